Source: an optimization exercise on an open RTL-to-GDS flow (aim: small area). Production flows keep margins and buffers that such runs may drop. In this exercise RTL edits were held to simulation tests only and were not proved equivalent to the original. The runs stand in the order in which they began. Some may have run side by side, so a run need not build on the results above it, and the first need not be the original design. Some runs may be left out. An edit can pass the tests and still lose a function that they never use. Power and IR drop assume default switching activity.

==> flow/design.v <==
module WSG_8CH
(
	input			 CLK24M,
	input			 RESET,
	input	 [5:0] ADDR,
	input  [7:0] DATA,
	input			 WE,
	input			 SND_ENABLE,
	output [7:0] WAVE_AD,
	input  [3:0] WAVE_DT,
	output reg [7:0] SOUT
);
reg	[9:0] clk24k_cnt;
wire  STEP_WSGx8 = (clk24k_cnt[6:0] == 7'h7F);		 
wire	STEP_WSG   = (clk24k_cnt[9:0] == 10'h1FF);	 
reg	 [7:0] fl [0:7];
reg	 [7:0] fm [0:7];
reg	 [3:0] fh [0:7];
reg	 [2:0] fv [0:7];
reg	 [3:0]  v [0:7];
wire	 [2:0] ra = ADDR[5:3];
integer i;
always @( posedge CLK24M ) begin
	if ( RESET ) begin
		for ( i = 0; i < 8; i = i + 1 ) begin
			v[i]  <= 4'h0;
			fl[i] <= 8'h0;
			fm[i] <= 8'h0;
			fh[i] <= 4'h0;
			fv[i] <= 3'h0;
		end
	end
	else if ( WE ) begin
		case ( ADDR[2:0] )
		3'h3:  v[ra] <= DATA[3:0];
		3'h4: fl[ra] <= DATA;
		3'h5: fm[ra] <= DATA;
		3'h6: begin
				fh[ra] <= DATA[3:0];
				fv[ra] <= DATA[6:4];
				end
		default: ;
		endcase
	end
	clk24k_cnt <= RESET ? 10'h0 : clk24k_cnt+1;
end
reg	[2:0]	phase;
reg	[7:0] o, ot;
reg  [19:0] c [0:7];
reg   [7:0] wa;
reg   [3:0] wm;
reg			en;
wire  [7:0] va = WAVE_DT * wm;
wire [19:0] cx = c[phase];
wire [19:0] fq = { fh[phase], fm[phase], fl[phase] };
assign WAVE_AD  = wa;
always @ ( posedge CLK24M ) begin
	if ( RESET ) begin
		for ( i = 0; i < 8; i = i + 1 )
			c[i] <= 20'h0;
		o     <= 8'h0;
		ot    <= 8'h0;
		en    <= 1'b0;
		wm    <= 4'h0;
		wa    <= 8'h0;
		phase <= 3'h0;
	end
	else if ( STEP_WSGx8 ) begin
		if ( phase ) begin
			ot <= ot + (en ? { 4'h0, va[7:4] } : 0);
		end
		else begin
			o  <= ot;
			ot <= (en ? { 4'h0, va[7:4] } : 0);
		end
		c[phase] <= cx + fq;
		en       <= (fq!=0);
		wm       <= v[phase];
		wa       <= { fv[phase], cx[19:15] };
		phase    <= phase + 1;
	end
end
wire [6:0] wsgmix = ( o[6:0] | {7{o[7]}} );
always @ ( posedge CLK24M ) begin
	if ( RESET )
		SOUT <= 8'h0;
	else if ( STEP_WSG )
		SOUT <= SND_ENABLE ? { wsgmix, 1'b0 } : 0;
end
endmodule
==> flow/run.sh <==
#!/bin/bash
# synth_recipe.tcl (not shown) runs the flow's synth.tcl, then flattens the netlist and writes it again
# the make line also repeats each setting of config.mk as NAME=value (left out here)
make -C /OpenROAD-flow-scripts/flow DESIGN_CONFIG=/design/flow/config.mk WORK_HOME=/design/flow/orfs CLKGATE_MAP_FILE= SYNTH_SCRIPT=/design/flow/synth_recipe.tcl finish
==> flow/config.mk <==
export PLATFORM = sky130hd
export DESIGN_NAME = WSG_8CH
export DESIGN_NICKNAME = WSG_8CH
export VERILOG_FILES = /design/flow/design.v
export SDC_FILE = /design/flow/constraint.sdc
export NUM_CORES = 8
export LEC_CHECK = 0
export CAP_MARGIN = 20
export CORE_MARGIN = 2
export CORE_UTILIZATION = 40
export SLEW_MARGIN = 20
==> flow/constraint.sdc <==
create_clock -name core_clock -period 10.0 [get_ports {CLK24M}]
set_input_delay 2.0000 -clock core_clock [delete_from_list [all_inputs] [get_ports {CLK24M}]]
set_output_delay 2.0000 -clock core_clock [all_outputs]
set_load 0.01 [all_outputs]
==> results of run 1 <==
through the flow:
stage | util, % | cells | setup slack (ns) | area, um2
global placement | 42.5 | 2175 | 3.89 | 21400
CTS | 45.4 | 2256 | 4.41 | 22800
floorplan | - | 1538 | 4.63 | 20400
finish | 45.4 | 2256 | 4.38 | 22800
global route | 45.4 | 2256 | 4.04 | 22800
detailed placement | 42.5 | 2175 | 3.86 | 21400
final cells by class:
class	instances	area (um2)	area share, %
clock buffers	57	1260	5.51
clock inverters	24	193	0.845
inverters	17	63.8	0.280
multi-input cells	1002	7620	33.4
flip-flops and latches	428	12300	54.1
well taps	672	841	3.69
repair buffers	56	490	2.15
worst max path at each step:
stage                    start  endpoint  slack, ns  depth (start not counted)
floorplan           WAVE_DT[0]     ot[6]       4.63                         18
global placement    WAVE_DT[1]     ot[6]       3.89                         19
detailed placement  WAVE_DT[1]     ot[6]       3.86                         19
CTS                 WAVE_DT[1]     ot[6]       4.41                         19
global route        WAVE_DT[0]     ot[6]       4.04                         19
finish              WAVE_DT[1]     ot[6]       4.38                         19
kinds of logic (layout without fill, tap and decap cells):
kind of cell	count (synthesis)	count (layout)
DFF	428	428
buffers and inverters	108	154
and+or+nand+nor	657	657
other	1	1
xor gates and xnor gates	36	36
muxes	145	145
adders and majority gates	41	41
AOI/OAI and AO/OA	122	122
worst reg2reg max path, delay by kind of cell, from the launching register on:
family                   cells  cell delay (ns)
AO/OA/AOI/OAI                5             1.36
XOR/XNOR                     1             0.63
adder cells (fa/ha/maj)      1             0.32
buffers and inverters        1             0.74
flip-flops                   1             0.80
multiplexers                 2             1.05
AND/OR/NAND/NOR              1             0.10
layer usage:
layer,vias up,part of all wire [%]
met2,329,49
met1,6102,44
met5,-,0
met3,55,5.4
li1,5606,-
met4,0,1.3
placed cells by master (no fill, tap or decap), types with 33 or more instances in the layout:
cell type and n:
edfxtp_1 376, mux2_2 41, nand2_1 60, dfxtp_1 49, ha_1 36, clkbuf_16 48
or2_2 33, mux4_2 90, and2_1 227, a21oi_1 48, nor2_1 245
flip-flops by register name (all words and copies together), names as in the netlist, named ones only:
| name | count |
|---|---|
| SOUT | 7 |
| v | 32 |
| wa | 8 |
| fm | 64 |
| wm | 4 |
| fv | 24 |
| clk24k_cnt | 10 |
| phase | 3 |
| fh | 32 |
| c | 160 |
| en | 1 |
| fl | 64 |
| o | 8 |
| ot | 8 |
power by group:
| part | leakage (nW) | internal (mW) | switching (mW) |
|---|---|---|---|
| Sequential | 4.13 | 2.01 | 0.0212 |
| Clock | 0.717 | 0.963 | 0.695 |
| Combinational | 3.01 | 0.0733 | 0.151 |
| Total | 7.86 | 3.04 | 0.868 |
==> flow_summary.toml, run 1 <==
[outcome]
run_status = "finished clean"

[worst_setup_path]
r2r_cells = 11
path_max_fanout = 4
cp-start-kind = "input pin"
cp.arrival_ns = 6.09
end_kind = "register"
cp_cell_sequence = "clkdlybuf4s50_1, nand2_1, fa_1, inv_1, fa_1, ha_1, nand4_1, o21bai_1, xor2_1, and2_1, ha_1, inv_1, fa_1, nor2b_1, o21ai_0, a21oi_1, nand3_1, xor2_1, nor3_1"
path_class = "input pin to register"
required_ns = 10.47
critPathMaxStageDelay_ns = 0.53
path_delay_family = "adder cells"
r2r_slack_ns = 4.73
crit_top_cell = "fa_1"
cp.buffers_inverters = 3
r2r-end = "c[0][15]"
critPathSlowestCell = "clkdlybuf4s50_1"

[sta]
max_freq_mhz = 178
slew_headroom_pct = 28.9
rsz0062_at_grt = "false"
setup_violations = 0
hold_viol = 0
fin_crit_sh_pct = 56.2
hold_ws_ns = 0.451
finalSetupTns_ns = 0
drv_slew = 0
worst_clock_skew_ns = 0.0237
min_period_ns = 5.62
max_slew.worst_pin.slew_ns = 1.06

[synth]
synth_top_family_by_area = "simple AND/OR/NAND/NOR gates"
synth-simple-area-share_pct = 16.4
synth.most_common_cell = "edfxtp_1"
yosysSeqAreaShare_pct = 60.5
syn_area_per_cell_um2 = 13.3
yosysTopAreaCell = "edfxtp_1"
synth_compound_area_share_pct = 3.75
yosys-top-cells-area = "edfxtp_1 (55%), mux4_2 (9.9%), and2_1 (7.0%), dfxtp_1 (5.1%), nor2_1 (4.5%)"
syn-num-nets = 1601
synth_cell_types = 54
ys_ff_latch = 428
synth_edf_count = 376
ys_async_sr_fraction_pct = 0
synthAdderAreaFrac_pct = 2.70
syn_inst = 1538
synth_common_cells = "edfxtp_1 (376), nor2_1 (246), and2_1 (227), mux4_2 (90), clkbuf_1 (62)"
muxShareOfSynthArea_pct = 12.9
syn-cell-area_um2 = 20400
yosys.area.top_type_share_pct = 55.4
synthXorXnorAreaFrac_pct = 1.62
yosys_warnings = 1
synth_ff_type = "edfxtp_1"

[cts]
htreeDepth = 2
cts.repair_timing.setup_buffer_count = 0
cts.hold.buffers_added = 0
cts_tree = "yes"
clkTransAtPathRegs_ns = 0.06
postCtsResizedCells = 0
cts-root-buf = "clkbuf_16"
clk_path_buf_depth = 3
cts_sinks = 428
cts_buffers = 45
clk_latency_ns = 0.56

[floorplan]
core_um2 = 50300
initial_utilization_pct = 40.6
pin_count = 38
fp.dieW_um = 230
die_y_um = 230
num_rows = 82
die_area_um2 = 52800

[route]
wire_per_inst_um = 21.2
antenna_left = 0
drcViolationCount = 0
via_per_inst = 5.36
dr_total_vias = 12100
wl_mm = 47.9
drtIter0Drc = 950
dr.pass1.iters = 5

[job]
cap_violations = 0

[pwr]
power_mw = 3.91
ir_drop_mv = 0.110
power_density_nw_per_um2 = 171
p_leak_nw = 7.86

[global_routing]
grt_max_degree = 62
track_usage_pct = 18.3
grt_pass1_vias = 12300
gr-usage-met3_pct = 2.70
grt_overflow = 0
grt_util_met2_pct = 31.0
met1_usage_pct = 25.5
antenna_found_initial = 1
grt-busiest-layer = "met2"
grt_pass1_wl_mm = 74.3

[worst_hold_path]
hp-class = "register to register"
min_to = "SOUT[4]"
worstHoldStart = "SOUT[4]"
holdPathStages = 2

[placed_design]
port_buffers = 36
routabilityCongestion = 0.815
post-dp-hpwl_mm = 31.1

[cells_and_area]
nets = 1613
num_antenna_cells = 0
nFillCells = 4543
area_delta_synth_final_pct = 11.9
layout-drive-gt1-share_pct = 16.9
==> run 2, diff against run 1 <==
==> flow/design.v (replaced) <==
module WSG_8CH
(
	input			 CLK24M,
	input			 RESET,
	input	 [5:0] ADDR,
	input  [7:0] DATA,
	input			 WE,
	input			 SND_ENABLE,
	output [7:0] WAVE_AD,
	input  [3:0] WAVE_DT,
	output [7:0] SOUT
);
integer i;
reg	[6:0] cnt;
reg	[7:0] sel;		 
wire	step   = (cnt == 7'h7F);
wire	step_o = step & sel[3];
wire	[7:0] cc;
wire	[6:0] cnt_inc;
assign cc[0] = 1'b1;
genvar g;
generate for ( g = 0; g < 7; g = g + 1 ) begin : cinc
	assign cnt_inc[g] = cnt[g] ^ cc[g];
	assign cc[g+1]    = cnt[g] & cc[g];
end endgenerate
always @( posedge CLK24M ) begin
	cnt <= RESET ? 7'h0 : cnt_inc;
	sel <= RESET ? 8'h1 : step ? { sel[6:0], sel[7] } : sel;
end
wire	ld_s   = step & ~RESET;
wire	hold_s = ~step & ~RESET;
reg	 [7:0] fl [0:7];
reg	 [7:0] fm [0:7];
reg	 [3:0] fh [0:7];
reg	 [2:0] fv [0:7];
reg	 [3:0]  v [0:7];
wire	 [7:0] d = DATA & {8{~RESET}};
wire	 [7:0] vsel = 8'h1 << ADDR[5:3];
wire	 [7:0] w3, w4, w5, w6;
generate for ( g = 0; g < 8; g = g + 1 ) begin : chreg
	assign w3[g] = RESET | (WE & vsel[g] & (ADDR[2:0] == 3'h3));
	assign w4[g] = RESET | (WE & vsel[g] & (ADDR[2:0] == 3'h4));
	assign w5[g] = RESET | (WE & vsel[g] & (ADDR[2:0] == 3'h5));
	assign w6[g] = RESET | (WE & vsel[g] & (ADDR[2:0] == 3'h6));
	always @( posedge CLK24M ) begin
		v[g]  <= ({4{w3[g]}} & d[3:0]) | ({4{~w3[g]}} & v[g]);
		fl[g] <= ({8{w4[g]}} & d)      | ({8{~w4[g]}} & fl[g]);
		fm[g] <= ({8{w5[g]}} & d)      | ({8{~w5[g]}} & fm[g]);
		fh[g] <= ({4{w6[g]}} & d[3:0]) | ({4{~w6[g]}} & fh[g]);
		fv[g] <= ({3{w6[g]}} & d[6:4]) | ({3{~w6[g]}} & fv[g]);
	end
end endgenerate
reg [19:0] fq;
reg  [3:0] vq;
reg  [2:0] fvq;
always @* begin
	fq = 20'h0; vq = 4'h0; fvq = 3'h0;
	for ( i = 0; i < 8; i = i + 1 ) begin
		fq  = fq  | ({20{sel[i]}} & { fh[i], fm[i], fl[i] });
		vq  = vq  | ({4{sel[i]}} & v[i]);
		fvq = fvq | ({3{sel[i]}} & fv[i]);
	end
end
reg  [19:0] ring [0:6];
reg  [19:0] R;
reg         first;		 
wire [19:0] sum;
wire [20:0] sc;
assign sc[0] = 1'b0;
generate for ( g = 0; g < 20; g = g + 1 ) begin : radd
	assign sum[g]  = R[g] ^ fq[g] ^ sc[g];
	assign sc[g+1] = (R[g] & fq[g]) | (sc[g] & (R[g] ^ fq[g]));
end endgenerate
always @( posedge CLK24M ) begin
	ring[0] <= step ? sum : ring[6];
	for ( i = 1; i < 7; i = i + 1 )
		ring[i] <= ring[i-1];
end
wire ld_r = ld_s & ~first;
always @( posedge CLK24M ) begin
	R     <= ({20{ld_r}} & ring[6]) | ({20{hold_s}} & R);
	first <= RESET | (first & ~(step & sel[6]));
end
reg   [7:0] wa;
reg   [3:0] wm;		 
reg   [6:0] o, ot;
reg   [6:0] so;
wire  [7:0] va = WAVE_DT * wm;
wire  [6:0] add = { 3'h0, va[7:4] };
wire        p0 = sel[0];
wire  [6:0] ot_n = (p0 ? 7'h0 : ot) + add;
wire        ld_o = ld_s & p0;
wire        hold_o = ~RESET & ~(step & p0);
wire  [3:0] wm_n = (fq != 20'h0) ? vq : 4'h0;
wire        ld_so = step_o & ~RESET;
wire        hold_so = ~step_o & ~RESET;
assign WAVE_AD = wa;
assign SOUT    = { so, 1'b0 };
always @( posedge CLK24M ) begin
	ot <= ({7{ld_s}} & ot_n) | ({7{hold_s}} & ot);
	o  <= ({7{ld_o}} & ot) | ({7{hold_o}} & o);
	wm <= ({4{ld_s}} & wm_n) | ({4{hold_s}} & wm);
	wa <= ({8{ld_s}} & { fvq, R[19:15] }) | ({8{hold_s}} & wa);
	so <= ({7{ld_so & SND_ENABLE}} & o) | ({7{hold_so}} & so);
end
endmodule
==> run 2 against run 1 <==
Die area fell by 28%. Critical path type is now register to register. Clock skew grew 0.0039 ns. Clock power hardly changed. Still clean. Via count decreased by 34%.
==> flow_summary.toml, run 2 <==
[sta]
hold_viol = 0
drv_slew = 0
finalSetupTns_ns = 0
fin_crit_sh_pct = 90.0
max_slew.worst_pin.slew_ns = 1.04
rsz0062_at_grt = "false"
setup_violations = 0
slew_headroom_pct = 30.5
max_freq_mhz = 111
min_period_ns = 9.00
worst_clock_skew_ns = 0.0276

[placed_design]
routabilityCongestion = 0.773
post-dp-hpwl_mm = 17.9
place_area_um2 = 15400
port_buffers = 36

[worst_setup_path]
crit_top_cell = "fa_1"
critPathMaxStageDelay_ns = 0.47
cp-start-kind = "register"
cp.buffers_inverters = 4
path_class = "register to register"
end_kind = "register"
path_delay_family = "adder cells"
path_max_fanout = 3
critPathSlowestCell = "fa_1"
required_ns = 10.37
cp.arrival_ns = 9.37

[pwr]
p_leak_nw = 5.90
ir_drop_mv = 0.140
power_density_nw_per_um2 = 217

[cells_and_area]
area_delta_synth_final_pct = 15.7
layout-drive-gt1-share_pct = 10.2
stdcell_area_um2 = 16900
final_cell_mix = "edfxtp_1 (216), dfxtp_1 (209), nand2_1 (97)"
nets = 1107
final_common_cell = "edfxtp_1"
num_antenna_cells = 0
post-route-util_pct = 47.2

[cts]
cts.hold.buffers_added = 0
htreeDepth = 2
clk_path_buf_depth = 3
cts_buffers = 41
cts_tree = "yes"
cts-root-buf = "clkbuf_16"
clkTransAtPathRegs_ns = 0.06
postCtsResizedCells = 0
cts_sinks = 425
cts.repair_timing.setup_buffer_count = 0
clk_latency_ns = 0.54

[global_routing]
track_usage_pct = 15.6
antenna_found_initial = 0
grt_pass1_wl_mm = 45.9
grt_overflow = 0
grt_pass1_vias = 7821
grt_max_degree = 68

[floorplan]
die_y_um = 195
fp.dieW_um = 195
initial_utilization_pct = 40.8
core_um2 = 35700
num_rows = 69
pin_count = 38
die_area_um2 = 38000

[synth]
yosys.area.top_type_share_pct = 44.5
syn_inst = 995
yosys_warnings = 7
ys_ff_latch = 425
yosysTopAreaCell = "edfxtp_1"
synth.most_common_cell = "edfxtp_1"
yosysSeqAreaShare_pct = 73.2
syn-num-nets = 1059
syn_area_per_cell_um2 = 14.7
synth_common_cells = "edfxtp_1 (216), dfxtp_1 (209), nand2_1 (97), a22oi_1 (85), a21oi_1 (37)"
yosys-top-cells-area = "edfxtp_1 (44%), dfxtp_1 (29%), a22oi_1 (4.4%), fa_1 (3.0%), nand2_1 (2.5%)"
ys_async_sr_fraction_pct = 0
synth_edf_count = 216
syn-cell-area_um2 = 14600
synth_cell_types = 47
synth_ff_type = "edfxtp_1"

[route]
dr_total_vias = 7992
drtIter0Drc = 708
wire_per_inst_um = 19.3
drcViolationCount = 0
via_per_inst = 5.20
antenna_left = 0
dr.pass1.iters = 5
wl_mm = 29.7

[outcome]
run_status = "finished clean"

[job]
cap_violations = 0

[worst_hold_path]
hp-class = "register to register"
-- run 2: cell types whose count changed in the layout (fill, tap and decap cells not counted), moves of 20 or more --
cell and delta:
and4_1 +21, nor3_1 -20, nand2_1 +37, or2_2 -32, a22oi_1 +85, mux2_2 -41
dfxtp_1 +160, edfxtp_1 -160, and2_1 -219, a22o_1 +30, nor2_1 -234, mux4_2 -90
-- run 2: layer usage --
metal  GRT usage, %  wire length (um)
met1           22.9             14300
met2           24.1             13100
met3           2.48              1660
met4           4.41               617
met5              0                 0
-- run 2: worst paths after layout --
kind	from	cells past startpoint	slack, ns	to
worst max-delay path	sel[3]	28	1.0	ring[0][19]
worst min-delay path	ring[3][0]	0	0.32	ring[4][0]
worst max register to register	sel[3]	28	1.0	ring[0][19]
worst min register to register	ring[3][0]	0	0.32	ring[4][0]
-- run 2: kinds of logic after synthesis --
family	after synthesis	share of synthesized area, %
adder cells (fa/ha/maj)	42	4.74
other	1	0.0257
AO/OA/AOI/OAI	240	11.8
buffers and inverters	87	2.93
multiplexers	1	0.0686
flip-flops	425	73.2
AND/OR/NAND/NOR	190	6.76
XOR/XNOR	9	0.541
-- run 2: area by class of cell --
cell class | instances | area [um2]
flip-flops and latches | 425 | 10700
fillers | 3139 | 18900
repair buffers | 57 | 513
clock buffers | 53 | 1240
multi-input cells | 483 | 3520
inverters | 35 | 131
clock inverters | 22 | 228
well taps | 461 | 577
-- run 2: worst reg2reg max path: cells and delay by family, from the launching register on --
family,cells,cell delay [ns]
simple gates,1,0.21
xor+xnor,2,0.30
compound gates,2,0.19
fa+ha+maj,19,7.50
flops,1,0.36
buf+inv,4,0.24
-- run 2: through the flow --
step / hold slack (ns) / total power [mW] / setup WS (ns) / instances
5_1_grt: 0.324 / 3.78 / 0.559 / 1536
2_1_floorplan: 0.310 / 2.02 / 1.18 / 995
4_1_cts: 0.318 / 3.69 / 0.910 / 1536
3_3_place_gp: 0.310 / 2.07 / 0.980 / 1461
6_report: 0.317 / 3.67 / 0.999 / 1536
3_5_place_dp: 0.312 / 2.07 / 0.965 / 1461
-- run 2: power by group --
group	total (mW)	internal, mW	switching (mW)
clock network	1.64	0.987	0.648
registers	1.93	1.91	0.0208
logic	0.0986	0.0296	0.0691
total	3.67	2.93	0.738
==> run 3, diff against run 2 <==
--- a/flow/config.mk
+++ b/flow/config.mk
@@ -8,4 +8,6 @@
 export CAP_MARGIN = 20
 export CORE_MARGIN = 2
 export CORE_UTILIZATION = 40
+export CTS_BUF_LIST = sky130_fd_sc_hd__clkbuf_8
+export CTS_CLUSTER_SIZE = 30
 export SLEW_MARGIN = 20
==> run 3 against run 2 <==
Area after synthesis unchanged. Register-to-register slack gained 0.02 ns. Sequential cell count unchanged. Die area stayed put. Combinational power shrank 0.5%. Synthesized cell count unchanged. Sequential share of layout area up 0.39 points. Critical path type unchanged. Critical endpoint unchanged.
==> flow_summary.toml, run 3 <==
[synth]
synth.most_common_cell = "edfxtp_1"
yosysSeqAreaShare_pct = 73.2
yosys-top-cells-area = "edfxtp_1 (44%), dfxtp_1 (29%), a22oi_1 (4.4%), fa_1 (3.0%), nand2_1 (2.5%)"
synth_cell_types = 47
syn_inst = 995
synth_common_cells = "edfxtp_1 (216), dfxtp_1 (209), nand2_1 (97), a22oi_1 (85), a21oi_1 (37)"
syn-num-nets = 1059
syn-cell-area_um2 = 14600
yosysTopAreaCell = "edfxtp_1"
synth_ff_type = "edfxtp_1"
yosys_warnings = 7
ys_ff_latch = 425
yosys.area.top_type_share_pct = 44.5
synth_edf_count = 216
ys_async_sr_fraction_pct = 0
syn_area_per_cell_um2 = 14.7

[global_routing]
antenna_found_initial = 0
grt_pass1_wl_mm = 46.3
grt_max_degree = 68
grt_pass1_vias = 8028
grt_overflow = 0
track_usage_pct = 15.9

[floorplan]
initial_utilization_pct = 40.8
num_rows = 69
pin_count = 38
core_um2 = 35700
die_area_um2 = 38000
fp.dieW_um = 195
die_y_um = 195

[pwr]
p_leak_nw = 5.93
ir_drop_mv = 0.0906
power_mw = 3.52
power_density_nw_per_um2 = 210

[sta]
worst_clock_skew_ns = 0.0214
slew_headroom_pct = 31.3
drv_slew = 0
fin_crit_sh_pct = 89.8
finalSetupTns_ns = 0
hold_viol = 0
max_slew.worst_pin.slew_ns = 1.03
min_period_ns = 8.98
rsz0062_at_grt = "false"
setup_violations = 0
max_freq_mhz = 111

[cts]
cts_tree = "yes"
htreeDepth = 3
postCtsResizedCells = 0
clk_latency_ns = 0.57
cts_buffers = 66
cts-root-buf = "clkbuf_8"
clk_path_buf_depth = 3
cts.repair_timing.setup_buffer_count = 0
cts_sinks = 425
clkTransAtPathRegs_ns = 0.06
cts.hold.buffers_added = 0

[cells_and_area]
multi_input_area_um2 = 3510
layout.area.seq_um2 = 10700
layout-drive-gt1-share_pct = 11.4
final_cell_mix = "edfxtp_1 (216), dfxtp_1 (209), nand2_1 (97)"
num_antenna_cells = 0
nFillCells = 3171
nets = 1132
area_delta_synth_final_pct = 15.0
final_common_cell = "edfxtp_1"

[route]
top_layer = "met4"
drtIter0Drc = 574
via_per_inst = 5.17
dr_total_vias = 8145
drcViolationCount = 0
dr_wl_met3_mm = 1.74
dr.pass1.iters = 7
wl_mm = 29.8
antenna_left = 0
wire_per_inst_um = 18.9
dr_wl_met2_mm = 13.2
drt-met1-wl_mm = 14.3

[worst_setup_path]
cp-start-kind = "register"
path_class = "register to register"
path_max_fanout = 3
end_kind = "register"
rr_startpoint = "sel[3]"
r2r_slack_ns = 1.02
required_ns = 10.42
critPathMaxStageDelay_ns = 0.46
cp.arrival_ns = 9.40
r2r-end = "ring[0][19]"
crit_top_cell = "fa_1"
critPathSlowestCell = "fa_1"
r2r_cells = 28

[placed_design]
port_buffers = 36
routabilityCongestion = 0.773
post-dp-hpwl_mm = 17.9

[worst_hold_path]
worstHoldStart = "ring[2][6]"
holdPathStages = 0
hp-class = "register to register"
min_to = "ring[3][6]"

[job]
cap_violations = 0

[outcome]
run_status = "finished clean"
run 3: cell counts after synthesis:
Identical to the previous run, type by type.
run 3: critical path: cells and delay by family (launching register included):
kind / cells / cell delay (ns)
flops: 1 / 0.36
simple gates: 1 / 0.21
xor+xnor: 2 / 0.31
buf+inv: 4 / 0.24
compound gates: 2 / 0.19
fa+ha+maj: 19 / 7.49
run 3: worst max-delay path by stage:
stage                start     endpoint  depth (start not counted)
global placement    sel[2]  ring[0][19]                         28
floorplan           sel[3]  ring[0][19]                         29
finish              sel[3]  ring[0][19]                         28
detailed placement  sel[0]  ring[0][19]                         28
global route        sel[1]  ring[0][19]                         28
CTS                 sel[3]  ring[0][19]                         28
run 3: stage by stage:
stage	setup slack [ns]	utilization [%]	cells	area [um2]	hold WS [ns]
6_report	1.02	46.9	1575	16800	0.309
4_1_cts	0.930	46.9	1575	16800	0.310
3_5_place_dp	0.965	43.1	1461	15400	0.312
3_3_place_gp	0.980	43.1	1461	15400	0.310
2_1_floorplan	1.18	-	995	14600	0.310
5_1_grt	0.579	46.9	1575	16800	0.315
run 3: layout make-up:
class | instances | area share (%)
well taps | 461 | 3.44
repair buffers | 57 | 3.06
flip-flops and latches | 425 | 63.6
inverters | 35 | 0.783
multi-input cells | 483 | 20.9
clock buffers | 80 | 6.56
clock inverters | 34 | 1.60
run 3: logic make-up (layout without fill, tap and decap cells):
family                   after synthesis  count (layout)  share of synthesized area [%]
AO/OA/AOI/OAI                        240             240                           11.8
multiplexers                           1               1                         0.0686
other                                  1               1                         0.0257
AND/OR/NAND/NOR                      190             190                           6.76
XOR/XNOR                               9               9                          0.541
flip-flops                           425             425                           73.2
buffers and inverters                 87             206                           2.93
adder cells (fa/ha/maj)               42              42                           4.74
run 3: report_power, final:
group / internal (mW) / switching, mW / total [mW]
combinational: 0.0295 / 0.0686 / 0.0981
clock: 0.850 / 0.634 / 1.48
sequential: 1.91 / 0.0205 / 1.93
total: 2.79 / 0.723 / 3.52
run 3: per-layer routing:
metal | up-vias | track usage (%)
li1 | 3820 | -
met1 | 4018 | 23.0
met2 | 251 | 23.8
met3 | 56 | 3.28
met4 | 0 | 5.29
met5 | - | 0
==> run 4, diff against run 3 <==
--- a/flow/design.v
+++ b/flow/design.v
@@ -83,23 +83,26 @@
 end
 reg   [7:0] wa;
 reg   [3:0] wm;		 
-reg   [6:0] o, ot;
+reg   [3:0] f;
+reg   [6:0] ot, o;
 reg   [6:0] so;
-wire  [7:0] va = WAVE_DT * wm;
-wire  [6:0] add = { 3'h0, va[7:4] };
-wire        p0 = sel[0];
-wire  [6:0] ot_n = (p0 ? 7'h0 : ot) + add;
-wire        ld_o = ld_s & p0;
-wire        hold_o = ~RESET & ~(step & p0);
+wire        it = (wm != 4'h0);
+wire  [4:0] fs = { 1'b0, f } + { 1'b0, WAVE_DT };
+wire  [6:0] ot_inc = ot + { 6'h0, it & fs[4] };
+wire  [3:0] wm_dec = wm - { 3'h0, it };
 wire  [3:0] wm_n = (fq != 20'h0) ? vq : 4'h0;
+wire        p7 = step & sel[7];
+wire        ld_o = p7 & ~RESET;
+wire        hold_o = ~p7 & ~RESET;
 wire        ld_so = step_o & ~RESET;
 wire        hold_so = ~step_o & ~RESET;
 assign WAVE_AD = wa;
 assign SOUT    = { so, 1'b0 };
 always @( posedge CLK24M ) begin
-	ot <= ({7{ld_s}} & ot_n) | ({7{hold_s}} & ot);
+	f  <= {4{it}} & fs[3:0];
+	ot <= {7{hold_o}} & ot_inc;
 	o  <= ({7{ld_o}} & ot) | ({7{hold_o}} & o);
-	wm <= ({4{ld_s}} & wm_n) | ({4{hold_s}} & wm);
+	wm <= ({4{ld_s}} & wm_n) | ({4{hold_s}} & wm_dec);
 	wa <= ({8{ld_s}} & { fvq, R[19:15] }) | ({8{hold_s}} & wa);
 	so <= ({7{ld_so & SND_ENABLE}} & o) | ({7{hold_so}} & so);
 end
--- a/flow/config.mk
+++ b/flow/config.mk
@@ -9,5 +9,6 @@
 export CORE_MARGIN = 2
 export CORE_UTILIZATION = 40
 export CTS_BUF_LIST = sky130_fd_sc_hd__clkbuf_8
-export CTS_CLUSTER_SIZE = 30
+export CTS_CLUSTER_DIAMETER = 100
+export CTS_CLUSTER_SIZE = 15
 export SLEW_MARGIN = 20
==> run 4 against run 3 <==
Worst setup slack got worse by 0.17 ns. Sequential cell count increased by 4. Die area decreased by 1.7%. Fmax decreased by 1.9%. Sequential share of layout area increased by 4.7 points. Clock power decreased by 42%. Critical path depth decreased by 2. Utilization decreased by 2.4 points. Area after synthesis decreased by 1.8%. Critical path type unchanged.
==> flow_summary.toml, run 4 <==
[placed_design]
routabilityCongestion = 0.783
post-place-ws_ns = 0.769
port_buffers = 36
post-dp-hpwl_mm = 17.6

[worst_setup_path]
cp.arrival_ns = 9.55
r2r_cells = 26
path_max_fanout = 28
required_ns = 10.40
r2r_slack_ns = 0.84
path_class = "register to register"
r2r-end = "ring[0][19]"
end_kind = "register"
cp-start-kind = "register"
rr_startpoint = "sel[0]"

[cells_and_area]
nets = 1053
num_antenna_cells = 0
final_common_cell = "edfxtp_1"
layout-drive-gt1-share_pct = 7.21
area_delta_synth_final_pct = 9.93
final_cell_mix = "edfxtp_1 (216), dfxtp_1 (213), a22oi_1 (95)"

[synth]
synth_common_cells = "edfxtp_1 (216), dfxtp_1 (213), a22oi_1 (95), nand2_1 (72), inv_1 (32)"
yosys_warnings = 7
synth_edf_count = 216
synth_top_family_by_area = "compound AO/OA/AOI/OAI gates"
ys_async_sr_fraction_pct = 0
synth_compound_area_share_pct = 11.0
yosysSeqAreaShare_pct = 75.0
yosys.area.top_type_share_pct = 45.3
synth-simple-area-share_pct = 6.59
syn-cell-area_um2 = 14300
ys_ff_latch = 429
yosysTopAreaCell = "edfxtp_1"
syn-num-nets = 1011
muxShareOfSynthArea_pct = 0.210
synth_ff_type = "edfxtp_1"
syn_inst = 956
synth.most_common_cell = "edfxtp_1"
synth_cell_types = 44
synthXorXnorAreaFrac_pct = 0.673
syn_area_per_cell_um2 = 15.0
yosys-top-cells-area = "edfxtp_1 (45%), dfxtp_1 (30%), a22oi_1 (5.0%), fa_1 (2.7%), nand2_1 (1.9%)"
synthAdderAreaFrac_pct = 3.88

[sta]
layout_setup_ws_ns = 0.842
fin_crit_sh_pct = 91.6
finalSetupTns_ns = 0
worst_clock_skew_ns = 0.0234
rsz0062_at_grt = "false"
hold_viol = 0
min_period_ns = 9.16
drv_slew = 0
setup_violations = 0
slew_headroom_pct = 32.0
max_freq_mhz = 109
max_slew.worst_pin.slew_ns = 1.02

[worst_hold_path]
worstHoldStart = "ring[3][1]"
hp-class = "register to register"
min_to = "ring[4][1]"
holdPathStages = 0

[cts]
cts_buffers = 34
cts.repair_timing.setup_buffer_count = 0
cts.hold.buffers_added = 0
cts-root-buf = "clkbuf_8"
postCtsResizedCells = 0
htreeDepth = 2
cts_sinks = 429
clkTransAtPathRegs_ns = 0.09
cts_tree = "yes"
clk_latency_ns = 0.55
clk_path_buf_depth = 3

[route]
antenna_left = 0
dr_total_vias = 7645
drtIter0Drc = 731
dr.pass1.iters = 5
wl_mm = 28.8
via_per_inst = 5.19
wire_per_inst_um = 19.5
drcViolationCount = 0

[global_routing]
grt_overflow = 0
track_usage_pct = 15.4
antenna_found_initial = 0
grt_pass1_wl_mm = 44.9
grt_max_degree = 64
grt_pass1_vias = 7711

[floorplan]
die_y_um = 193
num_rows = 69
core_um2 = 35400
initial_utilization_pct = 40.5
fp.dieW_um = 193
pin_count = 38
die_area_um2 = 37300

[job]
cap_violations = 0

[pwr]
ir_drop_mv = 0.104
p_leak_nw = 5.38
power_density_nw_per_um2 = 191

[outcome]
run_status = "finished clean"
-- run 4: changes by cell type in the layout (fill, tap and decap cells not counted), sizes merged, moves of 6 or more --
cell    delta
a21oi     -12
a22oi      +7
and2       -7
and4       -6
clkbuf    -43
clkinv    -10
ha         -6
inv        -8
nand2     -25
nand4      +8
nor2      +11
o211ai     +8
o21ai      -7
-- run 4: layer usage --
metal / GRT usage (%) / wire length (um) / vias to the layer above
li1: - / - / 3600
met1: 22.6 / 13800 / 3806
met2: 24.1 / 13000 / 197
met3: 2.32 / 1540 / 42
met4: 3.99 / 464 / 0
met5: 0 / 0 / -
-- run 4: area by class of cell --
type,count,area [um2]
inverter,32,120
multi-input combinational,446,3240
tap,461,577
clock buffer,37,509
clock inverter,13,53.8
timing repair buffer,55,498
sequential,429,10800
fill,3165,19600
-- run 4: logic make-up (layout without fill, tap and decap cells) --
family | count (synthesis) | after routing
buffers and inverters | 81 | 137
XOR/XNOR | 11 | 11
other | 1 | 1
adder cells (fa/ha/maj) | 33 | 33
flip-flops | 429 | 429
AND/OR/NAND/NOR | 180 | 180
multiplexers | 3 | 3
AO/OA/AOI/OAI | 218 | 218
-- run 4: per-stage QoR --
step	total power [mW]	instance area, um2	hold WS, ns	cells	utilization, %
after CTS	3.04	15700	0.315	1473	44.5
after global placement	2.19	15200	0.310	1423	42.9
after global routing	3.14	15700	0.333	1473	44.5
after floorplan	2.12	14300	0.310	956	-
final	3.01	15700	0.322	1473	44.5
after detailed placement	2.19	15200	0.312	1423	42.9
-- run 4: worst max-delay path by stage --
| stage | start | to | slack, ns | cells past startpoint |
|---|---|---|---|---|
| 4_1_cts | sel[0] | ring[0][19] | 0.77 | 26 |
| 6_report | sel[0] | ring[0][19] | 0.84 | 26 |
| 3_5_place_dp | sel[0] | ring[0][19] | 0.77 | 26 |
| 2_1_floorplan | sel[7] | ring[0][19] | 1.06 | 29 |
| 3_3_place_gp | sel[0] | ring[0][19] | 0.85 | 26 |
| 5_1_grt | sel[0] | ring[0][19] | 0.44 | 26 |
-- run 4: power breakdown --
part	switching (mW)	internal, mW
Combinational	0.108	0.0688
Clock	0.520	0.339
Sequential	0.0302	1.94
-- run 4: critical path: stages, from the launching register on --
cell and delay (ns):
dfxtp_1 0.34, buf_4 0.37, a22oi_1 0.16, and4_1 0.23, fa_1 0.39, fa_1 0.43
fa_1 0.43, fa_1 0.43, fa_1 0.44, fa_1 0.43, fa_1 0.42, fa_1 0.42
fa_1 0.42, fa_1 0.43, fa_1 0.46, fa_1 0.44, fa_1 0.42, fa_1 0.44
fa_1 0.41, inv_1 0.08, fa_1 0.16, inv_1 0.05, fa_1 0.41, fa_1 0.41
xnor2_1 0.18, xnor2_1 0.13, o21ai_0 0.08
==> run 5, diff against run 4 <==
==> flow/flow/run.sh (new file) <==
#!/bin/bash
# Layout flow: the standard ORFS flow (standard.sh), unchanged synthesis,
# with a smaller clock tree (larger sink clusters, no dummy loads) and
# minimum-size buffers on the input and output ports.
set -euo pipefail
CTS="-sink_clustering_enable -repair_clock_nets -dont_use_dummy_load -buf_list sky130_fd_sc_hd__clkbuf_8 -sink_clustering_size 15 -sink_clustering_max_diameter 100"
BP="-inputs -outputs -buffer_cell sky130_fd_sc_hd__buf_1"
bash standard.sh synth > synth.log 2>&1
bash standard.sh "CTS_ARGS=$CTS" "BUFFER_PORTS_ARGS=$BP" finish > layout.log 2>&1
==> flow/standard.sh (new file) <==
#!/bin/bash
# synth_recipe.tcl (not shown) runs the flow's synth.tcl, then flattens the netlist and writes it again
# the make line also repeats each setting of config.mk as NAME=value (left out here)
make -C /OpenROAD-flow-scripts/flow DESIGN_CONFIG=/design/flow/config.mk WORK_HOME=/design/flow/orfs CLKGATE_MAP_FILE= SYNTH_SCRIPT=/design/flow/synth_recipe.tcl "${@:-finish}"
--- a/flow/config.mk
+++ b/flow/config.mk
@@ -8,7 +8,4 @@
 export CAP_MARGIN = 20
 export CORE_MARGIN = 2
 export CORE_UTILIZATION = 40
-export CTS_BUF_LIST = sky130_fd_sc_hd__clkbuf_8
-export CTS_CLUSTER_DIAMETER = 100
-export CTS_CLUSTER_SIZE = 15
 export SLEW_MARGIN = 20
removed: flow/run.sh
==> run 5 against run 4 <==
Clock power decreased by 5.7%. Final cell count down 1.0%. Clock-buffer cell count is 3 lower. Still clean on timing, DRC and antenna. Routed wire length increased by 0.11%. Critical path type unchanged. Critical path depth up 2.
==> flow_summary.toml, run 5 <==
[outcome]
run_status = "finished clean"

[sta]
min_period_ns = 9.10
slew_headroom_pct = 28.7
worst_clock_skew_ns = 0.0561
rsz0062_at_grt = "false"
layout_setup_ws_ns = 0.904
hold_viol = 0
setup_violations = 0
fin_crit_sh_pct = 91.0
finalSetupTns_ns = 0
max_slew.worst_pin.slew_ns = 1.07
max_freq_mhz = 110
drv_slew = 0

[worst_setup_path]
end_kind = "register"
cp.arrival_ns = 9.45
rr_startpoint = "sel[1]"
crit_end = "ring[0][19]"
path_delay_family = "adder cells"
cp.depth = 28
cp-start-kind = "register"
path_class = "register to register"
cp.buffers_inverters = 4
critPathLaunch = "sel[1]"
path_max_fanout = 3
required_ns = 10.35
r2r-end = "ring[0][19]"
critPathMaxStageDelay_ns = 0.45
crit_top_cell = "fa_1"
r2r_cells = 28
r2r_slack_ns = 0.90
critPathSlowestCell = "fa_1"

[pwr]
power_mw = 2.96
p_sw_share_pct = 21.7
intPower_mw = 2.32
power.switching_mw = 0.642
clkPwrFrac_pct = 27.4
p_leak_nw = 5.20
p_seq_share_pct = 66.7
comb_power_share_pct = 5.8
ir_drop_mv = 0.0862
power_density_nw_per_um2 = 192

[cts]
postCtsResizedCells = 0
cts_tree = "yes"
htreeDepth = 2
clk_path_buf_depth = 3
cts.hold.buffers_added = 0
clk_latency_ns = 0.55
cts_buffers = 34
cts.repair_timing.setup_buffer_count = 0
cts_sinks = 429
cts-root-buf = "clkbuf_8"
clkTransAtPathRegs_ns = 0.10

[route]
drtIter0Drc = 738
via_per_inst = 5.26
dr_total_vias = 7663
antenna_left = 0
wl_mm = 28.8
drcViolationCount = 0
wire_per_inst_um = 19.8
dr.pass1.iters = 5

[synth]
syn-num-nets = 1011
synth_common_cells = "edfxtp_1 (216), dfxtp_1 (213), a22oi_1 (95), nand2_1 (72), inv_1 (32)"
syn-cell-area_um2 = 14300
yosys.area.top_type_share_pct = 45.3
synth_ff_type = "edfxtp_1"
synth.most_common_cell = "edfxtp_1"
yosysSeqAreaShare_pct = 75.0
ys_ff_latch = 429
yosysTopAreaCell = "edfxtp_1"
syn_inst = 956
synth_cell_types = 44
syn_area_per_cell_um2 = 15.0
yosys_warnings = 7
synth_edf_count = 216
yosys-top-cells-area = "edfxtp_1 (45%), dfxtp_1 (30%), a22oi_1 (5.0%), fa_1 (2.7%), nand2_1 (1.9%)"
ys_async_sr_fraction_pct = 0

[floorplan]
fp.dieW_um = 193
num_rows = 69
pin_count = 38
initial_utilization_pct = 40.5
die_y_um = 193
die_area_um2 = 37300
core_um2 = 35400

[global_routing]
antenna_found_initial = 0
grt_pass1_vias = 7613
grt_max_degree = 56
track_usage_pct = 15.6
grt_overflow = 0
grt_pass1_wl_mm = 45.3

[placed_design]
port_buffers = 36
post-dp-hpwl_mm = 17.5
routabilityCongestion = 0.775
dp.cells = 1423
post-place-ws_ns = 0.883

[cells_and_area]
post-route-util_pct = 43.6
nets = 1054
nFillCells = 3138
final_cell_mix = "edfxtp_1 (216), dfxtp_1 (213), a22oi_1 (95)"
layout-drive-gt1-share_pct = 6.82
final_cells = 1458
num_antenna_cells = 0
final_common_cell = "edfxtp_1"
area_delta_synth_final_pct = 7.70

[job]
cap_violations = 0

[worst_hold_path]
hp-class = "register to register"
[run 5: cell counts after synthesis]
No cell type changed its count.
[run 5: worst reg2reg max path, delay by kind of cell, from the launching register on]
| family | cells | cell delay [ns] |
|---|---|---|
| AOI/OAI and AO/OA | 2 | 0.17 |
| xor gates and xnor gates | 2 | 0.33 |
| adders and majority gates | 19 | 7.57 |
| buffers and inverters | 4 | 0.25 |
| DFF | 1 | 0.37 |
| and+or+nand+nor | 1 | 0.21 |
[run 5: layer usage]
metal	vias up	global-route usage, %	wire (um)
li1	3582	-	-
met1	3826	23.3	13700
met2	218	24.0	13000
met3	37	2.32	1660
met4	0	3.53	457
met5	-	0	0
[run 5: layout make-up]
type | count | area (um2) | area share [%]
flip-flops and latches | 429 | 10800 | 69.7
multi-input cells | 446 | 3230 | 20.9
well taps | 461 | 577 | 3.74
clock buffers | 34 | 468 | 3.03
repair buffers | 56 | 284 | 1.84
inverters | 32 | 120 | 0.779
[run 5: per-stage QoR]
| step | area [um2] | hold slack [ns] |
|---|---|---|
| 2_1_floorplan | 14300 | 0.310 |
| 3_3_place_gp | 15000 | 0.310 |
| 3_5_place_dp | 15000 | 0.312 |
| 4_1_cts | 15400 | 0.309 |
| 5_1_grt | 15400 | 0.312 |
| 6_report | 15400 | 0.314 |
[run 5: worst min path at each step]
| stage | start | to | depth (start not counted) |
|---|---|---|---|
| 4_1_cts | ring[0][2] | ring[1][2] | 0 |
| 3_5_place_dp | ring[0][10] | ring[1][10] | 0 |
| 5_1_grt | ring[4][10] | ring[5][10] | 0 |
| 6_report | ring[4][10] | ring[5][10] | 0 |
| 3_3_place_gp | ring[3][4] | ring[4][4] | 0 |
| 2_1_floorplan | ring[0][0] | ring[1][0] | 0 |
[run 5: logic make-up after synthesis]
kind of cell	share of synthesized area, %
fa+ha+maj	3.88
buf+inv	2.58
other cells	0.0262
xor+xnor	0.673
simple gates	6.59
mux	0.210
flops	75.0
compound gates	11.0
[run 5: power groups by stage]
stage | combinational, mW | sequential [mW] | clock [mW]
2_1_floorplan | 0.117 | 2.00 | 0
3_3_place_gp | 0.169 | 2.01 | 0
3_5_place_dp | 0.172 | 2.01 | 0
4_1_cts | 0.174 | 1.97 | 0.838
5_1_grt | 0.196 | 1.98 | 0.902
6_report | 0.173 | 1.97 | 0.810
==> run 6, diff against run 5 <==
==> flow/design.v (replaced) <==
module WSG_8CH
(
	input			 CLK24M,
	input			 RESET,
	input	 [5:0] ADDR,
	input  [7:0] DATA,
	input			 WE,
	input			 SND_ENABLE,
	output [7:0] WAVE_AD,
	input  [3:0] WAVE_DT,
	output [7:0] SOUT
);
integer i;
genvar  g;
reg	[9:0] cnt;
reg	[2:0] m1;			 
wire	step   = (cnt[6:0] == 7'h7F);
wire	[2:0] phase = cnt[9:7];
wire	step_o = step & (phase == 3'd3);
always @( posedge CLK24M ) begin
	cnt <= RESET ? 10'h0 : cnt + 10'h1;
	m1  <= (RESET | step) ? 3'd1 : (m1 == 3'd6) ? 3'd0 : m1 + 3'd1;
end
wire	ld_s   = step & ~RESET;
wire	hold_s = ~step & ~RESET;
wire	[2:0] k   = phase + ~ADDR[5:3];		 
wire	      isq = &k;
wire	[3:0] x   = { 1'b0, m1 } + { 1'b0, k[1:0], k[2] };	 
wire	[2:0] sm  = x[2:0] + { 2'b0, x[3] };			 
wire	      s0  = (sm == 3'd0) | (sm == 3'd7);
reg	[7:0] dest;
always @* begin
	dest = 8'h0;
	if ( isq )
		dest[step ? 0 : 7] = 1'b1;
	else if ( s0 )
		dest[step ? 7 : 0] = 1'b1;
	else
		dest[sm] = 1'b1;
end
wire	[3:0] fsel = { ADDR[2:0] == 3'h6, ADDR[2:0] == 3'h5, ADDR[2:0] == 3'h4, ADDR[2:0] == 3'h3 };
wire	[7:0] d = DATA;
wire	      we_n = WE & ~RESET;
wire	[26:0] wd = { d[6:4], d[3:0], d, d, d[3:0] };
reg	[26:0] wen [0:7];
reg	[26:0] hld [0:7];
always @* begin
	for ( i = 0; i < 8; i = i + 1 ) begin
		wen[i] = { {7{fsel[3]}}, {8{fsel[2]}}, {8{fsel[1]}}, {4{fsel[0]}} } & {27{we_n & dest[i]}};
		hld[i] = ~wen[i] & {27{~RESET}};
	end
end
reg  [26:0] rg [0:6];		 
reg  [19:0] ac [0:6];		 
reg  [26:0] Rg;
reg  [19:0] Ra;
reg         first;		 
wire [19:0] fq = Rg[23:4];
wire [3:0]  vq = Rg[3:0];
wire [2:0]  fvq = Rg[26:24];
wire [26:0] rg_d [0:6];
wire [26:0] Rg_d;
wsg_sel3 #(27) u_rg0 ( .a(wen[0]), .x(wd), .b(hld[0] & {27{step}}), .y(Rg),
                       .c(hld[0] & {27{~step}}), .z(rg[6]), .o(rg_d[0]) );
generate for ( g = 1; g < 7; g = g + 1 ) begin : rgs
	wsg_sel2 #(27) u_rg ( .a(wen[g]), .x(wd), .b(hld[g]), .y(rg[g-1]), .o(rg_d[g]) );
end endgenerate
wsg_sel3 #(27) u_rgR ( .a(wen[7]), .x(wd), .b(hld[7] & {27{step}}), .y(rg[6]),
                       .c(hld[7] & {27{~step}}), .z(Rg), .o(Rg_d) );
always @( posedge CLK24M ) begin
	for ( i = 0; i < 7; i = i + 1 )
		rg[i] <= rg_d[i];
	Rg <= Rg_d;
end
wire [19:0] sum;
wire [20:0] sc;
assign sc[0] = 1'b0;
generate for ( g = 0; g < 20; g = g + 1 ) begin : radd
	assign sum[g]  = Ra[g] ^ fq[g] ^ sc[g];
	assign sc[g+1] = (Ra[g] & fq[g]) | (sc[g] & (Ra[g] ^ fq[g]));
end endgenerate
wire        ld_r = ld_s & ~first;
wire [19:0] ac0_d, Ra_d;
wsg_sel2 #(20) u_ac0 ( .a({20{step}}), .x(sum), .b({20{~step}}), .y(ac[6]), .o(ac0_d) );
wsg_sel2 #(20) u_Ra  ( .a({20{ld_r}}), .x(ac[6]), .b({20{hold_s}}), .y(Ra), .o(Ra_d) );
always @( posedge CLK24M ) begin
	ac[0] <= ac0_d;
	for ( i = 1; i < 7; i = i + 1 )
		ac[i] <= ac[i-1];
	Ra    <= Ra_d;
	first <= RESET | (first & ~(step & (phase == 3'd6)));
end
reg   [7:0] wa;
reg   [3:0] wm;		 
reg   [3:0] f;
reg   [6:0] ot, o;
reg   [6:0] so;
wire        it = (wm != 4'h0);
wire  [4:0] fs = { 1'b0, f } + { 1'b0, WAVE_DT };
wire  [6:0] ot_inc = ot + { 6'h0, it & fs[4] };
wire  [3:0] wm_dec = wm - { 3'h0, it };
wire  [3:0] wm_n = (fq != 20'h0) ? vq : 4'h0;
wire        p7 = step & (phase == 3'd7);
wire        ld_o = p7 & ~RESET;
wire        hold_o = ~p7 & ~RESET;
wire        ld_so = step_o & ~RESET;
wire        hold_so = ~step_o & ~RESET;
wire  [7:0] wa_d;
wire  [3:0] wm_d;
wire  [6:0] o_d, so_d;
wsg_sel2 #(8) u_wa ( .a({8{ld_s}}), .x({ fvq, Ra[19:15] }), .b({8{hold_s}}), .y(wa), .o(wa_d) );
wsg_sel2 #(4) u_wm ( .a({4{ld_s}}), .x(wm_n), .b({4{hold_s}}), .y(wm_dec), .o(wm_d) );
wsg_sel2 #(7) u_o  ( .a({7{ld_o}}), .x(ot), .b({7{hold_o}}), .y(o), .o(o_d) );
wsg_sel2 #(7) u_so ( .a({7{ld_so & SND_ENABLE}}), .x(o), .b({7{hold_so}}), .y(so), .o(so_d) );
assign WAVE_AD = wa;
assign SOUT    = { so, 1'b0 };
always @( posedge CLK24M ) begin
	f  <= {4{it}} & fs[3:0];
	ot <= {7{hold_o}} & ot_inc;
	o  <= o_d;
	wm <= wm_d;
	wa <= wa_d;
	so <= so_d;
end
endmodule
module wsg_sel2 #( parameter W = 1 )
(
	input  [W-1:0] a, x, b, y,
	output [W-1:0] o
);
assign o = (a & x) | (b & y);
endmodule
module wsg_sel3 #( parameter W = 1 )
(
	input  [W-1:0] a, x, b, y, c, z,
	output [W-1:0] o
);
assign o = (a & x) | (b & y) | (c & z);
endmodule
--- a/flow/config.mk
+++ b/flow/config.mk
@@ -9,3 +9,4 @@
 export CORE_MARGIN = 2
 export CORE_UTILIZATION = 40
 export SLEW_MARGIN = 20
+export SYNTH_HIERARCHICAL = 1
==> run 6 against run 5 <==
Clock-buffer cell count is the same. Sequential share of layout area shrank 11 points. Clock power shrank 1%. Via count grew 6.2%. Non-clock buffer count shrank 8. Design area shrank 5.1%. Critical path type unchanged. Critical endpoint is now ac[0][19]. Largest power group unchanged. Highest routed layer unchanged.
==> flow_summary.toml, run 6 <==
[floorplan]
pin_count = 38
die_y_um = 187
die_area_um2 = 35100
num_rows = 67
initial_utilization_pct = 40.4
core_um2 = 33300
fp.dieW_um = 187

[cts]
clk_latency_ns = 0.53
cts.hold.buffers_added = 0
clk_path_buf_depth = 3
cts_buffers = 34
cts_tree = "yes"
cts_sinks = 427
cts-root-buf = "clkbuf_8"
clkTransAtPathRegs_ns = 0.09
cts.repair_timing.setup_buffer_count = 0
htreeDepth = 2
postCtsResizedCells = 0

[sta]
max_freq_mhz = 122
fin_crit_sh_pct = 81.8
worst_clock_skew_ns = 0.0318
min_period_ns = 8.18
setup_violations = 0
drv_slew = 0
layout_setup_ws_ns = 1.82
rsz0062_at_grt = "false"
max_slew.worst_pin.slew_ns = 1.04
slew_headroom_pct = 30.9
hold_viol = 0
finalSetupTns_ns = 0

[synth]
syn-num-nets = 1126
syn_inst = 1063
yosys_warnings = 15
yosysTopAreaCell = "dfxtp_1"
synth-simple-area-share_pct = 5.85
synth_common_cells = "dfxtp_1 (427), a22o_1 (228), inv_1 (74), nor2_1 (56), a222oi_1 (54)"
muxShareOfSynthArea_pct = 0.372
ys_async_sr_fraction_pct = 0
syn-cell-area_um2 = 13400
synth.most_common_cell = "dfxtp_1"
synth_ff_type = "dfxtp_1"
synth_cell_types = 55
synthAdderAreaFrac_pct = 4.99
yosysSeqAreaShare_pct = 63.6
yosys-top-cells-area = "dfxtp_1 (64%), a22o_1 (15%), a222oi_1 (4.0%), fa_1 (3.1%), inv_1 (2.1%)"
ys_ff_latch = 427
synth_compound_area_share_pct = 21.2
yosys.area.top_type_share_pct = 63.6
syn_area_per_cell_um2 = 12.6
synth_top_family_by_area = "compound AO/OA/AOI/OAI gates"
synth_edf_count = 0
synthXorXnorAreaFrac_pct = 1.45

[route]
drtIter0Drc = 779
wire_per_inst_um = 17.0
antenna_left = 0
dr_wl_met3_mm = 1.12
dr.pass1.iters = 10
drt-met1-wl_mm = 13.7
via_per_inst = 5.16
dr_wl_met2_mm = 11.4
dr_total_vias = 8139
drcViolationCount = 0
top_layer = "met4"
wl_mm = 26.9

[cells_and_area]
final_cell_mix = "dfxtp_1 (427), a22o_1 (228), inv_1 (74)"
num_antenna_cells = 0
largest_reg_flops = 189
layout.area.seq_um2 = 8550
final_common_cell = "dfxtp_1"
nets = 1195
nFillCells = 3144
area_delta_synth_final_pct = 8.91
layout-drive-gt1-share_pct = 6.11
post-route-util_pct = 44.0
reg_top3 = "rg: 189 flops, ac: 140 flops, Rg: 27 flops"
top_register = "rg"
multi_input_area_um2 = 4560

[outcome]
run_status = "finished clean"

[global_routing]
grt_pass1_wl_mm = 43.0
grt_overflow = 0
grt_max_degree = 45
grt_pass1_vias = 7755
track_usage_pct = 15.3
antenna_found_initial = 0

[worst_setup_path]
end_kind = "register"
r2r_slack_ns = 1.82
path_max_fanout = 4
cp.arrival_ns = 8.62
required_ns = 10.45
path_class = "register to register"
cp-start-kind = "register"

[placed_design]
post-place-ws_ns = 1.82
routabilityCongestion = 0.806
post-dp-hpwl_mm = 18.0
port_buffers = 36

[worst_hold_path]
hp-class = "register to register"

[pwr]
power_density_nw_per_um2 = 191
ir_drop_mv = 0.103
p_leak_nw = 6.10

[job]
cap_violations = 0
==> run 6: changes by cell type after synthesis, sizes merged, moves of 15 or more <==
cell and change:
a22o +202, a222oi +54, edfxtp -216, a21o -15
nor2 +39, clkbuf -15, o21ai -16, a22oi -96
dfxtp +214, inv +42, o21bai -16, buf -19
nand2 -58
==> run 6: per-stage QoR <==
step	hold WS (ns)	instances	total power [mW]	cell area (um2)
floorplan	0.310	1063	1.96	13400
global placement	0.310	1544	2.03	14200
detailed placement	0.312	1544	2.04	14200
CTS	0.318	1578	2.84	14600
global route	0.329	1578	2.93	14600
finish	0.313	1578	2.80	14600
==> run 6: layer usage <==
metal | GRT usage [%] | vias up
met4 | 5.10 | 0
met5 | 0 | -
li1 | - | 4070
met1 | 22.9 | 3826
met3 | 2.16 | 47
met2 | 22.8 | 196
==> run 6: area by class of cell <==
type                       instances  area share, %
timing repair buffer              48           1.55
sequential                       427           58.4
inverter                          75           1.92
clock buffer                      34           3.20
multi-input combinational        546           31.1
tap                              448           3.83
==> run 6: critical path, cell delays in order, from the launching register on <==
cell and delay, ns:
dfxtp_1 0.36, ha_1 0.22, fa_1 0.38, fa_1 0.40, fa_1 0.39, fa_1 0.39, fa_1 0.39, fa_1 0.40
fa_1 0.39, fa_1 0.39, fa_1 0.39, fa_1 0.40, fa_1 0.39, fa_1 0.39, fa_1 0.39, fa_1 0.40
fa_1 0.39, fa_1 0.39, fa_1 0.39, fa_1 0.38, xnor2_1 0.19, xnor2_1 0.09, a22o_1 0.21
==> run 6: logic make-up (layout without fill, tap and decap cells) <==
group                      count (synthesis)  after routing
AOI/OAI and AO/OA                        332            332
muxes                                      4              4
buffers and inverters                     90            157
other                                      1              1
and+or+nand+nor                          149            149
DFF                                      427            427
adders and majority gates                 41             41
xor gates and xnor gates                  19             19
==> run 6: final timing paths <==
| check | from | to | depth (start not counted) |
|---|---|---|---|
| max | Rg[4] | ac[0][19] | 22 |
| min | ac[1][5] | ac[2][5] | 0 |
| max reg2reg | Rg[4] | ac[0][19] | 22 |
| min reg2reg | ac[1][5] | ac[2][5] | 0 |
==> run 6: report_power, final <==
part / switching, mW / total [mW] / internal (mW)
clock network: 0.495 / 0.802 / 0.307
registers: 0.0163 / 1.75 / 1.73
logic: 0.160 / 0.255 / 0.0948
==> run 7, diff against run 6 <==
--- a/flow/design.v
+++ b/flow/design.v
@@ -12,15 +12,24 @@
 );
 integer i;
 genvar  g;
-reg	[9:0] cnt;
-reg	[2:0] m1;			 
-wire	step   = (cnt[6:0] == 7'h7F);
-wire	[2:0] phase = cnt[9:7];
+reg	[4:0] cd;
+reg	[2:0] cr;
+reg	[2:0] phase;
+wire	step   = (cd == 5'd18) & (cr == 3'd2);
 wire	step_o = step & (phase == 3'd3);
+wire	cr_w   = (cr == 3'd6);
 always @( posedge CLK24M ) begin
-	cnt <= RESET ? 10'h0 : cnt + 10'h1;
-	m1  <= (RESET | step) ? 3'd1 : (m1 == 3'd6) ? 3'd0 : m1 + 3'd1;
+	if ( RESET | step ) begin
+		cd <= 5'd0;
+		cr <= 3'd1;
+	end
+	else begin
+		cd <= cd + { 4'h0, cr_w };
+		cr <= cr_w ? 3'd0 : cr + 3'd1;
+	end
+	phase <= RESET ? 3'd0 : phase + { 2'b0, step };
 end
+wire	[2:0] m1 = cr;
 wire	ld_s   = step & ~RESET;
 wire	hold_s = ~step & ~RESET;
 wire	[2:0] k   = phase + ~ADDR[5:3];		 
==> flow/flow/run.sh (replaced) <==
#!/bin/bash
# Layout flow: the standard ORFS flow (standard.sh), unchanged synthesis,
# with a smaller clock tree (clkbuf_4 sink clusters of up to 10, no dummy
# loads) and minimum-size buffers on the input and output ports.
set -euo pipefail
CTS="-sink_clustering_enable -repair_clock_nets -dont_use_dummy_load -buf_list sky130_fd_sc_hd__clkbuf_4 -sink_clustering_size 10 -sink_clustering_max_diameter 60"
BP="-inputs -outputs -buffer_cell sky130_fd_sc_hd__buf_1"
bash standard.sh synth > synth.log 2>&1
bash standard.sh "CTS_ARGS=$CTS" "BUFFER_PORTS_ARGS=$BP" finish > layout.log 2>&1
--- a/flow/config.mk
+++ b/flow/config.mk
@@ -5,8 +5,8 @@
 export SDC_FILE = /design/flow/constraint.sdc
 export NUM_CORES = 8
 export LEC_CHECK = 0
-export CAP_MARGIN = 20
+export CAP_MARGIN = 0
 export CORE_MARGIN = 2
 export CORE_UTILIZATION = 40
-export SLEW_MARGIN = 20
+export SLEW_MARGIN = 0
 export SYNTH_HIERARCHICAL = 1
==> run 7 against run 6 <==
Still clean on timing, DRC and antenna. Worst setup slack got worse by 0.069 ns. Combinational power decreased by 22%. Clock power down 11%. Area after synthesis shrank 0.44%. Register-to-register slack worse by 0.07 ns. Fmax down 0.84%. Sequential cell count decreased by 2. Synthesized cell count down 1.4%. Highest routed layer unchanged.
==> flow_summary.toml, run 7 <==
[outcome]
run_status = "finished clean"

[global_routing]
grt_pass1_wl_mm = 44.1
grt_overflow = 0
met1_usage_pct = 23.3
grt-busiest-layer = "met2"
grt_max_degree = 36
gr-usage-met3_pct = 3.06
grt_util_met2_pct = 23.9
grt_pass1_vias = 7835
antenna_found_initial = 1
track_usage_pct = 15.8

[worst_setup_path]
cp_cell_sequence = "ha_1, fa_1, fa_1, fa_1, fa_1, fa_1, fa_1, fa_1, fa_1, fa_1, fa_1, fa_1, fa_1, fa_1, fa_1, fa_1, fa_1, fa_1, fa_1, xnor2_1, xnor2_1, a22o_1"
crit_top_cell = "fa_1"
path_delay_family = "adder cells"
required_ns = 10.58
critPathLaunch = "Rg[4]"
critPathSlowestCell = "fa_1"
end_kind = "register"
critPathMaxStageDelay_ns = 0.41
r2r_slack_ns = 1.75
path_class = "register to register"
cp-start-kind = "register"
cp.buffers_inverters = 0
r2r-end = "ac[0][19]"
path_max_fanout = 4
r2r_cells = 22
crit_end = "ac[0][19]"
cp.arrival_ns = 8.83
cp.depth = 22
rr_startpoint = "Rg[4]"

[sta]
rsz0062_at_grt = "false"
setup_violations = 0
slew_headroom_pct = 15.5
fin_crit_sh_pct = 82.5
max_freq_mhz = 121
finalSetupTns_ns = 0
min_period_ns = 8.25
worst_clock_skew_ns = 0.0869
max_slew.worst_pin.slew_ns = 1.26
layout_setup_ws_ns = 1.75
drv_slew = 0
hold_viol = 0

[cts]
cts-root-buf = "clkbuf_4"
clk_path_buf_depth = 3
postCtsResizedCells = 0
cts_sinks = 425
clk_latency_ns = 0.72
cts.repair_timing.setup_buffer_count = 0
cts_tree = "yes"
htreeDepth = 2
cts.hold.buffers_added = 0
clkTransAtPathRegs_ns = 0.11
cts_buffers = 48

[synth]
yosys.area.top_type_share_pct = 63.6
syn-num-nets = 1114
yosys_warnings = 15
synthAdderAreaFrac_pct = 5.29
yosys-top-cells-area = "dfxtp_1 (64%), a22o_1 (15%), a222oi_1 (4.0%), fa_1 (3.1%), inv_1 (2.2%)"
synth_edf_count = 0
synth_compound_area_share_pct = 22.0
yosysTopAreaCell = "dfxtp_1"
synth_top_family_by_area = "compound AO/OA/AOI/OAI gates"
synthXorXnorAreaFrac_pct = 1.33
synth-simple-area-share_pct = 5.03
ys_ff_latch = 425
synth_ff_type = "dfxtp_1"
synth_common_cells = "dfxtp_1 (425), a22o_1 (229), inv_1 (79), a222oi_1 (54), nor2_1 (35)"
syn_inst = 1048
synth.most_common_cell = "dfxtp_1"
syn_area_per_cell_um2 = 12.8
muxShareOfSynthArea_pct = 0.0841
synth_cell_types = 49
yosysSeqAreaShare_pct = 63.6
ys_async_sr_fraction_pct = 0
syn-cell-area_um2 = 13400

[route]
dr_total_vias = 8221
drtIter0Drc = 729
antenna_left = 0
via_per_inst = 5.22
dr.pass1.iters = 7
wire_per_inst_um = 17.6
wl_mm = 27.7
drcViolationCount = 0

[floorplan]
fp.dieW_um = 187
num_rows = 66
core_um2 = 32800
initial_utilization_pct = 40.8
pin_count = 38
die_y_um = 187
die_area_um2 = 34900

[job]
cap_violations = 0

[placed_design]
place_area_um2 = 14100
post-place-ws_ns = 1.76
post-dp-hpwl_mm = 18.8
routabilityCongestion = 0.811
port_buffers = 36

[cells_and_area]
area_delta_synth_final_pct = 8.12
stdcell_area_um2 = 14500
nets = 1201
final_cell_mix = "dfxtp_1 (425), a22o_1 (229), inv_1 (79)"
nFillCells = 3085
reg_top3 = "rg: 189 flops, ac: 140 flops, Rg: 27 flops"
final_common_cell = "dfxtp_1"
largest_reg_flops = 189
layout-drive-gt1-share_pct = 6.53
top_register = "rg"

[worst_hold_path]
hp-class = "register to register"
worstHoldStart = "ac[2][6]"

[pwr]
p_leak_nw = 6.04
power_density_nw_per_um2 = 181
ir_drop_mv = 0.0768
==> run 7: cell count changes in the layout (fill, tap and decap cells not counted), moves of 8 or more <==
cell / previous run / this run
clkbuf_4: 0 / 48
nor2_1: 56 / 35
nor3_1: 6 / 16
nor4_1: 6 / 14
a41oi_1: 0 / 8
clkbuf_8: 34 / 0
==> run 7: cell type report <==
| cell class | instances | area (um2) | share of cell area, % |
|---|---|---|---|
| diodes | 1 | 2.50 | 0.0173 |
| clock buffers | 48 | 360 | 2.49 |
| inverters | 80 | 300 | 2.07 |
| multi-input cells | 532 | 4520 | 31.3 |
| flip-flops and latches | 425 | 8510 | 58.8 |
| well taps | 442 | 553 | 3.82 |
| repair buffers | 48 | 225 | 1.56 |
==> run 7: worst register-to-register path, stage by stage, from the launching register on <==
cell,delay [ns]
dfxtp_1,0.36
ha_1,0.23
fa_1,0.40
fa_1,0.41
fa_1,0.40
fa_1,0.40
fa_1,0.39
fa_1,0.39
fa_1,0.39
fa_1,0.40
fa_1,0.39
fa_1,0.40
fa_1,0.39
fa_1,0.40
fa_1,0.40
fa_1,0.39
fa_1,0.39
fa_1,0.39
fa_1,0.38
fa_1,0.39
xnor2_1,0.20
xnor2_1,0.09
a22o_1,0.21
==> run 7: cells by family after synthesis <==
group / count (synthesis)
adders and majority gates: 44
and+or+nand+nor: 125
other: 1
DFF: 425
AOI/OAI and AO/OA: 344
buffers and inverters: 91
muxes: 1
xor gates and xnor gates: 17
==> run 7: how the worst min path moves through the flow <==
stage	endpoint	slack, ns	depth (start not counted)
6_report	ac[3][6]	0.31	0
5_1_grt	ac[3][6]	0.30	0
4_1_cts	ac[3][6]	0.31	0
3_5_place_dp	ac[6][17]	0.31	0
3_3_place_gp	ac[3][7]	0.31	0
2_1_floorplan	ac[1][0]	0.31	0
==> run 7: where the power goes <==
group          leakage (nW)  internal [mW]  switching, mW  total (mW)
combinational          2.40         0.0568          0.141       0.198
clock                 0.221          0.221          0.494       0.716
sequential             3.42           1.70        0.00719        1.71
==> run 7: stage by stage <==
stage	hold WS (ns)	util [%]	cells	power, mW
after global placement	0.310	43.0	1527	1.94
final	0.309	44.1	1576	2.62
after floorplan	0.310	-	1048	1.88
after detailed placement	0.312	43.0	1527	1.94
after CTS	0.312	44.1	1575	2.66
after global routing	0.301	44.1	1576	2.75
==> run 7: routing by layer <==
| metal | vias up | share of wire [%] | routed length [um] |
|---|---|---|---|
| met5 | - | 0 | 0 |
| li1 | 4138 | - | - |
| met2 | 196 | 43 | 11800 |
| met1 | 3852 | 51 | 14100 |
| met4 | 0 | 1.9 | 527 |
| met3 | 35 | 4.6 | 1280 |
==> run 8, diff against run 7 <==
--- a/flow/design.v
+++ b/flow/design.v
@@ -51,12 +51,18 @@
 wire	[7:0] d = DATA;
 wire	      we_n = WE & ~RESET;
 wire	[26:0] wd = { d[6:4], d[3:0], d, d, d[3:0] };
+wire	[3:0] fw = fsel & {4{we_n}};
 reg	[26:0] wen [0:7];
 reg	[26:0] hld [0:7];
+wire	[3:0] wf [0:7];
+wire	[3:0] hf [0:7];
+generate for ( g = 0; g < 8; g = g + 1 ) begin : wctl
+	wsg_wctl u_wctl ( .sel(dest[g]), .fw(fw), .rst(RESET), .w(wf[g]), .h(hf[g]) );
+end endgenerate
 always @* begin
 	for ( i = 0; i < 8; i = i + 1 ) begin
-		wen[i] = { {7{fsel[3]}}, {8{fsel[2]}}, {8{fsel[1]}}, {4{fsel[0]}} } & {27{we_n & dest[i]}};
-		hld[i] = ~wen[i] & {27{~RESET}};
+		wen[i] = { {7{wf[i][3]}}, {8{wf[i][2]}}, {8{wf[i][1]}}, {4{wf[i][0]}} };
+		hld[i] = { {7{hf[i][3]}}, {8{hf[i][2]}}, {8{hf[i][1]}}, {4{hf[i][0]}} };
 	end
 end
 reg  [26:0] rg [0:6];		 
@@ -146,3 +152,14 @@
 );
 assign o = (a & x) | (b & y) | (c & z);
 endmodule
+module wsg_wctl
+(
+	input        sel,
+	input  [3:0] fw,
+	input        rst,
+	output [3:0] w,
+	output [3:0] h
+);
+assign w = fw & {4{sel}};
+assign h = ~(w | {4{rst}});
+endmodule
==> run 8 against run 7 <==
Largest cell class unchanged. Register-to-register slack worse by 0.05 ns. Worst hold slack worse by 0.025 ns. Clock power about the same. Utilization up 0.22 points. First-iteration DRC count up 30%. Clock-buffer cell count unchanged. Synthesized cell count down 2.2%. Still clean on timing, DRC and antenna.
==> flow_summary.toml, run 8 <==
[synth]
yosys_warnings = 15
synth_compound_area_share_pct = 21.1
syn_inst = 1025
synth-simple-area-share_pct = 5.58
synthXorXnorAreaFrac_pct = 1.35
yosysSeqAreaShare_pct = 64.3
synth_edf_count = 0
syn-cell-area_um2 = 13200
yosys-top-cells-area = "dfxtp_1 (64%), a22o_1 (15%), a222oi_1 (4.1%), fa_1 (3.2%), and2_1 (2.5%)"
ys_ff_latch = 425
synth_ff_type = "dfxtp_1"
yosysTopAreaCell = "dfxtp_1"
synth.most_common_cell = "dfxtp_1"
synth_top_family_by_area = "compound AO/OA/AOI/OAI gates"
muxShareOfSynthArea_pct = 0.0757
yosys.area.top_type_share_pct = 64.3
syn_area_per_cell_um2 = 12.9
syn-num-nets = 1091
ys_async_sr_fraction_pct = 0
synthAdderAreaFrac_pct = 5.35
synth_cell_types = 34
synth_common_cells = "dfxtp_1 (425), a22o_1 (228), inv_1 (73), a222oi_1 (54), and2_1 (53)"

[sta]
hold_ws_ns = 0.285
rsz0062_at_grt = "false"
fin_crit_sh_pct = 83.0
drv_slew = 0
hold_viol = 0
max_slew.worst_pin.slew_ns = 0.959
finalSetupTns_ns = 0
max_freq_mhz = 121
slew_headroom_pct = 35.8
setup_violations = 0
min_period_ns = 8.30
worst_clock_skew_ns = 0.0716

[global_routing]
grt_overflow = 0
grt_pass1_vias = 8419
track_usage_pct = 16.9
grt_pass1_wl_mm = 45.6
antenna_found_initial = 1
grt_max_degree = 46

[cts]
cts.repair_timing.setup_buffer_count = 0
cts_sinks = 425
clk_path_buf_depth = 3
clk_latency_ns = 0.69
postCtsResizedCells = 0
cts.hold.buffers_added = 0
cts-root-buf = "clkbuf_4"
htreeDepth = 2
clkTransAtPathRegs_ns = 0.11
cts_tree = "yes"
cts_buffers = 48

[cells_and_area]
largest_reg_flops = 189
layout.area.seq_um2 = 8510
nets = 1194
layout-drive-gt1-share_pct = 6.93
multi_input_area_um2 = 4440
nFillCells = 3032
final_cells = 1570
reg_top3 = "rg: 189 flops, ac: 140 flops, Rg: 27 flops"
area_delta_synth_final_pct = 9.14
final_cell_mix = "dfxtp_1 (425), a22o_1 (228), inv_1 (73)"
final_common_cell = "dfxtp_1"
top_register = "rg"

[worst_setup_path]
cp-start-kind = "register"
path_class = "register to register"
required_ns = 10.59
path_max_fanout = 4
end_kind = "register"
cp.arrival_ns = 8.89

[pwr]
p_leak_nw = 6.13
ir_drop_mv = 0.0864
power_density_nw_per_um2 = 181

[floorplan]
pin_count = 38
fp.dieW_um = 186
core_um2 = 32500
num_rows = 66
die_y_um = 186
initial_utilization_pct = 40.7
die_area_um2 = 34500

[route]
drcViolationCount = 0
antenna_left = 0
dr.pass1.iters = 7
wl_mm = 28.8
wire_per_inst_um = 18.4
dr_total_vias = 8413
via_per_inst = 5.36
drtIter0Drc = 948

[outcome]
run_status = "finished clean"

[placed_design]
dp.cells = 1520
routabilityCongestion = 0.782
port_buffers = 36
post-dp-hpwl_mm = 18.2

[job]
cap_violations = 0

[worst_hold_path]
hp-class = "register to register"
-- run 8: kinds of logic after synthesis --
| family | count (synthesis) |
|---|---|
| and+or+nand+nor | 131 |
| adders and majority gates | 44 |
| other | 1 |
| muxes | 1 |
| buffers and inverters | 77 |
| AOI/OAI and AO/OA | 329 |
| DFF | 425 |
| xor gates and xnor gates | 17 |
-- run 8: through the flow --
step | total power [mW] | setup slack, ns | utilization (%) | area [um2]
global placement | 1.92 | 1.76 | 43.3 | 14100
global route | 2.73 | 1.44 | 44.4 | 14400
floorplan | 1.84 | 2.10 | - | 13200
finish | 2.61 | 1.70 | 44.4 | 14400
detailed placement | 1.93 | 1.69 | 43.3 | 14100
CTS | 2.64 | 1.70 | 44.4 | 14400
-- run 8: worst paths after layout --
check	end	slack, ns	from	depth (start not counted)
hold reg to reg	ac[2][12]	0.28	ac[1][12]	0
hold / removal	ac[2][12]	0.28	ac[1][12]	0
setup / recovery	ac[0][19]	1.70	Rg[4]	22
setup reg to reg	ac[0][19]	1.70	Rg[4]	22
-- run 8: worst max-delay path, stage by stage (launching register included) --
cell	delay (ns)
dfxtp_1	0.35
ha_1	0.22
fa_1	0.38
fa_1	0.39
fa_1	0.39
fa_1	0.40
fa_1	0.41
fa_1	0.40
fa_1	0.39
fa_1	0.40
fa_1	0.41
fa_1	0.40
fa_1	0.39
fa_1	0.43
fa_1	0.40
fa_1	0.43
fa_1	0.41
fa_1	0.39
fa_1	0.39
fa_1	0.38
xnor2_1	0.19
xnor2_1	0.09
a22o_1	0.21
-- run 8: final cells by class --
cell class | instances | area share, %
Antenna cell | 2 | 0.0347
Sequential cell | 425 | 58.9
Clock buffer | 48 | 2.50
Multi-Input combinational cell | 523 | 30.8
Timing Repair Buffer | 57 | 2.04
Inverter | 73 | 1.90
Tap cell | 442 | 3.83
-- run 8: Yosys stat by module, one instance, submodules excluded, excerpt --
module	flip-flops and latches	area (um2)	times used
WSG_8CH	425	10100	1
wsg_wctl	0	45.0	8
-- run 8: power breakdown --
part	total, mW	leakage (nW)	internal, mW	switching, mW
combinational	0.178	2.49	0.0529	0.125
sequential	1.71	3.42	1.70	0.00766
clock	0.719	0.221	0.221	0.498
-- run 8: layer usage --
metal	GRT usage (%)	vias to the layer above	part of all wire, %
li1	-	4025	-
met1	23.2	4109	48
met2	27.3	227	45
met3	2.74	52	5.0
met4	5.73	0	2.0
met5	0	-	0
==> run 9, diff against run 8 <==
==> flow/run.sh (new file) <==
#!/bin/bash
# synth_recipe.tcl (not shown) runs the flow's synth.tcl, then flattens the netlist and writes it again
# the make line also repeats each setting of config.mk as NAME=value (left out here)
make -C /OpenROAD-flow-scripts/flow DESIGN_CONFIG=/design/flow/config.mk WORK_HOME=/design/flow/orfs CLKGATE_MAP_FILE= SYNTH_SCRIPT=/design/flow/synth_recipe.tcl finish
--- a/flow/config.mk
+++ b/flow/config.mk
@@ -8,5 +8,8 @@
 export CAP_MARGIN = 0
 export CORE_MARGIN = 2
 export CORE_UTILIZATION = 40
+export CTS_BUF_LIST = sky130_fd_sc_hd__clkbuf_4
+export CTS_CLUSTER_DIAMETER = 60
+export CTS_CLUSTER_SIZE = 10
 export SLEW_MARGIN = 0
 export SYNTH_HIERARCHICAL = 1
removed: flow/flow/run.sh
removed: flow/standard.sh
==> run 9 against run 8 <==
Still clean. Clock-buffer cell count up 2. Routed wire length down 0.78%. Global-route usage down 0.25 points. Worst hold slack better by 0.0081 ns. Final cell count up 0.45%. Total power up 1.8%. Combinational power up 3%. Fmax down 0.46%. Die area unchanged. First-iteration DRC count down 11%.
==> flow_summary.toml, run 9 <==
[cts]
clk_latency_ns = 0.70
cts_tree = "yes"
htreeDepth = 2
cts_buffers = 48
cts-root-buf = "clkbuf_4"
cts.hold.buffers_added = 0
cts_sinks = 425
postCtsResizedCells = 0
clk_path_buf_depth = 3
clkTransAtPathRegs_ns = 0.11
cts.repair_timing.setup_buffer_count = 0

[worst_hold_path]
hp-class = "register to register"

[synth]
synth_top_family_by_area = "compound AO/OA/AOI/OAI gates"
syn_inst = 1025
synthAdderAreaFrac_pct = 5.35
yosys-top-cells-area = "dfxtp_1 (64%), a22o_1 (15%), a222oi_1 (4.1%), fa_1 (3.2%), and2_1 (2.5%)"
yosysSeqAreaShare_pct = 64.3
syn_area_per_cell_um2 = 12.9
synthXorXnorAreaFrac_pct = 1.35
ys_ff_latch = 425
syn-cell-area_um2 = 13200
synth.most_common_cell = "dfxtp_1"
syn-num-nets = 1091
yosys.area.top_type_share_pct = 64.3
muxShareOfSynthArea_pct = 0.0757
synth-simple-area-share_pct = 5.58
yosysTopAreaCell = "dfxtp_1"
ys_async_sr_fraction_pct = 0
synth_common_cells = "dfxtp_1 (425), a22o_1 (228), inv_1 (73), a222oi_1 (54), and2_1 (53)"
synth_ff_type = "dfxtp_1"
synth_edf_count = 0
synth_cell_types = 34
synth_compound_area_share_pct = 21.1
yosys_warnings = 15

[sta]
worst_clock_skew_ns = 0.0451
finalSetupTns_ns = 0
rsz0062_at_grt = "false"
fin_crit_sh_pct = 83.4
hold_viol = 0
setup_violations = 0
layout_setup_ws_ns = 1.66
max_freq_mhz = 120
drv_slew = 0
slew_headroom_pct = 34.1
max_slew.worst_pin.slew_ns = 0.985
min_period_ns = 8.34

[global_routing]
grt_overflow = 0
track_usage_pct = 16.7
grt_pass1_vias = 8162
antenna_found_initial = 1
grt_max_degree = 46
grt_pass1_wl_mm = 45.2

[pwr]
p_leak_nw = 6.26
p_seq_share_pct = 64.4
comb_power_share_pct = 6.9
ir_drop_mv = 0.0730
p_sw_share_pct = 23.9
clkPwrFrac_pct = 28.6
power.switching_mw = 0.634
power_density_nw_per_um2 = 180
intPower_mw = 2.02

[placed_design]
routabilityCongestion = 0.765
dp.cells = 1522
post-dp-hpwl_mm = 18.0
place_area_um2 = 14300
post-place-ws_ns = 1.71
port_buffers = 36

[cells_and_area]
largest_reg_flops = 189
nets = 1196
final_cell_mix = "dfxtp_1 (425), a22o_1 (228), inv_1 (73)"
stdcell_area_um2 = 14700
top_register = "rg"
final_cells = 1577
final_common_cell = "dfxtp_1"
reg_top3 = "rg: 189 flops, ac: 140 flops, Rg: 27 flops"
layout-drive-gt1-share_pct = 7.41
area_delta_synth_final_pct = 11.3
nFillCells = 3054

[route]
drtIter0Drc = 846
wire_per_inst_um = 18.1
wl_mm = 28.6
drcViolationCount = 0
via_per_inst = 5.40
dr.pass1.iters = 9
antenna_left = 0
dr_total_vias = 8508

[outcome]
run_status = "finished clean"

[floorplan]
initial_utilization_pct = 40.7
pin_count = 38
die_area_um2 = 34500
die_y_um = 186
core_um2 = 32500
num_rows = 66
fp.dieW_um = 186

[worst_setup_path]
cp.buffers_inverters = 0
r2r-end = "ac[0][19]"
r2r_slack_ns = 1.66
path_class = "register to register"
cp_cell_sequence = "ha_1, fa_1, fa_1, fa_1, fa_1, fa_1, fa_1, fa_1, fa_1, fa_1, fa_1, fa_1, fa_1, fa_1, fa_1, fa_1, fa_1, fa_1, fa_1, xnor2_1, xnor2_1, a22o_1"
path_max_fanout = 4
cp-start-kind = "register"
cp.arrival_ns = 8.93
end_kind = "register"
rr_startpoint = "Rg[4]"
required_ns = 10.60
critPathLaunch = "Rg[4]"
r2r_cells = 22
crit_top_cell = "fa_1"
critPathSlowestCell = "fa_1"
critPathMaxStageDelay_ns = 0.43
path_delay_family = "adder cells"
crit_end = "ac[0][19]"
cp.depth = 22

[job]
cap_violations = 0
[run 9: cell counts after synthesis]
Identical to the previous run, type by type.
[run 9: worst min-delay path by stage]
stage	cells past startpoint	startpoint	endpoint	slack, ns
after detailed placement	0	ac[0][0]	ac[1][0]	0.31
after global routing	0	ac[5][10]	ac[6][10]	0.30
after global placement	0	ac[4][3]	ac[5][3]	0.31
after floorplan	0	ac[0][0]	ac[1][0]	0.31
final	0	ac[2][10]	ac[3][10]	0.29
after CTS	0	ac[5][10]	ac[6][10]	0.28
[run 9: Yosys stat by module, one instance, submodules excluded, a selection]
module | cells inside | cell area (um2)
WSG_8CH | 625 | 10100
wsg_wctl | 8 | 45.0
[run 9: layer usage]
| metal | routed length [um] | track usage, % | up-vias |
|---|---|---|---|
| met5 | 0 | 0 | - |
| met4 | 549 | 5.13 | 0 |
| met3 | 1540 | 2.52 | 52 |
| met2 | 13100 | 26.3 | 265 |
| met1 | 13500 | 23.6 | 4149 |
| li1 | - | - | 4042 |
[run 9: power by group through the flow]
stage	Sequential, mW	Combinational (mW)	Clock, mW
after floorplan	1.75	0.0931	0
after global placement	1.75	0.175	0
after detailed placement	1.75	0.179	0
after CTS	1.71	0.180	0.795
after global routing	1.71	0.198	0.868
final	1.71	0.184	0.761
[run 9: logic make-up (layout without fill, tap and decap cells)]
| family | Yosys count | after routing |
|---|---|---|
| buffers and inverters | 77 | 186 |
| other | 1 | 2 |
| adder cells (fa/ha/maj) | 44 | 44 |
| XOR/XNOR | 17 | 17 |
| multiplexers | 1 | 1 |
| flip-flops | 425 | 425 |
| AO/OA/AOI/OAI | 329 | 329 |
| AND/OR/NAND/NOR | 131 | 131 |
[run 9: cell type report]
| class | count | area (um2) | share of cell area (%) |
|---|---|---|---|
| timing repair buffer | 59 | 528 | 3.59 |
| sequential | 425 | 8510 | 57.8 |
| tap | 442 | 553 | 3.76 |
| multi-input combinational | 523 | 4430 | 30.1 |
| antenna | 1 | 2.50 | 0.0170 |
| inverter | 73 | 274 | 1.86 |
| clock inverter | 4 | 46.3 | 0.314 |
| clock buffer | 50 | 375 | 2.55 |
[run 9: through the flow]
| step | total power [mW] | hold slack (ns) | util, % |
|---|---|---|---|
| 5_1_grt | 2.78 | 0.305 | 45.2 |
| 3_5_place_dp | 1.93 | 0.312 | 43.9 |
| 6_report | 2.66 | 0.293 | 45.2 |
| 2_1_floorplan | 1.84 | 0.310 | - |
| 3_3_place_gp | 1.93 | 0.310 | 43.9 |
| 4_1_cts | 2.69 | 0.284 | 45.2 |

## port drivers added, routing unchanged
In the flow no input, the clock included, has a driving cell. The finished layouts below were timed again as built, in two steps.
Step 1: set_driving_cell puts a clkbuf_16 on CLK24M and a buf_2 on each other input, an assumption about the parent block.
Step 2 moves the port delays by t, midway between the first and last clock arrival at a register: inputs arrive t later, outputs are due t later. That takes back most of the time a late clock gives input paths.
Slacks: ideal / step 1 / step 2; pairs: ideal / step 1.
run | t (ns) | slack for setup (ns) | worst register clock-pin slew, ns
run 1 | 0.601 | 4.380 / 4.410 / 3.809 | 0.06 / 0.06
run 2 | 0.576 | 0.999 / 0.999 / 0.999 | 0.07 / 0.07
run 3 | 0.615 | 1.016 / 1.016 / 1.016 | 0.06 / 0.06
run 4 | 0.585 | 0.842 / 0.842 / 0.842 | 0.10 / 0.10
run 5 | 0.569 | 0.904 / 0.904 / 0.904 | 0.10 / 0.10
run 6 | 0.567 | 1.822 / 1.822 / 1.822 | 0.09 / 0.09
run 7 | 0.712 | 1.754 / 1.754 / 1.754 | 0.12 / 0.12
run 8 | 0.700 | 1.703 / 1.703 / 1.703 | 0.11 / 0.11
run 9 | 0.718 | 1.665 / 1.665 / 1.665 | 0.11 / 0.11
After both steps setup and hold are still met in every run listed. The setup slack of run 1, which loses most, moves by +0.030 ns with the drivers and by -0.571 ns with both steps.
